Source: an optimization exercise on an open RTL-to-GDS flow (aim: small area and a short achievable clock period). Production flows keep margins and buffers that such runs may drop.
RTL that was checked went through simulation tests only; none was proved equivalent to the original.
Runs are listed by start time; runs that overlapped did not see each other's results, and the first one shown may already differ from the original design.
The series may have gaps, and a smaller design here may also do less where the tests do not look.
Only the layout flow was run in run 2; the RTL was not checked for function there.

===== design/flow/config.mk =====
export PLATFORM = sky130hd
export DESIGN_NAME = Core
export DESIGN_NICKNAME = Core
export VERILOG_FILES = /design/flow/design.v
export SDC_FILE = /design/flow/constraint.sdc
export NUM_CORES = 4
export LEC_CHECK = 0
export CAP_MARGIN = 20
export CORE_MARGIN = 2
export CORE_UTILIZATION = 40
export SETUP_SLACK_MARGIN = 0.6
export SLEW_MARGIN = 20

===== design/flow/constraint.sdc =====
create_clock -name core_clock -period 14.5 [get_ports {clock}]
set_input_delay 2.9000 -clock core_clock [delete_from_list [all_inputs] [get_ports {clock}]]
set_output_delay 2.9000 -clock core_clock [all_outputs]
set_load 0.01 [all_outputs]

===== design/flow/design.v =====
module Control(
  input  [6:0] io_opcode,
  input  [2:0] io_funct3,
  input  [6:0] io_funct7,
  output       io_signals_regWrite,
  output       io_signals_memRead,
  output       io_signals_memWrite,
  output       io_signals_memToReg,
  output       io_signals_aluSrc,
  output       io_signals_branch,
  output       io_signals_jump,
  output [3:0] io_signals_aluOp
);
  wire  _io_signals_T = io_opcode == 7'h33;  
  wire  _io_signals_sig_aluOp_T = io_funct3 == 3'h0;  
  wire  _io_signals_sig_aluOp_T_2 = ~io_funct7[5];  
  wire  _io_signals_sig_aluOp_T_3 = io_funct3 == 3'h0 & ~io_funct7[5];  
  wire  _io_signals_sig_aluOp_T_7 = _io_signals_sig_aluOp_T & io_funct7[5];  
  wire  _io_signals_sig_aluOp_T_8 = io_funct3 == 3'h1;  
  wire  _io_signals_sig_aluOp_T_9 = io_funct3 == 3'h2;  
  wire  _io_signals_sig_aluOp_T_10 = io_funct3 == 3'h3;  
  wire  _io_signals_sig_aluOp_T_11 = io_funct3 == 3'h4;  
  wire  _io_signals_sig_aluOp_T_12 = io_funct3 == 3'h5;  
  wire  _io_signals_sig_aluOp_T_15 = io_funct3 == 3'h5 & _io_signals_sig_aluOp_T_2;  
  wire  _io_signals_sig_aluOp_T_19 = _io_signals_sig_aluOp_T_12 & io_funct7[5];  
  wire  _io_signals_sig_aluOp_T_20 = io_funct3 == 3'h6;  
  wire  _io_signals_sig_aluOp_T_21 = io_funct3 == 3'h7;  
  wire [3:0] _io_signals_sig_aluOp_T_22 = _io_signals_sig_aluOp_T_21 ? 4'h2 : 4'h0;  
  wire [3:0] _io_signals_sig_aluOp_T_23 = _io_signals_sig_aluOp_T_20 ? 4'h3 : _io_signals_sig_aluOp_T_22;  
  wire [3:0] _io_signals_sig_aluOp_T_24 = _io_signals_sig_aluOp_T_19 ? 4'h7 : _io_signals_sig_aluOp_T_23;  
  wire [3:0] _io_signals_sig_aluOp_T_25 = _io_signals_sig_aluOp_T_15 ? 4'h6 : _io_signals_sig_aluOp_T_24;  
  wire [3:0] _io_signals_sig_aluOp_T_26 = _io_signals_sig_aluOp_T_11 ? 4'h4 : _io_signals_sig_aluOp_T_25;  
  wire [3:0] _io_signals_sig_aluOp_T_27 = _io_signals_sig_aluOp_T_10 ? 4'h9 : _io_signals_sig_aluOp_T_26;  
  wire [3:0] _io_signals_sig_aluOp_T_28 = _io_signals_sig_aluOp_T_9 ? 4'h8 : _io_signals_sig_aluOp_T_27;  
  wire [3:0] _io_signals_sig_aluOp_T_29 = _io_signals_sig_aluOp_T_8 ? 4'h5 : _io_signals_sig_aluOp_T_28;  
  wire [3:0] _io_signals_sig_aluOp_T_30 = _io_signals_sig_aluOp_T_7 ? 4'h1 : _io_signals_sig_aluOp_T_29;  
  wire [3:0] io_signals_sig_aluOp = _io_signals_sig_aluOp_T_3 ? 4'h0 : _io_signals_sig_aluOp_T_30;  
  wire  _io_signals_T_1 = io_opcode == 7'h13;  
  wire [3:0] io_signals_sig_1_aluOp = _io_signals_sig_aluOp_T ? 4'h0 : _io_signals_sig_aluOp_T_29;  
  wire  _io_signals_T_2 = io_opcode == 7'h37;  
  wire  _io_signals_T_3 = io_opcode == 7'h17;  
  wire  _io_signals_T_4 = io_opcode == 7'h6f;  
  wire  _io_signals_T_5 = io_opcode == 7'h67;  
  wire  _io_signals_T_6 = io_opcode == 7'h63;  
  wire  _io_signals_T_7 = io_opcode == 7'h3;  
  wire  _io_signals_T_8 = io_opcode == 7'h23;  
  wire  _io_signals_T_10_memWrite = _io_signals_T_7 ? 1'h0 : _io_signals_T_8;  
  wire  _io_signals_T_11_regWrite = _io_signals_T_6 ? 1'h0 : _io_signals_T_7;  
  wire  _io_signals_T_11_memWrite = _io_signals_T_6 ? 1'h0 : _io_signals_T_10_memWrite;  
  wire  _io_signals_T_11_aluSrc = _io_signals_T_6 ? 1'h0 : _io_signals_T_7 | _io_signals_T_8;  
  wire  _io_signals_T_12_memRead = _io_signals_T_5 ? 1'h0 : _io_signals_T_11_regWrite;  
  wire  _io_signals_T_12_memWrite = _io_signals_T_5 ? 1'h0 : _io_signals_T_11_memWrite;  
  wire  _io_signals_T_12_branch = _io_signals_T_5 ? 1'h0 : _io_signals_T_6;  
  wire  _io_signals_T_13_memRead = _io_signals_T_4 ? 1'h0 : _io_signals_T_12_memRead;  
  wire  _io_signals_T_13_memWrite = _io_signals_T_4 ? 1'h0 : _io_signals_T_12_memWrite;  
  wire  _io_signals_T_13_aluSrc = _io_signals_T_4 ? 1'h0 : _io_signals_T_5 | _io_signals_T_11_aluSrc;  
  wire  _io_signals_T_13_branch = _io_signals_T_4 ? 1'h0 : _io_signals_T_12_branch;  
  wire  _io_signals_T_14_memRead = _io_signals_T_3 ? 1'h0 : _io_signals_T_13_memRead;  
  wire  _io_signals_T_14_memWrite = _io_signals_T_3 ? 1'h0 : _io_signals_T_13_memWrite;  
  wire  _io_signals_T_14_branch = _io_signals_T_3 ? 1'h0 : _io_signals_T_13_branch;  
  wire  _io_signals_T_14_jump = _io_signals_T_3 ? 1'h0 : _io_signals_T_4 | _io_signals_T_5;  
  wire  _io_signals_T_15_memRead = _io_signals_T_2 ? 1'h0 : _io_signals_T_14_memRead;  
  wire  _io_signals_T_15_memWrite = _io_signals_T_2 ? 1'h0 : _io_signals_T_14_memWrite;  
  wire  _io_signals_T_15_branch = _io_signals_T_2 ? 1'h0 : _io_signals_T_14_branch;  
  wire  _io_signals_T_15_jump = _io_signals_T_2 ? 1'h0 : _io_signals_T_14_jump;  
  wire  _io_signals_T_16_memRead = _io_signals_T_1 ? 1'h0 : _io_signals_T_15_memRead;  
  wire  _io_signals_T_16_memWrite = _io_signals_T_1 ? 1'h0 : _io_signals_T_15_memWrite;  
  wire  _io_signals_T_16_branch = _io_signals_T_1 ? 1'h0 : _io_signals_T_15_branch;  
  wire  _io_signals_T_16_jump = _io_signals_T_1 ? 1'h0 : _io_signals_T_15_jump;  
  wire [3:0] _io_signals_T_16_aluOp = _io_signals_T_1 ? io_signals_sig_1_aluOp : 4'h0;  
  assign io_signals_regWrite = _io_signals_T | (_io_signals_T_1 | (_io_signals_T_2 | (_io_signals_T_3 | (_io_signals_T_4
     | (_io_signals_T_5 | _io_signals_T_11_regWrite)))));  
  assign io_signals_memRead = _io_signals_T ? 1'h0 : _io_signals_T_16_memRead;  
  assign io_signals_memWrite = _io_signals_T ? 1'h0 : _io_signals_T_16_memWrite;  
  assign io_signals_memToReg = _io_signals_T ? 1'h0 : _io_signals_T_16_memRead;  
  assign io_signals_aluSrc = _io_signals_T ? 1'h0 : _io_signals_T_1 | (_io_signals_T_2 | (_io_signals_T_3 |
    _io_signals_T_13_aluSrc));  
  assign io_signals_branch = _io_signals_T ? 1'h0 : _io_signals_T_16_branch;  
  assign io_signals_jump = _io_signals_T ? 1'h0 : _io_signals_T_16_jump;  
  assign io_signals_aluOp = _io_signals_T ? io_signals_sig_aluOp : _io_signals_T_16_aluOp;  
endmodule
module RegFile(
  input         clock,
  input         reset,
  input  [4:0]  io_readAddr1,
  input  [4:0]  io_readAddr2,
  output [31:0] io_readData1,
  output [31:0] io_readData2,
  input  [4:0]  io_writeAddr,
  input  [31:0] io_writeData,
  input         io_writeEn
);
  reg [31:0] regs_0;  
  reg [31:0] regs_1;  
  reg [31:0] regs_2;  
  reg [31:0] regs_3;  
  reg [31:0] regs_4;  
  reg [31:0] regs_5;  
  reg [31:0] regs_6;  
  reg [31:0] regs_7;  
  reg [31:0] regs_8;  
  reg [31:0] regs_9;  
  reg [31:0] regs_10;  
  reg [31:0] regs_11;  
  reg [31:0] regs_12;  
  reg [31:0] regs_13;  
  reg [31:0] regs_14;  
  reg [31:0] regs_15;  
  reg [31:0] regs_16;  
  reg [31:0] regs_17;  
  reg [31:0] regs_18;  
  reg [31:0] regs_19;  
  reg [31:0] regs_20;  
  reg [31:0] regs_21;  
  reg [31:0] regs_22;  
  reg [31:0] regs_23;  
  reg [31:0] regs_24;  
  reg [31:0] regs_25;  
  reg [31:0] regs_26;  
  reg [31:0] regs_27;  
  reg [31:0] regs_28;  
  reg [31:0] regs_29;  
  reg [31:0] regs_30;  
  reg [31:0] regs_31;  
  wire [31:0] _GEN_1 = 5'h1 == io_readAddr1 ? regs_1 : regs_0;  
  wire [31:0] _GEN_2 = 5'h2 == io_readAddr1 ? regs_2 : _GEN_1;  
  wire [31:0] _GEN_3 = 5'h3 == io_readAddr1 ? regs_3 : _GEN_2;  
  wire [31:0] _GEN_4 = 5'h4 == io_readAddr1 ? regs_4 : _GEN_3;  
  wire [31:0] _GEN_5 = 5'h5 == io_readAddr1 ? regs_5 : _GEN_4;  
  wire [31:0] _GEN_6 = 5'h6 == io_readAddr1 ? regs_6 : _GEN_5;  
  wire [31:0] _GEN_7 = 5'h7 == io_readAddr1 ? regs_7 : _GEN_6;  
  wire [31:0] _GEN_8 = 5'h8 == io_readAddr1 ? regs_8 : _GEN_7;  
  wire [31:0] _GEN_9 = 5'h9 == io_readAddr1 ? regs_9 : _GEN_8;  
  wire [31:0] _GEN_10 = 5'ha == io_readAddr1 ? regs_10 : _GEN_9;  
  wire [31:0] _GEN_11 = 5'hb == io_readAddr1 ? regs_11 : _GEN_10;  
  wire [31:0] _GEN_12 = 5'hc == io_readAddr1 ? regs_12 : _GEN_11;  
  wire [31:0] _GEN_13 = 5'hd == io_readAddr1 ? regs_13 : _GEN_12;  
  wire [31:0] _GEN_14 = 5'he == io_readAddr1 ? regs_14 : _GEN_13;  
  wire [31:0] _GEN_15 = 5'hf == io_readAddr1 ? regs_15 : _GEN_14;  
  wire [31:0] _GEN_16 = 5'h10 == io_readAddr1 ? regs_16 : _GEN_15;  
  wire [31:0] _GEN_17 = 5'h11 == io_readAddr1 ? regs_17 : _GEN_16;  
  wire [31:0] _GEN_18 = 5'h12 == io_readAddr1 ? regs_18 : _GEN_17;  
  wire [31:0] _GEN_19 = 5'h13 == io_readAddr1 ? regs_19 : _GEN_18;  
  wire [31:0] _GEN_20 = 5'h14 == io_readAddr1 ? regs_20 : _GEN_19;  
  wire [31:0] _GEN_21 = 5'h15 == io_readAddr1 ? regs_21 : _GEN_20;  
  wire [31:0] _GEN_22 = 5'h16 == io_readAddr1 ? regs_22 : _GEN_21;  
  wire [31:0] _GEN_23 = 5'h17 == io_readAddr1 ? regs_23 : _GEN_22;  
  wire [31:0] _GEN_24 = 5'h18 == io_readAddr1 ? regs_24 : _GEN_23;  
  wire [31:0] _GEN_25 = 5'h19 == io_readAddr1 ? regs_25 : _GEN_24;  
  wire [31:0] _GEN_26 = 5'h1a == io_readAddr1 ? regs_26 : _GEN_25;  
  wire [31:0] _GEN_27 = 5'h1b == io_readAddr1 ? regs_27 : _GEN_26;  
  wire [31:0] _GEN_28 = 5'h1c == io_readAddr1 ? regs_28 : _GEN_27;  
  wire [31:0] _GEN_29 = 5'h1d == io_readAddr1 ? regs_29 : _GEN_28;  
  wire [31:0] _GEN_30 = 5'h1e == io_readAddr1 ? regs_30 : _GEN_29;  
  wire [31:0] _GEN_31 = 5'h1f == io_readAddr1 ? regs_31 : _GEN_30;  
  wire [31:0] _GEN_33 = 5'h1 == io_readAddr2 ? regs_1 : regs_0;  
  wire [31:0] _GEN_34 = 5'h2 == io_readAddr2 ? regs_2 : _GEN_33;  
  wire [31:0] _GEN_35 = 5'h3 == io_readAddr2 ? regs_3 : _GEN_34;  
  wire [31:0] _GEN_36 = 5'h4 == io_readAddr2 ? regs_4 : _GEN_35;  
  wire [31:0] _GEN_37 = 5'h5 == io_readAddr2 ? regs_5 : _GEN_36;  
  wire [31:0] _GEN_38 = 5'h6 == io_readAddr2 ? regs_6 : _GEN_37;  
  wire [31:0] _GEN_39 = 5'h7 == io_readAddr2 ? regs_7 : _GEN_38;  
  wire [31:0] _GEN_40 = 5'h8 == io_readAddr2 ? regs_8 : _GEN_39;  
  wire [31:0] _GEN_41 = 5'h9 == io_readAddr2 ? regs_9 : _GEN_40;  
  wire [31:0] _GEN_42 = 5'ha == io_readAddr2 ? regs_10 : _GEN_41;  
  wire [31:0] _GEN_43 = 5'hb == io_readAddr2 ? regs_11 : _GEN_42;  
  wire [31:0] _GEN_44 = 5'hc == io_readAddr2 ? regs_12 : _GEN_43;  
  wire [31:0] _GEN_45 = 5'hd == io_readAddr2 ? regs_13 : _GEN_44;  
  wire [31:0] _GEN_46 = 5'he == io_readAddr2 ? regs_14 : _GEN_45;  
  wire [31:0] _GEN_47 = 5'hf == io_readAddr2 ? regs_15 : _GEN_46;  
  wire [31:0] _GEN_48 = 5'h10 == io_readAddr2 ? regs_16 : _GEN_47;  
  wire [31:0] _GEN_49 = 5'h11 == io_readAddr2 ? regs_17 : _GEN_48;  
  wire [31:0] _GEN_50 = 5'h12 == io_readAddr2 ? regs_18 : _GEN_49;  
  wire [31:0] _GEN_51 = 5'h13 == io_readAddr2 ? regs_19 : _GEN_50;  
  wire [31:0] _GEN_52 = 5'h14 == io_readAddr2 ? regs_20 : _GEN_51;  
  wire [31:0] _GEN_53 = 5'h15 == io_readAddr2 ? regs_21 : _GEN_52;  
  wire [31:0] _GEN_54 = 5'h16 == io_readAddr2 ? regs_22 : _GEN_53;  
  wire [31:0] _GEN_55 = 5'h17 == io_readAddr2 ? regs_23 : _GEN_54;  
  wire [31:0] _GEN_56 = 5'h18 == io_readAddr2 ? regs_24 : _GEN_55;  
  wire [31:0] _GEN_57 = 5'h19 == io_readAddr2 ? regs_25 : _GEN_56;  
  wire [31:0] _GEN_58 = 5'h1a == io_readAddr2 ? regs_26 : _GEN_57;  
  wire [31:0] _GEN_59 = 5'h1b == io_readAddr2 ? regs_27 : _GEN_58;  
  wire [31:0] _GEN_60 = 5'h1c == io_readAddr2 ? regs_28 : _GEN_59;  
  wire [31:0] _GEN_61 = 5'h1d == io_readAddr2 ? regs_29 : _GEN_60;  
  wire [31:0] _GEN_62 = 5'h1e == io_readAddr2 ? regs_30 : _GEN_61;  
  wire [31:0] _GEN_63 = 5'h1f == io_readAddr2 ? regs_31 : _GEN_62;  
  assign io_readData1 = io_readAddr1 == 5'h0 ? 32'h0 : _GEN_31;  
  assign io_readData2 = io_readAddr2 == 5'h0 ? 32'h0 : _GEN_63;  
  always @(posedge clock) begin
    if (reset) begin  
      regs_0 <= 32'h0;  
    end else if (io_writeEn & io_writeAddr != 5'h0) begin  
      if (5'h0 == io_writeAddr) begin  
        regs_0 <= io_writeData;  
      end
    end
    if (reset) begin  
      regs_1 <= 32'h0;  
    end else if (io_writeEn & io_writeAddr != 5'h0) begin  
      if (5'h1 == io_writeAddr) begin  
        regs_1 <= io_writeData;  
      end
    end
    if (reset) begin  
      regs_2 <= 32'h0;  
    end else if (io_writeEn & io_writeAddr != 5'h0) begin  
      if (5'h2 == io_writeAddr) begin  
        regs_2 <= io_writeData;  
      end
    end
    if (reset) begin  
      regs_3 <= 32'h0;  
    end else if (io_writeEn & io_writeAddr != 5'h0) begin  
      if (5'h3 == io_writeAddr) begin  
        regs_3 <= io_writeData;  
      end
    end
    if (reset) begin  
      regs_4 <= 32'h0;  
    end else if (io_writeEn & io_writeAddr != 5'h0) begin  
      if (5'h4 == io_writeAddr) begin  
        regs_4 <= io_writeData;  
      end
    end
    if (reset) begin  
      regs_5 <= 32'h0;  
    end else if (io_writeEn & io_writeAddr != 5'h0) begin  
      if (5'h5 == io_writeAddr) begin  
        regs_5 <= io_writeData;  
      end
    end
    if (reset) begin  
      regs_6 <= 32'h0;  
    end else if (io_writeEn & io_writeAddr != 5'h0) begin  
      if (5'h6 == io_writeAddr) begin  
        regs_6 <= io_writeData;  
      end
    end
    if (reset) begin  
      regs_7 <= 32'h0;  
    end else if (io_writeEn & io_writeAddr != 5'h0) begin  
      if (5'h7 == io_writeAddr) begin  
        regs_7 <= io_writeData;  
      end
    end
    if (reset) begin  
      regs_8 <= 32'h0;  
    end else if (io_writeEn & io_writeAddr != 5'h0) begin  
      if (5'h8 == io_writeAddr) begin  
        regs_8 <= io_writeData;  
      end
    end
    if (reset) begin  
      regs_9 <= 32'h0;  
    end else if (io_writeEn & io_writeAddr != 5'h0) begin  
      if (5'h9 == io_writeAddr) begin  
        regs_9 <= io_writeData;  
      end
    end
    if (reset) begin  
      regs_10 <= 32'h0;  
    end else if (io_writeEn & io_writeAddr != 5'h0) begin  
      if (5'ha == io_writeAddr) begin  
        regs_10 <= io_writeData;  
      end
    end
    if (reset) begin  
      regs_11 <= 32'h0;  
    end else if (io_writeEn & io_writeAddr != 5'h0) begin  
      if (5'hb == io_writeAddr) begin  
        regs_11 <= io_writeData;  
      end
    end
    if (reset) begin  
      regs_12 <= 32'h0;  
    end else if (io_writeEn & io_writeAddr != 5'h0) begin  
      if (5'hc == io_writeAddr) begin  
        regs_12 <= io_writeData;  
      end
    end
    if (reset) begin  
      regs_13 <= 32'h0;  
    end else if (io_writeEn & io_writeAddr != 5'h0) begin  
      if (5'hd == io_writeAddr) begin  
        regs_13 <= io_writeData;  
      end
    end
    if (reset) begin  
      regs_14 <= 32'h0;  
    end else if (io_writeEn & io_writeAddr != 5'h0) begin  
      if (5'he == io_writeAddr) begin  
        regs_14 <= io_writeData;  
      end
    end
    if (reset) begin  
      regs_15 <= 32'h0;  
    end else if (io_writeEn & io_writeAddr != 5'h0) begin  
      if (5'hf == io_writeAddr) begin  
        regs_15 <= io_writeData;  
      end
    end
    if (reset) begin  
      regs_16 <= 32'h0;  
    end else if (io_writeEn & io_writeAddr != 5'h0) begin  
      if (5'h10 == io_writeAddr) begin  
        regs_16 <= io_writeData;  
      end
    end
    if (reset) begin  
      regs_17 <= 32'h0;  
    end else if (io_writeEn & io_writeAddr != 5'h0) begin  
      if (5'h11 == io_writeAddr) begin  
        regs_17 <= io_writeData;  
      end
    end
    if (reset) begin  
      regs_18 <= 32'h0;  
    end else if (io_writeEn & io_writeAddr != 5'h0) begin  
      if (5'h12 == io_writeAddr) begin  
        regs_18 <= io_writeData;  
      end
    end
    if (reset) begin  
      regs_19 <= 32'h0;  
    end else if (io_writeEn & io_writeAddr != 5'h0) begin  
      if (5'h13 == io_writeAddr) begin  
        regs_19 <= io_writeData;  
      end
    end
    if (reset) begin  
      regs_20 <= 32'h0;  
    end else if (io_writeEn & io_writeAddr != 5'h0) begin  
      if (5'h14 == io_writeAddr) begin  
        regs_20 <= io_writeData;  
      end
    end
    if (reset) begin  
      regs_21 <= 32'h0;  
    end else if (io_writeEn & io_writeAddr != 5'h0) begin  
      if (5'h15 == io_writeAddr) begin  
        regs_21 <= io_writeData;  
      end
    end
    if (reset) begin  
      regs_22 <= 32'h0;  
    end else if (io_writeEn & io_writeAddr != 5'h0) begin  
      if (5'h16 == io_writeAddr) begin  
        regs_22 <= io_writeData;  
      end
    end
    if (reset) begin  
      regs_23 <= 32'h0;  
    end else if (io_writeEn & io_writeAddr != 5'h0) begin  
      if (5'h17 == io_writeAddr) begin  
        regs_23 <= io_writeData;  
      end
    end
    if (reset) begin  
      regs_24 <= 32'h0;  
    end else if (io_writeEn & io_writeAddr != 5'h0) begin  
      if (5'h18 == io_writeAddr) begin  
        regs_24 <= io_writeData;  
      end
    end
    if (reset) begin  
      regs_25 <= 32'h0;  
    end else if (io_writeEn & io_writeAddr != 5'h0) begin  
      if (5'h19 == io_writeAddr) begin  
        regs_25 <= io_writeData;  
      end
    end
    if (reset) begin  
      regs_26 <= 32'h0;  
    end else if (io_writeEn & io_writeAddr != 5'h0) begin  
      if (5'h1a == io_writeAddr) begin  
        regs_26 <= io_writeData;  
      end
    end
    if (reset) begin  
      regs_27 <= 32'h0;  
    end else if (io_writeEn & io_writeAddr != 5'h0) begin  
      if (5'h1b == io_writeAddr) begin  
        regs_27 <= io_writeData;  
      end
    end
    if (reset) begin  
      regs_28 <= 32'h0;  
    end else if (io_writeEn & io_writeAddr != 5'h0) begin  
      if (5'h1c == io_writeAddr) begin  
        regs_28 <= io_writeData;  
      end
    end
    if (reset) begin  
      regs_29 <= 32'h0;  
    end else if (io_writeEn & io_writeAddr != 5'h0) begin  
      if (5'h1d == io_writeAddr) begin  
        regs_29 <= io_writeData;  
      end
    end
    if (reset) begin  
      regs_30 <= 32'h0;  
    end else if (io_writeEn & io_writeAddr != 5'h0) begin  
      if (5'h1e == io_writeAddr) begin  
        regs_30 <= io_writeData;  
      end
    end
    if (reset) begin  
      regs_31 <= 32'h0;  
    end else if (io_writeEn & io_writeAddr != 5'h0) begin  
      if (5'h1f == io_writeAddr) begin  
        regs_31 <= io_writeData;  
      end
    end
  end
endmodule
module Alu(
  input  [3:0]  io_op,
  input  [31:0] io_in1,
  input  [31:0] io_in2,
  output [31:0] io_out,
  output        io_zero
);
  wire [4:0] shamt = io_in2[4:0];  
  wire  _io_out_T = io_op == 4'h0;  
  wire [31:0] _io_out_T_2 = io_in1 + io_in2;  
  wire  _io_out_T_3 = io_op == 4'h1;  
  wire [31:0] _io_out_T_5 = io_in1 - io_in2;  
  wire  _io_out_T_6 = io_op == 4'h2;  
  wire [31:0] _io_out_T_7 = io_in1 & io_in2;  
  wire  _io_out_T_8 = io_op == 4'h3;  
  wire [31:0] _io_out_T_9 = io_in1 | io_in2;  
  wire  _io_out_T_10 = io_op == 4'h4;  
  wire [31:0] _io_out_T_11 = io_in1 ^ io_in2;  
  wire  _io_out_T_12 = io_op == 4'h5;  
  wire [62:0] _GEN_0 = {{31'd0}, io_in1};  
  wire [62:0] _io_out_T_13 = _GEN_0 << shamt;  
  wire  _io_out_T_14 = io_op == 4'h6;  
  wire [31:0] _io_out_T_15 = io_in1 >> shamt;  
  wire  _io_out_T_16 = io_op == 4'h7;  
  wire [31:0] _io_out_T_19 = $signed(io_in1) >>> shamt;  
  wire  _io_out_T_20 = io_op == 4'h8;  
  wire  _io_out_T_23 = $signed(io_in1) < $signed(io_in2);  
  wire  _io_out_T_24 = io_op == 4'h9;  
  wire  _io_out_T_25 = io_in1 < io_in2;  
  wire  _io_out_T_27 = _io_out_T_20 ? _io_out_T_23 : _io_out_T_24 & _io_out_T_25;  
  wire [31:0] _io_out_T_28 = _io_out_T_16 ? _io_out_T_19 : {{31'd0}, _io_out_T_27};  
  wire [31:0] _io_out_T_29 = _io_out_T_14 ? _io_out_T_15 : _io_out_T_28;  
  wire [62:0] _io_out_T_30 = _io_out_T_12 ? _io_out_T_13 : {{31'd0}, _io_out_T_29};  
  wire [62:0] _io_out_T_31 = _io_out_T_10 ? {{31'd0}, _io_out_T_11} : _io_out_T_30;  
  wire [62:0] _io_out_T_32 = _io_out_T_8 ? {{31'd0}, _io_out_T_9} : _io_out_T_31;  
  wire [62:0] _io_out_T_33 = _io_out_T_6 ? {{31'd0}, _io_out_T_7} : _io_out_T_32;  
  wire [62:0] _io_out_T_34 = _io_out_T_3 ? {{31'd0}, _io_out_T_5} : _io_out_T_33;  
  wire [62:0] _io_out_T_35 = _io_out_T ? {{31'd0}, _io_out_T_2} : _io_out_T_34;  
  assign io_out = _io_out_T_35[31:0];  
  assign io_zero = io_out == 32'h0;  
endmodule
module Core(
  input         clock,
  input         reset,
  output [31:0] io_instrAddr,
  input  [31:0] io_instrData,
  output [31:0] io_dataAddr,
  output [31:0] io_dataWrite,
  input  [31:0] io_dataRead,
  output        io_dataWen,
  output        io_dataRen,
  output [3:0]  io_dataMask,
  output [31:0] io_pcDebug
);
  wire [6:0] control_io_opcode;  
  wire [2:0] control_io_funct3;  
  wire [6:0] control_io_funct7;  
  wire  control_io_signals_regWrite;  
  wire  control_io_signals_memRead;  
  wire  control_io_signals_memWrite;  
  wire  control_io_signals_memToReg;  
  wire  control_io_signals_aluSrc;  
  wire  control_io_signals_branch;  
  wire  control_io_signals_jump;  
  wire [3:0] control_io_signals_aluOp;  
  wire  regFile_clock;  
  wire  regFile_reset;  
  wire [4:0] regFile_io_readAddr1;  
  wire [4:0] regFile_io_readAddr2;  
  wire [31:0] regFile_io_readData1;  
  wire [31:0] regFile_io_readData2;  
  wire [4:0] regFile_io_writeAddr;  
  wire [31:0] regFile_io_writeData;  
  wire  regFile_io_writeEn;  
  wire [3:0] alu_io_op;  
  wire [31:0] alu_io_in1;  
  wire [31:0] alu_io_in2;  
  wire [31:0] alu_io_out;  
  wire  alu_io_zero;  
  reg [31:0] pcReg;  
  wire  _aluIn1_T_1 = io_instrData[6:0] == 7'h17;  
  wire [31:0] datapath_regRead1 = regFile_io_readData1;  
  wire [19:0] _aluIn2_T_2 = io_instrData[31] ? 20'hfffff : 20'h0;  
  wire [31:0] _aluIn2_T_6 = {_aluIn2_T_2,io_instrData[31:20]};  
  wire [31:0] datapath_regRead2 = regFile_io_readData2;  
  wire [31:0] aluIn2 = control_io_signals_aluSrc ? _aluIn2_T_6 : datapath_regRead2;  
  wire [31:0] _finalAluIn2_T_6 = {io_instrData[31:12],12'h0};  
  wire [31:0] _datapath_regWriteData_T_1 = pcReg + 32'h4;  
  wire [31:0] datapath_aluResult = alu_io_out;  
  wire [31:0] _datapath_regWriteData_T_2 = control_io_signals_jump ? _datapath_regWriteData_T_1 : datapath_aluResult;  
  wire [18:0] _branchTarget_T_2 = io_instrData[31] ? 19'h7ffff : 19'h0;  
  wire [31:0] _branchTarget_T_9 = {_branchTarget_T_2,io_instrData[31],io_instrData[7],io_instrData[30:25],io_instrData[
    11:8],1'h0};  
  wire [31:0] branchTarget = pcReg + _branchTarget_T_9;  
  wire  _jumpTarget_T_1 = io_instrData[6:0] == 7'h67;  
  wire [31:0] _jumpTarget_T_10 = datapath_regRead1 + _aluIn2_T_6;  
  wire [31:0] _jumpTarget_T_12 = _jumpTarget_T_10 & 32'hfffffffe;  
  wire [10:0] _jumpTarget_T_15 = io_instrData[31] ? 11'h7ff : 11'h0;  
  wire [31:0] _jumpTarget_T_22 = {_jumpTarget_T_15,io_instrData[31],io_instrData[19:12],io_instrData[20],io_instrData[30
    :21],1'h0};  
  wire [31:0] _jumpTarget_T_24 = pcReg + _jumpTarget_T_22;  
  wire  _nextPc_T_2 = control_io_signals_branch & alu_io_zero;  
  Control control (  
    .io_opcode(control_io_opcode),
    .io_funct3(control_io_funct3),
    .io_funct7(control_io_funct7),
    .io_signals_regWrite(control_io_signals_regWrite),
    .io_signals_memRead(control_io_signals_memRead),
    .io_signals_memWrite(control_io_signals_memWrite),
    .io_signals_memToReg(control_io_signals_memToReg),
    .io_signals_aluSrc(control_io_signals_aluSrc),
    .io_signals_branch(control_io_signals_branch),
    .io_signals_jump(control_io_signals_jump),
    .io_signals_aluOp(control_io_signals_aluOp)
  );
  RegFile regFile (  
    .clock(regFile_clock),
    .reset(regFile_reset),
    .io_readAddr1(regFile_io_readAddr1),
    .io_readAddr2(regFile_io_readAddr2),
    .io_readData1(regFile_io_readData1),
    .io_readData2(regFile_io_readData2),
    .io_writeAddr(regFile_io_writeAddr),
    .io_writeData(regFile_io_writeData),
    .io_writeEn(regFile_io_writeEn)
  );
  Alu alu (  
    .io_op(alu_io_op),
    .io_in1(alu_io_in1),
    .io_in2(alu_io_in2),
    .io_out(alu_io_out),
    .io_zero(alu_io_zero)
  );
  assign io_instrAddr = pcReg;  
  assign io_dataAddr = alu_io_out;  
  assign io_dataWrite = regFile_io_readData2;  
  assign io_dataWen = control_io_signals_memWrite;  
  assign io_dataRen = control_io_signals_memRead;  
  assign io_dataMask = 4'hf;  
  assign io_pcDebug = pcReg;  
  assign control_io_opcode = io_instrData[6:0];  
  assign control_io_funct3 = io_instrData[14:12];  
  assign control_io_funct7 = io_instrData[31:25];  
  assign regFile_clock = clock;
  assign regFile_reset = reset;
  assign regFile_io_readAddr1 = io_instrData[19:15];  
  assign regFile_io_readAddr2 = io_instrData[24:20];  
  assign regFile_io_writeAddr = io_instrData[11:7];  
  assign regFile_io_writeData = control_io_signals_memToReg ? io_dataRead : _datapath_regWriteData_T_2;  
  assign regFile_io_writeEn = control_io_signals_regWrite;  
  assign alu_io_op = control_io_signals_aluOp;  
  assign alu_io_in1 = _aluIn1_T_1 ? pcReg : datapath_regRead1;  
  assign alu_io_in2 = io_instrData[6:0] == 7'h37 ? _finalAluIn2_T_6 : aluIn2;  
  always @(posedge clock) begin
    if (reset) begin  
      pcReg <= 32'h80000000;  
    end else if (control_io_signals_jump) begin  
      if (_jumpTarget_T_1) begin  
        pcReg <= _jumpTarget_T_12;
      end else begin
        pcReg <= _jumpTarget_T_24;
      end
    end else if (_nextPc_T_2) begin  
      pcReg <= branchTarget;
    end else begin
      pcReg <= _datapath_regWriteData_T_1;
    end
  end
endmodule

===== design/flow/run.sh =====
#!/bin/bash
# synth_recipe.tcl (not shown) runs the flow's synth.tcl, then flattens the netlist and writes it again
# the make line also repeats each setting of config.mk as NAME=value (left out here)
make -C /OpenROAD-flow-scripts/flow DESIGN_CONFIG=/design/flow/config.mk WORK_HOME=/design/flow/orfs CLKGATE_MAP_FILE= SYNTH_SCRIPT=/design/flow/synth_recipe.tcl finish

==> results of run 1 <==
## worst paths after layout
check | to | slack (ns) | cells past startpoint
max reg2reg | pcReg[23] | 5.29 | 39
min | regFile.regs_0[24] | 0.48 | 1
min reg2reg | regFile.regs_0[24] | 0.48 | 1
max | io_dataAddr[12] | 0.53 | 27
## kinds of logic (layout without fill, tap and decap cells)
kind of cell	Yosys count	count (layout)	synth area share [%]
flip-flops	1055	1055	29.2
adder cells (fa/ha/maj)	176	176	3.10
other	2	22	0.0104
AO/OA/AOI/OAI	3634	3634	34.9
XOR/XNOR	113	113	1.37
AND/OR/NAND/NOR	3299	3299	20.9
buffers and inverters	1173	1275	6.80
multiplexers	261	261	3.75
## final cells by class
type / count / area [um^2] / share of cell area, %
well taps: 2370 / 2970 / 3.53
diodes: 16 / 40.0 / 0.0477
repair buffers: 902 / 7730 / 9.21
clock buffers: 153 / 3250 / 3.87
flip-flops and latches: 1055 / 21100 / 25.2
inverters: 158 / 594 / 0.708
multi-input cells: 7489 / 47400 / 56.4
clock inverters: 62 / 891 / 1.06
## per-stage QoR
stage | setup TNS (ns) | hold slack [ns] | worst slack (ns)
CTS | 0 | 0.481 | 0.613
floorplan | 0 | 0.447 | 2.18
finish | 0 | 0.478 | 0.527
detailed placement | -0.0729 | 0.469 | -0.0372
global placement | -0.564 | 0.469 | -0.188
global route | 0 | 0.492 | 0.529
## repair_timing
item | 4_1_cts | 5_1_grt
pin swaps | 4 | 6
endpoints found under the setup margin | 18 | 18
resized for setup | 10 | 44
buffers inserted | 3 | 6
gates cloned | 0 | 0
## placed cells by master (no fill, tap or decap), types with 71 or more instances in the layout
cell and n:
nor2b_1 117, o21ai_0 453, xnor2_1 74, o22ai_1 191, a21oi_1 569, clkbuf_16 119, dfxtp_1 1055, a22oi_1 155
nand2_1 480, mux2i_1 217, clkdlybuf4s50_1 180, inv_1 143, o211ai_1 80, a211oi_1 1203, and3_1 74, a221oi_1 85
nor2_1 1626, nand3_1 254, nor3_1 224, ha_1 171, a21o_1 87, buf_4 674, a31oi_1 71
## per-layer routing
layer  GRT usage [%]  vias to the layer above  wire length [um]
li1                -                    36368                 -
met1            56.0                    40769            164000
met2            69.7                     6588            190000
met3            13.7                     1925             53300
met4            42.5                       32             50000
met5               0                        -               229
==> metrics.csv, run 1 <==
metric;value;unit
synthArstFlopShare;0;%
syn-cell-area;72400;um^2
cp_common_cell;buf_4;
worstHoldStart;regFile.regs_0[24];
die-area;184000;um^2
drtPass1Iterations;7;
hold_viol;0;
numCtsBuffers;118;
seq_area_frac_synth;29.2;%
io_buffers;193;
hold_path.class;reg -> reg;
cp.arrival;11.07;ns
crit_buf_inv;9;
ant_nets;0;
synth_edf_count;0;
antenna_found_initial;35;
dp.cells;11959;
die_w;429;um
crit_path_max_incr_delay;0.93;ns
yosys-top-cells-area;dfxtp_1 (29%), a211oi_1 (13%), nor2_1 (8.7%);
grt_usage;47.4;%
post_drt_via_cell_ratio;7.02;
slew_violations;0;
cts_tree;built;
synthDistinctLibCells;119;
setup_viol;0;
grt_pass1_wl;629000;um
nets;9966;
grt_pass1_vias;77552;
gp_congestion;1.16;
clockBufferDepth;3;
synthTopCellsByCount;nor2_1 (1672), a211oi_1 (1207), dfxtp_1 (1055);
hpwlAfterDp;341000;um
ys_ff_latch;1055;
cp-start-kind;input pin;
critical_path.top_delay_family;compound AO/OA/AOI/OAI gates;
required;11.60;ns
wl_per_cell;37.5;um
synth_most_common_cell;nor2_1;
yosys.area.top_type;dfxtp_1;
slowest_stage;clkdlybuf4s50_1;
fill_cells;18169;
core;180000;um^2
post-route-period-util;96.4;%
syn_inst;9713;
worst_pin_slew;1.40;ns
max_slew_margin;6.78;%
clock_skew;0.0638;ns
synth_warnings;2;
die_h;429;um
path_class;in -> out;
clock-root-buffer;clkbuf_16;
max_cap_violations;0;
vias;85682;
status;finished clean;
cts_max_level;3;
routed_wl;458000;um
rows;156;
drc_errors;0;
period_needed;13.97;ns
grt_setup_unrepaired;yes;
crit_start;io_instrData[5];
syn_to_final_growth;16.0;%
cts.sinks;1055;
dpl_cell_area;79300;um^2
grt_start_max_net_pins;195;
drt-initial-drc-count;13393;
clock_latency;0.82;ns
synth_ff_type;dfxtp_1;
hold_buffers;0;
worstSetupEndpointType;primary output;
clkTransAtPathRegs;0.06;ns
drive_above_1_share;12.5;%
start_util;40.2;%
timing.rr.start;regFile.regs_1[10];
instances_no_fill;12205;
final_area;84000;um^2
fmax;0.0716;GHz
overflow;0;
ios;200;
post-route-util;46.6;%
crit_path_max_fanout;10;
yosysTopAreaCellShare;29.2;%
syn-mean-instance-area;7.45;um^2
Power of run 1 is not shown: the default activity estimate is doubtful for this run.
==> inputs of run 2 (changes only) <==
==> design/flow/design.v (replaced) <==
module Core(
  input         clock,
  input         reset,
  output [31:0] io_instrAddr,
  input  [31:0] io_instrData,
  output [31:0] io_dataAddr,
  output [31:0] io_dataWrite,
  input  [31:0] io_dataRead,
  output        io_dataWen,
  output        io_dataRen,
  output [3:0]  io_dataMask,
  output [31:0] io_pcDebug
);
  wire [31:0] ins = io_instrData;
  wire [6:0]  op  = ins[6:0];
  wire [4:0]  rd  = ins[11:7];
  wire [2:0]  f3  = ins[14:12];
  wire [4:0]  rs1 = ins[19:15];
  wire [4:0]  rs2 = ins[24:20];
  wire isOP    = op == 7'h33;
  wire isOPI   = op == 7'h13;
  wire isLUI   = op == 7'h37;
  wire isAUIPC = op == 7'h17;
  wire isJAL   = op == 7'h6f;
  wire isJALR  = op == 7'h67;
  wire isBR    = op == 7'h63;
  wire isLD    = op == 7'h03;
  wire isST    = op == 7'h23;
  wire regWrite = isOP | isOPI | isLUI | isAUIPC | isJAL | isJALR | isLD;
  wire [31:0] iimm = {{20{ins[31]}}, ins[31:20]};
  wire [31:0] uimm = {ins[31:12], 12'h0};
  wire [31:0] bimm = {{20{ins[31]}}, ins[7], ins[30:25], ins[11:8], 1'b0};
  wire [31:0] jimm = {{12{ins[31]}}, ins[19:12], ins[20], ins[30:21], 1'b0};
  reg  [31:0] pc;
  reg  [32*32-1:32] rf;
  reg  [31:1] valid;
  wire [31:1] sel1, sel2, wen;
  genvar gi;
  generate
    for (gi = 1; gi < 32; gi = gi + 1) begin : g_dec
      assign sel1[gi] = valid[gi] & (rs1 == gi);
      assign sel2[gi] = valid[gi] & (rs2 == gi);
      assign wen[gi]  = regWrite & (rd == gi);
    end
  endgenerate
  reg [31:0] r1, r2;
  integer i;
  always @* begin
    r1 = 32'h0;
    r2 = 32'h0;
    for (i = 1; i < 32; i = i + 1) begin
      r1 = r1 | ({32{sel1[i]}} & rf[i*32 +: 32]);
      r2 = r2 | ({32{sel2[i]}} & rf[i*32 +: 32]);
    end
  end
  wire [12:0] alo  = {1'b0, r1[11:0]} + {1'b0, ins[31:20]};
  wire [19:0] ahi  = r1[31:12];
  wire [19:0] ainc = ahi + 20'h1;
  wire [19:0] adec = ahi - 20'h1;
  wire        c12  = alo[12];
  wire        sgn  = ins[31];
  wire [19:0] ahiSum = (c12 == sgn) ? ahi : (c12 ? ainc : adec);
  wire [31:0] addr = {ahiSum, alo[11:0]};
  wire [31:0] bsrc = isLUI ? uimm : (isOPI ? iimm : r2);
  wire opAlu = isOP | isOPI;
  wire isCmp = opAlu & (f3[2:1] == 2'b01);
  wire sub   = (isOP & (f3 == 3'h0) & ins[30]) | isCmp;
  wire [32:0] sum33 = {1'b0, r1} + {1'b0, bsrc ^ {32{sub}}} + {32'h0, sub};
  wire [31:0] sum = sum33[31:0];
  wire sltu = ~sum33[32];
  wire slt  = (r1[31] ^ bsrc[31]) ? r1[31] : sum[31];
  wire [4:0]  shamt = bsrc[4:0];
  wire        left  = ~f3[2];
  wire [31:0] r1rev;
  wire [31:0] shrev;
  generate
    for (gi = 0; gi < 32; gi = gi + 1) begin : g_rev
      assign r1rev[gi] = r1[31 - gi];
    end
  endgenerate
  wire [31:0] shin = left ? r1rev : r1;
  wire        fill = ~left & ins[30] & r1[31];
  wire [63:0] shx  = {{32{fill}}, shin} >> shamt;
  wire [31:0] shr  = shx[31:0];
  generate
    for (gi = 0; gi < 32; gi = gi + 1) begin : g_rev2
      assign shrev[gi] = shr[31 - gi];
    end
  endgenerate
  wire [31:0] shres = left ? shrev : shr;
  reg [31:0] aluOut;
  always @* begin
    if (opAlu) begin
      case (f3)
        3'h0: aluOut = sum;
        3'h1: aluOut = shres;
        3'h2: aluOut = {31'h0, slt};
        3'h3: aluOut = {31'h0, sltu};
        3'h4: aluOut = r1 ^ bsrc;
        3'h5: aluOut = shres;
        3'h6: aluOut = r1 | bsrc;
        default: aluOut = r1 & bsrc;
      endcase
    end else begin
      aluOut = sum;
    end
  end
  wire [31:0] pc4   = pc + 32'h4;
  wire [31:0] pcImm = isAUIPC ? iimm : (ins[3] ? jimm : bimm);
  wire [31:0] pcAdd = pc + pcImm;
  wire        taken = isBR & (sum == 32'h0);
  wire [31:0] wdata = isLD ? io_dataRead :
                      (isJAL | isJALR) ? pc4 :
                      isAUIPC ? pcAdd : aluOut;
  always @(posedge clock) begin
    if (reset)
      pc <= 32'h80000000;
    else if (isJALR)
      pc <= {addr[31:1], 1'b0};
    else if (isJAL | taken)
      pc <= pcAdd;
    else
      pc <= pc4;
  end
  always @(posedge clock) begin
    if (reset)
      valid <= 31'h0;
    else
      valid <= valid | wen;
  end
  integer k;
  always @(posedge clock) begin
    for (k = 1; k < 32; k = k + 1)
      if (wen[k]) rf[k*32 +: 32] <= wdata;
  end
  assign io_instrAddr = pc;
  assign io_pcDebug   = pc;
  assign io_dataAddr  = addr;
  assign io_dataWrite = r2;
  assign io_dataWen   = isST;
  assign io_dataRen   = isLD;
  assign io_dataMask  = 4'hf;
endmodule
==> run 2 against run 1 <==
  * Clock skew rose by 0.023 ns
  * Synthesized cell count fell by 47%
  * Via count is 34% lower
  * Still clean on timing, DRC and antenna
  * Worst setup slack gained 0.46 ns
  * Utilization up 0.27 points
==> metrics.csv, run 2 <==
metric;value;unit;change
grt_start_max_net_pins;54;;-72%
synth_xor_xnor_area_share;2.04;%;+0.67 points
cp.arrival;10.61;ns;-0.46 ns
cp-start-kind;input pin;;
synth_most_common_cell;edfxtp_1;;
synthTopCellsByCount;edfxtp_1 (992), a22oi_1 (620), nand2_1 (402);;
routed_wl;349000;um;-24%
post_drt_via_cell_ratio;7.67;;+9.2%
drt-initial-drc-count;12788;;-4.5%
period_needed;13.51;ns;-0.460 ns
synth_warnings;1;;-1
crit_path_max_fanout;37;;+27
yosys-top-cells-area;edfxtp_1 (52%), a22oi_1 (8.1%), ha_1 (3.4%);;
die-area;147000;um^2;-20%
hold_buffers;0;;unchanged
synth_compound_area_share;19.0;%;-16 points
antenna_found_initial;34;;-2.9%
status;finished clean;;
syn_to_final_growth;16.5;%;
grt_usage;45.9;%;-1.5 points
cts_resized;0;;-10
max_cap_violations;0;;unchanged
post-route-period-util;93.2;%;-3.2 points
core;143000;um^2;-20%
grt_pass1_vias;51626;;-33%
synthDistinctLibCells;93;;-22%
rows;139;;-11%
io_buffers;195;;+1.0%
worst_pin_slew;1.29;ns;-0.105 ns
slowest_stage;clkdlybuf4s50_1;;
largestRegisters;rf x992, pc x31, valid x31;;
final_area;67200;um^2;-20%
hpwlAfterDp;230000;um;-33%
crit_path_max_incr_delay;0.62;ns;-0.31 ns
synth_edf_count;992;;+992
final_common_cell;edfxtp_1;;
synthAdderAreaFrac;3.55;%;+0.45 points
synth-simple-area-share;15.1;%;-5.8 points
nets;5583;;-44%
overflow;0;;unchanged
synthMuxAreaShare;2.71;%;-1.0 points
ios;200;;unchanged
grt_setup_unrepaired;no;;
syn_inst;5134;;-47%
syn-cell-area;57600;um^2;-20%
drc_errors;0;;unchanged
grt_pass1_wl;457000;um;-27%
finalSetupTns;0;ns;unchanged
postCtsSetupBuffers;0;;-3
max_slew_margin;11.5;%;+4.8 points
synth_top_family_by_area;compound AO/OA/AOI/OAI gates;;
drtPass1Iterations;14;;+7
setup_viol;0;;unchanged
clkTransAtPathRegs;0.06;ns;about the same
die_h;384;um;-11%
clock_skew;0.0868;ns;+0.0231 ns
cts.sinks;1055;;unchanged
ys_ff_latch;1055;;unchanged
fill_cells;13160;;-28%
dpl_cell_area;63200;um^2;-20%
ant_nets;0;;unchanged
clock_latency;0.81;ns;about the same
regMostFlops;rf;;
yosysTopAreaCellShare;51.7;%;+22 points
drive_above_1_share;12.7;%;+0.26 points
slew_violations;0;;unchanged
start_util;40.2;%;+0.059 points
fmax;0.0740;GHz;+3.4%
numCtsBuffers;111;;-5.9%
yosys.area.top_type;edfxtp_1;;
cts_max_level;3;;unchanged
worstSetupEndpointType;primary output;;
hold_path.class;reg -> reg;;
hold_viol;0;;unchanged
wl_per_cell;47.3;um;+26%
die_w;384;um;-11%
cts_tree;built;;
hold_ws;0.554;ns;+0.0759 ns
synthArstFlopShare;0;%;unchanged
clockBufferDepth;3;;unchanged
seq_area_frac_synth;53.9;%;+25 points
path_class;in -> out;;
vias;56578;;-34%
final_cell_mix;edfxtp_1 (992), a22oi_1 (620), nand2_1 (402);;
clock-root-buffer;clkbuf_16;;
synth_ff_type;edfxtp_1;;
syn-mean-instance-area;11.2;um^2;+51%
required;11.60;ns;about the same
gp_congestion;1.05;;-9.8%
largest_register_ffs;992;;
==> run 2: changes by cell type in the layout (fill, tap and decap cells not counted), moves of 359 or more <==
cell      change
edfxtp_1    +992
nor2_1     -1423
a211oi_1   -1163
dfxtp_1     -992
a22oi_1     +465
a21oi_1     -408
buf_4       -359
==> run 2: metrics by stage <==
step / std cells / utilization [%] / setup WS, ns
finish: 7379 / 46.9 / 0.986
global route: 7354 / 46.8 / 0.607
CTS: 7348 / 46.8 / 0.882
detailed placement: 7141 / 44.1 / 0.892
global placement: 7139 / 44.1 / 0.817
floorplan: 5137 / - / 2.69
==> run 2: final cells by class <==
type / count / area, um^2 / share of cell area (%)
antenna: 26 / 65.1 / 0.0969
clock buffer: 129 / 2880 / 4.28
clock inverter: 78 / 961 / 1.43
inverter: 114 / 429 / 0.639
multi-input combinational: 3557 / 25000 / 37.2
sequential: 1055 / 31000 / 46.2
tap: 1903 / 2380 / 3.54
timing repair buffer: 517 / 4430 / 6.59
==> run 2: cell families (layout without fill, tap and decap cells) <==
kind of cell    after synthesis  after routing
compound gates             1475           1475
xor+xnor                    134            134
fa+ha+maj                   161            161
buf+inv                     525            838
flops                      1055           1055
mux                         123            123
other cells                   1             30
simple gates               1660           1660
==> run 2: metal layers <==
metal | up-vias | GRT usage (%) | wire length (um)
met4 | 34 | 36.6 | 36300
met2 | 6295 | 65.0 | 141000
met1 | 27326 | 54.7 | 117000
li1 | 20996 | - | -
met5 | - | 0.390 | 363
met3 | 1927 | 18.8 | 54400
==> run 2: worst max-delay path, delay by kind of cell <==
| family | cells | cell delay, ns |
|---|---|---|
| AO/OA/AOI/OAI | 13 | 3.08 |
| buffers and inverters | 7 | 2.13 |
| AND/OR/NAND/NOR | 9 | 1.42 |
| adder cells (fa/ha/maj) | 2 | 0.55 |
| XOR/XNOR | 1 | 0.34 |
| multiplexers | 1 | 0.14 |
==> run 2: final timing paths <==
| kind | startpoint | end | slack, ns | cells past startpoint |
|---|---|---|---|---|
| worst max-delay path | io_instrData[17] | io_dataAddr[31] | 0.99 | 33 |
| worst max register to register | valid[12] | pc[31] | 5.19 | 23 |
| worst min-delay path | valid[3] | valid[3] | 0.55 | 2 |
| worst min register to register | valid[3] | valid[3] | 0.55 | 2 |
Power of run 2 is not shown: the default activity estimate is doubtful for this run.
==> inputs of run 3 (changes only) <==
==> design/flow/design.v (replaced) <==
module Core(
  input         clock,
  input         reset,
  output [31:0] io_instrAddr,
  input  [31:0] io_instrData,
  output [31:0] io_dataAddr,
  output [31:0] io_dataWrite,
  input  [31:0] io_dataRead,
  output        io_dataWen,
  output        io_dataRen,
  output [3:0]  io_dataMask,
  output [31:0] io_pcDebug
);
  wire [31:0] ins = io_instrData;
  wire [6:0]  op  = ins[6:0];
  wire [4:0]  rd  = ins[11:7];
  wire [2:0]  f3  = ins[14:12];
  wire [4:0]  rs1 = ins[19:15];
  wire [4:0]  rs2 = ins[24:20];
  wire isOP    = op == 7'h33;
  wire isOPI   = op == 7'h13;
  wire isLUI   = op == 7'h37;
  wire isAUIPC = op == 7'h17;
  wire isJAL   = op == 7'h6f;
  wire isJALR  = op == 7'h67;
  wire isBR    = op == 7'h63;
  wire isLD    = op == 7'h03;
  wire isST    = op == 7'h23;
  wire regWrite = isOP | isOPI | isLUI | isAUIPC | isJAL | isJALR | isLD;
  wire [31:0] iimm = {{20{ins[31]}}, ins[31:20]};
  wire [31:0] uimm = {ins[31:12], 12'h0};
  wire [31:0] bimm = {{20{ins[31]}}, ins[7], ins[30:25], ins[11:8], 1'b0};
  wire [31:0] jimm = {{12{ins[31]}}, ins[19:12], ins[20], ins[30:21], 1'b0};
  reg  [31:1] pcr;
  wire [31:0] pc = {pcr, 1'b0};    
  reg  [32*32-1:32] rf;
  reg  [31:1] valid;
  wire [31:1] wen;
  genvar gi;
  generate
    for (gi = 1; gi < 32; gi = gi + 1) begin : g_dec
      assign wen[gi] = regWrite & (rd == gi);
    end
  endgenerate
  wire [31:0] r1, r2;
  RegRead read1 (.rs(rs1), .valid(valid), .rf(rf), .r(r1));
  RegRead read2 (.rs(rs2), .valid(valid), .rf(rf), .r(r2));
  wire [31:0] addr;
  AddrGen agen (.r1(r1), .imm(ins[31:20]), .addr(addr));
  wire [31:0] bsrc = isLUI ? uimm : (isOPI ? iimm : r2);
  wire opAlu = isOP | isOPI;
  wire isCmp = opAlu & (f3[2:1] == 2'b01);
  wire sub   = (isOP & (f3 == 3'h0) & ins[30]) | isCmp;
  wire [31:0] pc4   = pc + 32'h4;
  wire [31:0] pcImm = isAUIPC ? iimm : (ins[3] ? jimm : bimm);
  wire [31:0] pcAdd = pc + pcImm;
  wire [9:0] wsel;
  assign wsel[0] = isLUI | (opAlu & (f3 == 3'h0));           
  assign wsel[1] = opAlu & (f3 == 3'h1);                     
  assign wsel[2] = opAlu & (f3 == 3'h5);                     
  assign wsel[3] = opAlu & (f3 == 3'h4 | f3 == 3'h6);        
  assign wsel[4] = opAlu & (f3 == 3'h6 | f3 == 3'h7);        
  assign wsel[5] = opAlu & (f3 == 3'h2);                     
  assign wsel[6] = opAlu & (f3 == 3'h3);                     
  assign wsel[7] = isLD;
  assign wsel[8] = isJAL | isJALR;
  assign wsel[9] = isAUIPC;
  wire [31:0] wdata;
  wire        sumZero;
  Exec exec (.r1(r1), .b(bsrc), .sub(sub), .left(~f3[2]), .arith(ins[30]),
             .wsel(wsel), .ld(io_dataRead), .pc4(pc4), .pcAdd(pcAdd),
             .wdata(wdata), .zero(sumZero));
  wire        taken = isBR & sumZero;
  always @(posedge clock) begin
    if (reset)
      pcr <= 31'h40000000;
    else if (isJALR)
      pcr <= addr[31:1];
    else if (isJAL | taken)
      pcr <= pcAdd[31:1];
    else
      pcr <= pc4[31:1];
  end
  always @(posedge clock) begin
    if (reset)
      valid <= 31'h0;
    else
      valid <= valid | wen;
  end
  integer k;
  always @(posedge clock) begin
    for (k = 1; k < 32; k = k + 1)
      if (wen[k]) rf[k*32 +: 32] <= wdata;
  end
  assign io_instrAddr = pc;
  assign io_pcDebug   = pc;
  assign io_dataAddr  = addr;
  assign io_dataWrite = r2;
  assign io_dataWen   = isST;
  assign io_dataRen   = isLD;
  assign io_dataMask  = 4'hf;
endmodule
module RegRead(
  input  [4:0]       rs,
  input  [31:1]      valid,
  input  [1023:32]   rf,
  output reg [31:0]  r
);
  wire [3:0] lo;
  wire [7:0] hi;
  genvar gi;
  generate
    for (gi = 0; gi < 4; gi = gi + 1) begin : g_lo
      assign lo[gi] = rs[1:0] == gi;
    end
    for (gi = 0; gi < 8; gi = gi + 1) begin : g_hi
      assign hi[gi] = rs[4:2] == gi;
    end
  endgenerate
  wire [31:1] sel;
  generate
    for (gi = 1; gi < 32; gi = gi + 1) begin : g_sel
      assign sel[gi] = valid[gi] & lo[gi % 4] & hi[gi / 4];
    end
  endgenerate
  wire [32:0] sx = {1'b0, sel, 1'b0};    
  generate
    for (gi = 0; gi < 32; gi = gi + 1) begin : g_bit
      wire [32:0] d;
      wire [10:0] y;
      genvar k;
      for (k = 0; k < 33; k = k + 1) begin : g_d
        if (k >= 1 && k <= 31) begin : v
          assign d[k] = rf[k*32 + gi];
        end else begin : z
          assign d[k] = 1'b0;
        end
      end
      for (k = 0; k < 11; k = k + 1) begin : g_aoi
        Aoi222 u (.a1(sx[3*k]), .a2(d[3*k]), .b1(sx[3*k+1]), .b2(d[3*k+1]),
                  .c1(sx[3*k+2]), .c2(d[3*k+2]), .y(y[k]));
      end
      wire o0, o1, o2;
      Nand4 n0 (.a(y[0]), .b(y[1]), .c(y[2]), .d(y[3]), .y(o0));
      Nand4 n1 (.a(y[4]), .b(y[5]), .c(y[6]), .d(y[7]), .y(o1));
      Nand3 n2 (.a(y[8]), .b(y[9]), .c(y[10]), .y(o2));
      always @* r[gi] = o0 | o1 | o2;
    end
  endgenerate
endmodule
module AddrGen(
  input  [31:0] r1,
  input  [11:0] imm,
  output [31:0] addr
);
  genvar gi;
  wire [11:0] la = r1[11:0];
  wire [11:0] lb = imm;
  wire [11:0] kg0 = la & lb;
  wire [11:0] kt0 = la | lb;
  wire [11:0] kg1, kt1, kg2, kt2, kg3, kt3, kg4;
  generate
    for (gi = 0; gi < 12; gi = gi + 1) begin : g_ks
      if (gi >= 1) begin : l1
        assign kg1[gi] = kg0[gi] | (kt0[gi] & kg0[gi-1]);
        assign kt1[gi] = kt0[gi] & kt0[gi-1];
      end else begin : l1n
        assign kg1[gi] = kg0[gi];
        assign kt1[gi] = kt0[gi];
      end
      if (gi >= 2) begin : l2
        assign kg2[gi] = kg1[gi] | (kt1[gi] & kg1[gi-2]);
        assign kt2[gi] = kt1[gi] & kt1[gi-2];
      end else begin : l2n
        assign kg2[gi] = kg1[gi];
        assign kt2[gi] = kt1[gi];
      end
      if (gi >= 4) begin : l3
        assign kg3[gi] = kg2[gi] | (kt2[gi] & kg2[gi-4]);
        assign kt3[gi] = kt2[gi] & kt2[gi-4];
      end else begin : l3n
        assign kg3[gi] = kg2[gi];
        assign kt3[gi] = kt2[gi];
      end
      if (gi >= 8) begin : l4
        assign kg4[gi] = kg3[gi] | (kt3[gi] & kg3[gi-8]);
      end else begin : l4n
        assign kg4[gi] = kg3[gi];
      end
    end
  endgenerate
  wire [11:0] lc  = {kg4[10:0], 1'b0};
  wire [11:0] alo = (la ^ lc) ^ lb;
  wire        c12 = kg4[11];
  wire [19:0] ahi = r1[31:12];
  wire [19:0] incm, decm;
  generate
    for (gi = 0; gi < 20; gi = gi + 1) begin : g_incdec
      if (gi == 0) begin : b0
        assign incm[gi] = 1'b1;
        assign decm[gi] = 1'b1;
      end else begin : bn
        assign incm[gi] = &ahi[gi-1:0];
        assign decm[gi] = ~|ahi[gi-1:0];
      end
    end
  endgenerate
  wire        sgn  = imm[11];
  wire [19:0] flip = (c12 == sgn) ? 20'h0 : (c12 ? incm : decm);
  assign addr = {ahi ^ flip, alo};
endmodule
module Aoi222(input a1, a2, b1, b2, c1, c2, output y);
  assign y = ~((a1 & a2) | (b1 & b2) | (c1 & c2));
endmodule
module Nand4(input a, b, c, d, output y);
  assign y = ~(a & b & c & d);
endmodule
module Nand3(input a, b, c, output y);
  assign y = ~(a & b & c);
endmodule
module Exec(
  input  [31:0] r1,
  input  [31:0] b,
  input         sub,
  input         left,
  input         arith,
  input  [9:0]  wsel,
  input  [31:0] ld,
  input  [31:0] pc4,
  input  [31:0] pcAdd,
  output [31:0] wdata,
  output        zero
);
  genvar gi, l;
  wire [31:0] bx = b ^ {32{sub}};
  wire [31:0] p  = r1 ^ bx;
  wire [31:0] g  = r1 & bx;
  wire [31:0] G [0:5];
  wire [31:0] P [0:5];
  assign G[0] = {g[31:1], g[0] | (p[0] & sub)};
  assign P[0] = p;
  generate
    for (l = 0; l < 5; l = l + 1) begin : g_lvl
      for (gi = 0; gi < 32; gi = gi + 1) begin : g_b
        if ((gi >> l) & 1) begin : m
          localparam integer J = ((gi >> l) << l) - 1;
          assign G[l+1][gi] = G[l][gi] | (P[l][gi] & G[l][J]);
          assign P[l+1][gi] = P[l][gi] & P[l][J];
        end else begin : k
          assign G[l+1][gi] = G[l][gi];
          assign P[l+1][gi] = P[l][gi];
        end
      end
    end
  endgenerate
  wire [31:0] c   = {G[5][30:0], sub};
  wire [31:0] sum = p ^ c;
  wire        cout = G[5][31];
  wire sltu = ~cout;
  wire slt  = (r1[31] ^ b[31]) ? r1[31] : sum[31];
  assign zero = ~|sum;
  wire [31:0] shin;
  generate
    for (gi = 0; gi < 32; gi = gi + 1) begin : g_rev
      assign shin[gi] = left ? r1[31 - gi] : r1[gi];
    end
  endgenerate
  wire fill = ~left & arith & r1[31];
  wire [4:0] sh = b[4:0];
  wire [31:0] S [0:5];
  assign S[0] = shin;
  generate
    for (l = 0; l < 5; l = l + 1) begin : g_sh
      for (gi = 0; gi < 32; gi = gi + 1) begin : g_b
        if (gi + (1 << l) < 32) begin : m
          assign S[l+1][gi] = sh[l] ? S[l][gi + (1 << l)] : S[l][gi];
        end else begin : f
          assign S[l+1][gi] = sh[l] ? fill : S[l][gi];
        end
      end
    end
  endgenerate
  wire [31:0] shr = S[5];
  generate
    for (gi = 0; gi < 32; gi = gi + 1) begin : g_out
      wire t = (wsel[0] & sum[gi]) | (wsel[1] & shr[31 - gi]) | (wsel[2] & shr[gi]) |
               (wsel[3] & p[gi]) | (wsel[4] & g[gi]) |
               (wsel[7] & ld[gi]) | (wsel[8] & pc4[gi]) | (wsel[9] & pcAdd[gi]);
      if (gi == 0) begin : b0
        assign wdata[gi] = t | (wsel[5] & slt) | (wsel[6] & sltu);
      end else begin : bn
        assign wdata[gi] = t;
      end
    end
  endgenerate
endmodule
--- a/design/flow/config.mk
+++ b/design/flow/config.mk
@@ -9,4 +9,5 @@
 export CORE_MARGIN = 2
-export CORE_UTILIZATION = 40
-export SETUP_SLACK_MARGIN = 0.6
+export CORE_UTILIZATION = 50
+export SETUP_SLACK_MARGIN = 5
 export SLEW_MARGIN = 20
+export SYNTH_HIERARCHICAL = 1
==> run 3 against run 2 <==
  * Still clean
  * Register-to-register slack gained 1.7 ns
  * Non-clock buffer count rose by 131
  * Hold slack got worse by 0.068 ns
  * Worst setup slack gained 3.2 ns
  * Global-route usage up 0.78 points
  * Flip-flop and latch count decreased by 1
  * Wire length fell by 26%
  * Clock skew fell by 0.051 ns
  * Critical path type unchanged
==> metrics.csv, run 3 <==
metric;value;unit;change
clockBufferDepth;3;;unchanged
cts_max_level;3;;unchanged
synth_ff_type;edfxtp_1;;
synth_warnings;9;;+8
grt_pass1_wl;343000;um;-25%
crit_chain;buf_12 > and3b_2 > and3_4 > buf_12 > buf_6 > buf_6 > bufbuf_16 > a222oi_1 > nand4_1 > or3_4 > nor3_4 > buf_4 > nand2b_1 > or3_1 > mux2i_1 > xor2_1 > buf_4 > clkdlybuf4s15_2;;
syn_inst;3766;;-27%
final_common_cell;edfxtp_1;;
vias;47673;;-16%
synthDistinctLibCells;101;;+8.6%
drive_above_1_share;22.3;%;+9.6 points
cts.sinks;1054;;-0.095%
max_slew_margin;23.3;%;+12 points
max_cap_violations;0;;unchanged
ys_ff_latch;1054;;-0.095%
crit_path_max_fanout;9;;-76%
hpwlAfterDp;156000;um;-32%
rows;117;;-16%
slowest_stage;or3_4;;
grt_pass1_vias;43351;;-16%
io_buffers;193;;-1.0%
clock_latency;0.74;ns;-0.07 ns
start_util;50.5;%;+10 points
clock_skew;0.0362;ns;-0.0506 ns
die-area;106000;um^2;-28%
core;102000;um^2;-29%
required;11.60;ns;about the same
hold_buffers;0;;unchanged
yosysTopAreaCellShare;57.9;%;+6.2 points
dpl_cell_area;56700;um^2;-10%
die_w;325;um;-15%
fill_cells;7654;;-42%
nets;4763;;-15%
timing.rr.start;valid[18];;
synth_edf_count;992;;unchanged
routed_wl;258000;um;-26%
period_needed;10.30;ns;-3.21 ns
clkTransAtPathRegs;0.06;ns;about the same
gp_congestion;1.05;;+0.39%
syn-mean-instance-area;13.7;um^2;+22%
hold_ws;0.486;ns;-0.0685 ns
largest_register_ffs;992;;unchanged
instances_no_fill;6098;;-17%
regMostFlops;rf;;
drc_errors;0;;unchanged
hold_viol;0;;unchanged
crit_path_max_incr_delay;0.73;ns;+0.11 ns
finalSetupTns;0;ns;unchanged
largestRegisters;rf x992, pcr x31, valid x31;;
hold_depth;1;;-1
drtPass1Iterations;13;;-1
clock-root-buffer;clkbuf_16;;
ios;200;;unchanged
fmax;0.0971;GHz;+31%
seq_area_frac_synth;60.3;%;+6.4 points
hold_path.class;reg -> reg;;
worst_pin_slew;1.15;ns;-0.145 ns
grt_setup_unrepaired;yes;;
ant_nets;0;;unchanged
slew_violations;0;;unchanged
overflow;0;;unchanged
final_cell_mix;edfxtp_1 (992), a222oi_1 (725), buf_4 (318);;
die_h;325;um;-15%
path_class;in -> out;;
cp.arrival;7.40;ns;-3.21 ns
wl_per_cell;42.3;um;-11%
synthArstFlopShare;0;%;unchanged
worstSetupEndpointType;primary output;;
r2r_cells;27;;+17%
grt_usage;46.7;%;+0.78 points
multiInputGateArea;22300;um^2;-11%
worstHoldStart;valid[26];;
antenna_found_initial;30;;-12%
synth_most_common_cell;edfxtp_1;;
syn-cell-area;51500;um^2;-11%
numCtsBuffers;108;;-2.7%
seq_area;31000;um^2;about the same
setup_viol;0;;unchanged
dp.cells;5570;;-22%
yosys.area.top_type;edfxtp_1;;
final_area;65700;um^2;-2.2%
grt_start_max_net_pins;49;;-9.3%
synthTopCellsByCount;edfxtp_1 (992), a222oi_1 (725), nand2_1 (202);;
post_drt_via_cell_ratio;7.82;;+2.0%
syn_to_final_growth;27.5;%;
post-route-period-util;71.0;%;-22 points
status;finished clean;;
cts_tree;built;;
yosys-top-cells-area;edfxtp_1 (58%), a222oi_1 (14%), dfxtp_1 (2.4%);;
drt-initial-drc-count;12338;;-3.5%
crit_start;io_instrData[17];;
cp-start-kind;input pin;;
-- run 3: per-layer routing --
layer  track usage, %  wire length (um)  share of wire [%]
met1             59.9             87300                 34
met2             66.0            105000                 41
met3             18.0             43300                 17
met4             30.1             21900                8.5
met5                0               361               0.14
-- run 3: layout make-up --
type | instances | share of cell area, %
Clock inverter | 70 | 1.17
Clock buffer | 129 | 4.27
Inverter | 48 | 0.274
Sequential cell | 1054 | 47.3
Tap cell | 1368 | 2.61
Timing Repair Buffer | 648 | 10.5
Antenna cell | 18 | 0.0686
Multi-Input combinational cell | 2763 | 33.9
-- run 3: logic make-up (layout without fill, tap and decap cells) --
kind of cell	after synthesis	in the layout	synth area share, %
other	4	281	0.0292
flip-flops	1054	1054	60.3
adder cells (fa/ha/maj)	81	81	2.05
XOR/XNOR	153	153	2.62
AO/OA/AOI/OAI	1193	1194	20.5
buffers and inverters	223	895	2.25
multiplexers	110	110	2.73
AND/OR/NAND/NOR	948	962	9.62
-- run 3: timing repair --
action                     in CTS  in global routing
gates resized for setup       534                129
cloned                         40                  7
pin swaps                     207                140
buffers inserted              194                 70
setup endpoints to repair     215                 65
-- run 3: per-module statistics from Yosys, one instance, submodules excluded --
module   copies in the design  cell area (um^2)  flip-flops and latches
Exec                        1              5480                       0
RegRead                     2               523                       0
Nand3                      64              5.00                       0
Nand4                     128              6.26                       0
Aoi222                    704              10.0                       0
Core                        1             35500                    1054
AddrGen                     1              1300                       0
-- run 3: critical path, delay by kind of cell --
family          cells  cell delay (ns)
compound gates      1             0.39
xor+xnor            1             0.17
buf+inv             8             1.31
mux                 1             0.17
simple gates        7             2.44
-- run 3: per-stage QoR --
stage / worst slack (ns) / util, %
6_report: 4.20 / 64.5
3_3_place_gp: 2.30 / 55.7
3_5_place_dp: 2.11 / 55.7
4_1_cts: 4.44 / 63.1
5_1_grt: 4.20 / 64.4
2_1_floorplan: 4.96 / -
-- run 3: final timing paths --
kind                          end  slack, ns
setup / recovery  io_dataAddr[22]       4.20
hold / removal          valid[26]       0.49
setup reg to reg          pcr[27]       6.92
hold reg to reg         valid[26]       0.49
Power of run 3 is not shown: the default activity estimate is doubtful for this run.
==> inputs of run 4 (changes only) <==
==> design/flow/flow/run.sh (new file) <==
#!/bin/bash
# Layout flow: the standard flow (standard.sh) with the standard synthesis
# unchanged, and two changes to how the layout is made:
#  - the port buffers are buf_2 cells instead of the delay buffers buffer_ports
#    picks by default (every port still gets its buffer);
#  - the clock tree is built without dummy loads;
# Each step's full output goes to a log file of its own in this folder.
set -euo pipefail
bash standard.sh synth > log_1_synth.txt 2>&1
bash standard.sh \
  "BUFFER_PORTS_ARGS=-buffer_cell sky130_fd_sc_hd__buf_2" \
  "CTS_ARGS=-sink_clustering_enable -repair_clock_nets -dont_use_dummy_load" \
  finish > log_2_layout.txt 2>&1
==> design/flow/standard.sh (new file) <==
#!/bin/bash
# synth_recipe.tcl (not shown) runs the flow's synth.tcl, then flattens the netlist and writes it again
# the make line also repeats each setting of config.mk as NAME=value (left out here)
make -C /OpenROAD-flow-scripts/flow DESIGN_CONFIG=/design/flow/config.mk WORK_HOME=/design/flow/orfs CLKGATE_MAP_FILE= SYNTH_SCRIPT=/design/flow/synth_recipe.tcl "${@:-finish}"
removed: design/flow/run.sh
==> run 4 against run 3 <==
  * Register-to-register slack worse by 0.03 ns
  * Critical endpoint is now io_dataAddr[31]
  * Still clean
  * Die area unchanged
  * Synthesized cell count unchanged
  * Final cell count shrank 2.9%
  * Worst setup slack better by 0.046 ns
  * Global-route usage fell by 3.4 points
  * Synthesized area unchanged
==> metrics.csv, run 4 <==
metric;value;unit;change
status;finished clean;;
hold_buffers;0;;unchanged
grt_usage;43.3;%;-3.4 points
die_h;325;um;unchanged
core;102000;um^2;unchanged
required;11.60;ns;about the same
cp.arrival;7.36;ns;-0.04 ns
synth_compound_area_share;20.5;%;unchanged
drtPass1Iterations;13;;unchanged
synth_ff_type;edfxtp_1;;
synthDistinctLibCells;101;;unchanged
synthMuxAreaShare;2.73;%;unchanged
clockBufferDepth;3;;unchanged
finalSetupTns;0;ns;unchanged
gp_congestion;1.08;;+2.6%
clkTransAtPathRegs;0.06;ns;about the same
period_needed;10.26;ns;-0.0464 ns
clock-root-buffer;clkbuf_16;;
cts_tree;built;;
ys_ff_latch;1054;;unchanged
io_buffers;193;;unchanged
hold_viol;0;;unchanged
worstSetupEndpointType;primary output;;
numCtsBuffers;106;;-1.9%
largest_register_ffs;992;;unchanged
drive_above_1_share;23.4;%;+1.1 points
worst_pin_slew;1.22;ns;+0.0678 ns
routed_wl;246000;um;-4.5%
antenna_found_initial;33;;+10%
grt_pass1_wl;321000;um;-6.3%
yosys.area.top_type;edfxtp_1;;
clock_skew;0.103;ns;+0.0670 ns
synthArstFlopShare;0;%;unchanged
die-area;106000;um^2;unchanged
synth_xor_xnor_area_share;2.62;%;unchanged
yosysTopAreaCellShare;57.9;%;unchanged
hpwlAfterDp;149000;um;-4.9%
slew_violations;0;;unchanged
grt_setup_unrepaired;yes;;
max_slew_margin;18.9;%;-4.3 points
synth_warnings;9;;unchanged
regMostFlops;rf;;
final_cell_mix;edfxtp_1 (992), a222oi_1 (725), conb_1 (263);;
syn_to_final_growth;22.4;%;
drc_errors;0;;unchanged
path_class;in -> out;;
syn-mean-instance-area;13.7;um^2;unchanged
yosys-top-cells-area;edfxtp_1 (58%), a222oi_1 (14%), dfxtp_1 (2.4%);;
grt_pass1_vias;40993;;-5.4%
cts_max_level;3;;unchanged
synth-simple-area-share;9.62;%;unchanged
final_common_cell;edfxtp_1;;
cp-start-kind;input pin;;
die_w;325;um;unchanged
overflow;0;;unchanged
hold_path.class;reg -> reg;;
crit_path_max_fanout;11;;+2
synthAdderAreaFrac;2.05;%;unchanged
rows;117;;unchanged
syn_inst;3766;;unchanged
drt-initial-drc-count;12198;;-1.1%
setup_viol;0;;unchanged
vias;46218;;-3.1%
nets;4673;;-1.9%
synthTopCellsByCount;edfxtp_1 (992), a222oi_1 (725), nand2_1 (202);;
ios;200;;unchanged
post-route-period-util;70.7;%;-0.32 points
synth_top_family_by_area;compound AO/OA/AOI/OAI gates;;
grt_start_max_net_pins;50;;+2.0%
largestRegisters;rf x992, pcr x31, valid x31;;
wl_per_cell;41.6;um;-1.7%
synth_edf_count;992;;unchanged
ant_nets;0;;unchanged
seq_area_frac_synth;60.3;%;unchanged
synth_most_common_cell;edfxtp_1;;
post_drt_via_cell_ratio;7.80;;-0.17%
max_cap_violations;0;;unchanged
multiInputGateArea;22300;um^2;about the same
cts.sinks;1054;;unchanged
clock_latency;0.72;ns;-0.02 ns
seq_area;31000;um^2;unchanged
fill_cells;7944;;+3.8%
fmax;0.0975;GHz;+0.45%
syn-cell-area;51500;um^2;unchanged
start_util;50.5;%;unchanged
-- run 4: changes by cell type in the layout (fill, tap and decap cells not counted), moves of 10 or more --
cell,before,now
clkinv_2,19,0
clkdlybuf4s50_1,153,0
bufinv_16,13,0
and3_4,56,44
bufbuf_16,22,8
buf_12,53,43
buf_4,318,252
clkinv_1,27,1
buf_6,56,43
buf_2,22,180
clkbuf_1,20,0
-- run 4: kinds of logic after synthesis --
group,Yosys count
AO/OA/AOI/OAI,1193
flip-flops,1054
AND/OR/NAND/NOR,948
buffers and inverters,223
XOR/XNOR,153
multiplexers,110
adder cells (fa/ha/maj),81
other,4
-- run 4: path summary, 6_finish.rpt --
check                           slack, ns  cells after the start               to              from
worst max-delay path                 4.24                     13  io_dataAddr[31]  io_instrData[16]
worst min-delay path                 0.48                      2        valid[29]         valid[29]
worst max register to register       6.89                     24          pcr[31]         valid[21]
worst min register to register       0.48                      2        valid[29]         valid[29]
-- run 4: area by class of cell --
cell class / count / area share, %
multi-input combinational: 2765 / 35.3
tap: 1368 / 2.72
antenna: 23 / 0.0914
clock buffer: 106 / 4.21
inverter: 48 / 0.286
timing repair buffer: 558 / 8.11
sequential: 1054 / 49.3
-- run 4: metal layers --
layer	wire length, um	part of all wire [%]	track usage [%]	vias up
met5	174	0.071	0	-
met3	42000	17	17.0	854
met1	84100	34	56.2	22732
li1	-	-	-	18066
met4	17100	6.9	22.3	28
met2	103000	42	62.9	4538
-- run 4: stage by stage --
stage	instances	setup slack [ns]	hold slack, ns	area (um^2)	util, %
2_1_floorplan	4025	4.96	0.446	52500	-
3_3_place_gp	5558	2.90	0.463	55700	54.7
3_5_place_dp	5559	2.74	0.469	55700	54.7
4_1_cts	5784	4.49	0.483	60900	59.8
5_1_grt	5901	4.27	0.522	62900	61.8
6_report	5922	4.24	0.483	63000	61.8
-- run 4: what timing repair did --
| item | 4_1_cts | 5_1_grt |
|---|---|---|
| setup endpoints to repair | 61 | 58 |
| cloned | 23 | 24 |
| pin swaps | 125 | 133 |
| buffers inserted | 96 | 91 |
| gates resized for setup | 292 | 182 |
-- run 4: worst max-delay path: stages --
cell,delay (ns)
buf_12,0.13
and3b_2,0.24
and3_4,0.20
bufbuf_16,0.30
a222oi_1,0.43
nand4_1,0.69
or3_4,0.74
nor3_4,0.26
nand4_1,0.17
or4b_1,0.52
mux2i_1,0.19
xor2_1,0.31
buf_2,0.21
-- run 4: per-module statistics from Yosys, one instance, submodules excluded --
module / times used / cell area, um^2 / flip-flops and latches / cells
AddrGen: 1 / 1300 / 0 / 185
Aoi222: 704 / 10.0 / 0 / 1
Exec: 1 / 5480 / 0 / 773
Nand3: 64 / 5.00 / 0 / 1
Nand4: 128 / 6.26 / 0 / 1
RegRead: 2 / 523 / 0 / 80
Core: 1 / 35500 / 1054 / 1752
Power of run 4 is not shown: the default activity estimate is doubtful for this run.
==> inputs of run 5 (changes only) <==
--- a/design/flow/design.v
+++ b/design/flow/design.v
@@ -45,6 +45,9 @@
   wire [31:0] r1, r2;
-  RegRead read1 (.rs(rs1), .valid(valid), .rf(rf), .r(r1));
-  RegRead read2 (.rs(rs2), .valid(valid), .rf(rf), .r(r2));
+  wire [31:0] r1n, r2n;
+  RegRead read1 (.rs(rs1), .valid(valid), .rf(rf), .rn(r1n));
+  RegRead read2 (.rs(rs2), .valid(valid), .rf(rf), .rn(r2n));
+  assign r1 = ~r1n;
+  assign r2 = ~r2n;
   wire [31:0] addr;
-  AddrGen agen (.r1(r1), .imm(ins[31:20]), .addr(addr));
+  AddrGen agen (.r1n(r1n), .imm(ins[31:20]), .addr(addr));
   wire [31:0] bsrc = isLUI ? uimm : (isOPI ? iimm : r2);
@@ -70,3 +73,3 @@
   Exec exec (.r1(r1), .b(bsrc), .sub(sub), .left(~f3[2]), .arith(ins[30]),
-             .wsel(wsel), .ld(io_dataRead), .pc4(pc4), .pcAdd(pcAdd),
+             .wsel(wsel), .ld(io_dataRead), .pc4(pc4[31:1]), .pcAdd(pcAdd),
              .wdata(wdata), .zero(sumZero));
@@ -106,3 +109,3 @@
   input  [1023:32]   rf,
-  output reg [31:0]  r
+  output [31:0]      rn
 );
@@ -125,19 +128,15 @@
   endgenerate
-  wire [32:0] sx = {1'b0, sel, 1'b0};    
   generate
     for (gi = 0; gi < 32; gi = gi + 1) begin : g_bit
-      wire [32:0] d;
+      wire [31:1] d;
       wire [10:0] y;
       genvar k;
-      for (k = 0; k < 33; k = k + 1) begin : g_d
-        if (k >= 1 && k <= 31) begin : v
-          assign d[k] = rf[k*32 + gi];
-        end else begin : z
-          assign d[k] = 1'b0;
-        end
+      for (k = 1; k < 32; k = k + 1) begin : g_d
+        assign d[k] = rf[k*32 + gi];
       end
-      for (k = 0; k < 11; k = k + 1) begin : g_aoi
-        Aoi222 u (.a1(sx[3*k]), .a2(d[3*k]), .b1(sx[3*k+1]), .b2(d[3*k+1]),
-                  .c1(sx[3*k+2]), .c2(d[3*k+2]), .y(y[k]));
+      for (k = 0; k < 10; k = k + 1) begin : g_aoi
+        Aoi222 u (.a1(sel[3*k+1]), .a2(d[3*k+1]), .b1(sel[3*k+2]), .b2(d[3*k+2]),
+                  .c1(sel[3*k+3]), .c2(d[3*k+3]), .y(y[k]));
       end
+      Nand2 u31 (.a(sel[31]), .b(d[31]), .y(y[10]));
       wire o0, o1, o2;
@@ -146,3 +145,3 @@
       Nand3 n2 (.a(y[8]), .b(y[9]), .c(y[10]), .y(o2));
-      always @* r[gi] = o0 | o1 | o2;
+      Nor3 nr (.a(o0), .b(o1), .c(o2), .y(rn[gi]));
     end
@@ -151,3 +150,3 @@
 module AddrGen(
-  input  [31:0] r1,
+  input  [31:0] r1n,
   input  [11:0] imm,
@@ -156,7 +155,10 @@
   genvar gi;
-  wire [11:0] la = r1[11:0];
-  wire [11:0] lb = imm;
-  wire [11:0] kg0 = la & lb;
-  wire [11:0] kt0 = la | lb;
-  wire [11:0] kg1, kt1, kg2, kt2, kg3, kt3, kg4;
+  wire [11:0] an = r1n[11:0];
+  wire [11:0] g0, t0;
+  generate
+    for (gi = 0; gi < 12; gi = gi + 1) begin : g_gt
+      GtN u (.an(an[gi]), .b(imm[gi]), .g(g0[gi]), .t(t0[gi]));
+    end
+  endgenerate
+  wire [11:0] g1, t1, g2, t2, g3, t3, g4;
   generate
@@ -164,26 +166,26 @@
       if (gi >= 1) begin : l1
-        assign kg1[gi] = kg0[gi] | (kt0[gi] & kg0[gi-1]);
-        assign kt1[gi] = kt0[gi] & kt0[gi-1];
+        Ao21 ug (.g1(g0[gi]), .t1(t0[gi]), .g0(g0[gi-1]), .g(g1[gi]));
+        And2 ut (.a(t0[gi]), .b(t0[gi-1]), .y(t1[gi]));
       end else begin : l1n
-        assign kg1[gi] = kg0[gi];
-        assign kt1[gi] = kt0[gi];
+        assign g1[gi] = g0[gi];
+        assign t1[gi] = t0[gi];
       end
       if (gi >= 2) begin : l2
-        assign kg2[gi] = kg1[gi] | (kt1[gi] & kg1[gi-2]);
-        assign kt2[gi] = kt1[gi] & kt1[gi-2];
+        Ao21 ug (.g1(g1[gi]), .t1(t1[gi]), .g0(g1[gi-2]), .g(g2[gi]));
+        And2 ut (.a(t1[gi]), .b(t1[gi-2]), .y(t2[gi]));
       end else begin : l2n
-        assign kg2[gi] = kg1[gi];
-        assign kt2[gi] = kt1[gi];
+        assign g2[gi] = g1[gi];
+        assign t2[gi] = t1[gi];
       end
       if (gi >= 4) begin : l3
-        assign kg3[gi] = kg2[gi] | (kt2[gi] & kg2[gi-4]);
-        assign kt3[gi] = kt2[gi] & kt2[gi-4];
+        Ao21 ug (.g1(g2[gi]), .t1(t2[gi]), .g0(g2[gi-4]), .g(g3[gi]));
+        And2 ut (.a(t2[gi]), .b(t2[gi-4]), .y(t3[gi]));
       end else begin : l3n
-        assign kg3[gi] = kg2[gi];
-        assign kt3[gi] = kt2[gi];
+        assign g3[gi] = g2[gi];
+        assign t3[gi] = t2[gi];
       end
       if (gi >= 8) begin : l4
-        assign kg4[gi] = kg3[gi] | (kt3[gi] & kg3[gi-8]);
+        Ao21 ug (.g1(g3[gi]), .t1(t3[gi]), .g0(g3[gi-8]), .g(g4[gi]));
       end else begin : l4n
-        assign kg4[gi] = kg3[gi];
+        assign g4[gi] = g3[gi];
       end
@@ -191,15 +193,24 @@
   endgenerate
-  wire [11:0] lc  = {kg4[10:0], 1'b0};
-  wire [11:0] alo = (la ^ lc) ^ lb;
-  wire        c12 = kg4[11];
-  wire [19:0] ahi = r1[31:12];
-  wire [19:0] incm, decm;
+  wire [11:0] c   = {g4[10:0], 1'b0};
+  wire [11:0] x   = an ^ ~imm;
+  wire [11:0] lo  = x ^ c;
+  wire        c12 = g4[11];
+  wire [19:0] hn = r1n[31:12];
+  wire [19:0] hi = ~hn;
+  wire [19:0] A [0:5];
+  wire [19:0] D [0:5];
+  assign A[0] = hi;
+  assign D[0] = hn;
+  genvar l;
   generate
-    for (gi = 0; gi < 20; gi = gi + 1) begin : g_incdec
-      if (gi == 0) begin : b0
-        assign incm[gi] = 1'b1;
-        assign decm[gi] = 1'b1;
-      end else begin : bn
-        assign incm[gi] = &ahi[gi-1:0];
-        assign decm[gi] = ~|ahi[gi-1:0];
+    for (l = 0; l < 5; l = l + 1) begin : g_pl
+      for (gi = 0; gi < 20; gi = gi + 1) begin : g_b
+        if ((gi >> l) & 1) begin : m
+          localparam integer J = ((gi >> l) << l) - 1;
+          And2 ua (.a(A[l][gi]), .b(A[l][J]), .y(A[l+1][gi]));
+          And2 ud (.a(D[l][gi]), .b(D[l][J]), .y(D[l+1][gi]));
+        end else begin : k
+          assign A[l+1][gi] = A[l][gi];
+          assign D[l+1][gi] = D[l][gi];
+        end
       end
@@ -207,5 +218,24 @@
   endgenerate
-  wire        sgn  = imm[11];
-  wire [19:0] flip = (c12 == sgn) ? 20'h0 : (c12 ? incm : decm);
-  assign addr = {ahi ^ flip, alo};
+  wire [19:0] incm = {A[5][18:0], 1'b1};
+  wire [19:0] decm = {D[5][18:0], 1'b1};
+  wire        sgn = imm[11];
+  wire [19:0] withC = sgn ? hi : hi ^ incm;
+  wire [19:0] noC   = sgn ? hi ^ decm : hi;
+  assign addr = {c12 ? withC : noC, lo};
+endmodule
+module GtN(input an, b, output g, t);
+  assign g = ~an & b;
+  assign t = ~an | b;
+endmodule
+module Nand2(input a, b, output y);
+  assign y = ~(a & b);
+endmodule
+module Nor3(input a, b, c, output y);
+  assign y = ~(a | b | c);
+endmodule
+module Ao21(input g1, t1, g0, output g);
+  assign g = g1 | (t1 & g0);
+endmodule
+module And2(input a, b, output y);
+  assign y = a & b;
 endmodule
@@ -228,3 +258,3 @@
   input  [31:0] ld,
-  input  [31:0] pc4,
+  input  [31:1] pc4,
   input  [31:0] pcAdd,
@@ -287,3 +317,3 @@
                (wsel[3] & p[gi]) | (wsel[4] & g[gi]) |
-               (wsel[7] & ld[gi]) | (wsel[8] & pc4[gi]) | (wsel[9] & pcAdd[gi]);
+               (wsel[7] & ld[gi]) | (wsel[9] & pcAdd[gi]);
       if (gi == 0) begin : b0
@@ -291,3 +321,3 @@
       end else begin : bn
-        assign wdata[gi] = t;
+        assign wdata[gi] = t | (wsel[8] & pc4[gi]);
       end
==> run 5 against run 4 <==
  * Worst setup slack improved by 0.34 ns
  * Clock-buffer cell count is the same
  * Final cell count is 2.6% lower
  * Die area up 1.3%
  * Non-clock buffer count down 43
  * Final area down 2.0%
  * Clock skew down 0.060 ns
  * Utilization shrank 2.2 points
  * Register-to-register slack gained 0.32 ns
  * Wire length decreased by 3.8%
  * First-iteration DRC count fell by 12%
  * Critical endpoint is now io_dataAddr[26]
==> metrics.csv, run 5 <==
metric;value;unit;change
io_buffers;193;;unchanged
final_common_cell;edfxtp_1;;
core;103000;um^2;+1.6%
status;finished clean;;
syn-cell-area;52200;um^2;+1.3%
fmax;0.101;GHz;+3.4%
post_drt_via_cell_ratio;7.77;;-0.45%
crit_cells;17;;+4
largestRegisters;rf x992, pcr x31, valid x31;;
drt-initial-drc-count;10684;;-12%
path_class;in -> out;;
hpwlAfterDp;148000;um;-0.23%
syn-mean-instance-area;13.4;um^2;-1.8%
worstSetupEndpointType;primary output;;
finalSetupTns;0;ns;unchanged
hold_path.class;reg -> reg;;
setup_viol;0;;unchanged
gp_congestion;1.11;;+2.6%
crit_path_max_fanout;10;;-1
clockBufferDepth;3;;unchanged
max_cap_violations;0;;unchanged
syn_to_final_growth;18.4;%;
worst_pin_slew;1.20;ns;-0.0179 ns
critical_path.top_delay_family;simple AND/OR/NAND/NOR gates;;
regMostFlops;rf;;
die_h;327;um;+0.64%
start_util;50.4;%;-0.14 points
crit_path_max_incr_delay;0.48;ns;-0.26 ns
post-route-util;59.7;%;-2.2 points
slew_violations;0;;unchanged
period_needed;9.92;ns;-0.340 ns
max_slew_margin;20.1;%;+1.2 points
ant_nets;0;;unchanged
die-area;107000;um^2;+1.3%
clock_skew;0.0430;ns;-0.0602 ns
clock_latency;0.71;ns;about the same
rows;118;;+0.85%
routed_wl;237000;um;-3.8%
grt_pass1_vias;40832;;-0.39%
r2r_cells;29;;+21%
clock-root-buffer;clkbuf_16;;
synth_warnings;9;;unchanged
grt_usage;42.2;%;-1.1 points
slowest_stage;nor3_4;;
overflow;0;;unchanged
cts_tree;built;;
clkTransAtPathRegs;0.06;ns;about the same
required;11.60;ns;about the same
hold_ws;0.502;ns;+0.0191 ns
final_cell_mix;edfxtp_1 (992), a222oi_1 (660), nand2_1 (234);;
grt_setup_unrepaired;yes;;
grt_pass1_wl;316000;um;-1.6%
ios;200;;unchanged
grt_start_max_net_pins;51;;+2.0%
hold_depth;1;;-1
numCtsBuffers;106;;unchanged
drive_above_1_share;23.2;%;-0.17 points
wl_per_cell;41.0;um;-1.2%
hold_viol;0;;unchanged
largest_register_ffs;992;;unchanged
crit_chain;buf_6 > and2_1 > and3_4 > buf_4 > a222oi_1 > nand4_1 > nor3_4 > nand2b_1 > a21o_1 > a21o_1 > a21o_1 > a21o_4 > and2b_4 > buf_12 > a22oi_2 > xnor2_2 > buf_2;;
cp-start-kind;input pin;;
vias;44806;;-3.1%
syn_inst;3886;;+3.2%
drtPass1Iterations;13;;unchanged
antenna_found_initial;21;;-36%
cts.sinks;1054;;unchanged
cp.arrival;7.02;ns;-0.34 ns
cts_max_level;3;;unchanged
post-route-period-util;68.4;%;-2.3 points
drc_errors;0;;unchanged
nets;4511;;-3.5%
crit_buf_inv;4;;+1
die_w;327;um;+0.64%
cp_common_cell;a21o_1;;
==> run 5: through the flow <==
stage               std cells  worst slack [ns]  cell area (um^2)
floorplan                3890              5.14             52200
global placement         5457              2.63             55600
detailed placement       5457              2.67             55600
CTS                      5673              4.89             60400
global route             5753              4.68             61700
finish                   5767              4.58             61700
==> run 5: path summary, 6_finish.rpt <==
path / start / endpoint / slack (ns)
hold reg to reg: valid[29] / valid[29] / 0.50
hold / removal: valid[29] / valid[29] / 0.50
setup reg to reg: valid[16] / pcr[27] / 7.21
setup / recovery: io_instrData[15] / io_dataAddr[26] / 4.58
==> run 5: layer usage <==
metal / routed length (um) / GRT usage, %
met2: 102000 / 63.5
met1: 78600 / 51.7
met3: 37000 / 15.5
met4: 18600 / 26.1
met5: 116 / 0
==> run 5: what timing repair did <==
item / in CTS / in global routing
hold buffers: 0 / 0
pin swaps: 127 / 114
setup buffers: 93 / 65
endpoints found under the setup margin: 61 / 58
gates cloned: 17 / 13
gates resized for setup: 228 / 113
==> run 5: area by class of cell <==
type                       count  area, um^2
timing repair buffer         515        4560
clock buffer                 106        2650
inverter                     126         473
sequential                  1054       31000
antenna                       16        40.0
multi-input combinational   2570       21300
tap                         1380        1730
fill                        8225       41800
==> run 5: worst reg2reg max path, delay by kind of cell (launching register included) <==
kind	cells	cell delay [ns]
flops	1	0.39
fa+ha+maj	2	0.76
xor+xnor	2	0.41
buf+inv	6	1.09
compound gates	10	1.92
simple gates	9	2.58
Power of run 5 is not shown: the default activity estimate is doubtful for this run.
==> inputs of run 6 (changes only) <==
--- a/design/flow/design.v
+++ b/design/flow/design.v
@@ -122,6 +122,7 @@
   endgenerate
-  wire [31:1] sel;
+  wire [31:1] selA, selB;
   generate
     for (gi = 1; gi < 32; gi = gi + 1) begin : g_sel
-      assign sel[gi] = valid[gi] & lo[gi % 4] & hi[gi / 4];
+      And3 ua (.a(valid[gi]), .b(lo[gi % 4]), .c(hi[gi / 4]), .y(selA[gi]));
+      And3 ub (.a(valid[gi]), .b(lo[gi % 4]), .c(hi[gi / 4]), .y(selB[gi]));
     end
@@ -130,2 +131,3 @@
     for (gi = 0; gi < 32; gi = gi + 1) begin : g_bit
+      wire [31:1] sel = (gi < 16) ? selA : selB;
       wire [31:1] d;
@@ -229,2 +231,5 @@
 endmodule
+module And3(input a, b, c, output y);
+  assign y = a & b & c;
+endmodule
 module Nand2(input a, b, output y);
--- a/design/flow/flow/run.sh
+++ b/design/flow/flow/run.sh
@@ -5,3 +5,3 @@
 #    picks by default (every port still gets its buffer);
-#  - the clock tree is built without dummy loads;
+#  - the clock tree is built without dummy loads, from larger sink clusters.
 # Each step's full output goes to a log file of its own in this folder.
@@ -11,3 +11,3 @@
   "BUFFER_PORTS_ARGS=-buffer_cell sky130_fd_sc_hd__buf_2" \
-  "CTS_ARGS=-sink_clustering_enable -repair_clock_nets -dont_use_dummy_load" \
+  "CTS_ARGS=-sink_clustering_enable -repair_clock_nets -dont_use_dummy_load -sink_clustering_size 30 -sink_clustering_max_diameter 100" \
   finish > log_2_layout.txt 2>&1
==> run 6 against run 5 <==
  * Hold slack better by 0.055 ns
  * Critical path type unchanged
  * Clock skew rose by 0.092 ns
  * Flip-flop and latch count did not move
  * Synthesized cell count grew 3.1%
  * Final cell count is 0.52% lower
==> metrics.csv, run 6 <==
metric;value;unit;change
status;finished clean;;
hold_depth;2;;+1
synth_warnings;9;;unchanged
clock_latency;0.72;ns;about the same
clkTransAtPathRegs;0.10;ns;+0.04 ns
fmax;0.103;GHz;+1.8%
r2r_cells;29;;unchanged
post-route-period-util;67.2;%;-1.2 points
dpl_cell_area;55800;um^2;+0.38%
nets;4493;;-0.40%
cts.sinks;1054;;unchanged
syn-mean-instance-area;13.1;um^2;-2.4%
clock-root-buffer;clkbuf_16;;
ant_nets;0;;unchanged
final_cell_mix;edfxtp_1 (992), a222oi_1 (661), nand2_1 (254);;
drc_errors;0;;unchanged
post_drt_via_cell_ratio;7.57;;-2.5%
regMostFlops;rf;;
die_w;328;um;+0.32%
overflow;0;;unchanged
max_slew_margin;27.1;%;+7.0 points
hold_path.class;reg -> reg;;
largestRegisters;rf x992, pcr x31, valid x31;;
gp_congestion;1.07;;-3.7%
numCtsBuffers;46;;-57%
core;104000;um^2;+0.29%
routed_wl;209000;um;-12%
worstSetupEndpointType;primary output;;
required;11.60;ns;about the same
cts_max_level;2;;-1
grt_start_max_net_pins;65;;+27%
hold_viol;0;;unchanged
drive_above_1_share;20.7;%;-2.5 points
path_class;in -> out;;
syn_to_final_growth;13.5;%;
final_common_cell;edfxtp_1;;
vias;43440;;-3.0%
cp.arrival;6.84;ns;-0.18 ns
wl_per_cell;36.5;um;-11%
wl_met2;92800;um;-9.4%
clock_skew;0.135;ns;+0.0920 ns
fill_cells;8538;;+3.8%
grt_pass1_vias;39651;;-2.9%
die-area;108000;um^2;+0.63%
m1WireLength;75100;um;-4.5%
start_util;50.6;%;+0.18 points
drt-initial-drc-count;9599;;-10%
io_buffers;193;;unchanged
syn_inst;4007;;+3.1%
top_layer_used;met5;;
die_h;328;um;+0.32%
grt_usage;37.1;%;-5.1 points
largest_register_ffs;992;;unchanged
wl_met3;29700;um;-19%
cp-start-kind;input pin;;
clockBufferDepth;3;;unchanged
hold_buffers;0;;unchanged
antenna_found_initial;3;;-86%
ios;200;;unchanged
max_cap_violations;0;;unchanged
slew_violations;0;;unchanged
final_area;59600;um^2;-3.5%
grt_pass1_wl;289000;um;-8.7%
drtPass1Iterations;11;;-2
worst_pin_slew;1.09;ns;-0.109 ns
setup_viol;0;;unchanged
grt_setup_unrepaired;yes;;
cts_tree;built;;
syn-cell-area;52500;um^2;+0.64%
period_needed;9.74;ns;-0.175 ns
hpwlAfterDp;140000;um;-5.7%
finalSetupTns;0;ns;unchanged
rows;118;;unchanged
crit_path_max_fanout;16;;+6
-- run 6: cell count changes in the layout (fill, tap and decap cells not counted), sizes merged, moves of 12 or more --
cell    previous run  this run
a21oi             93       106
and3              85       143
buf              497       441
clkbuf           118        53
diode             16         4
nand2            236       256
nor2             171       208
o21a              40        11
-- run 6: cell type report --
cell class | count | area, um^2 | area share [%]
Inverter | 130 | 488 | 0.819
Tap cell | 1380 | 1730 | 2.90
Antenna cell | 4 | 10.0 | 0.0168
Timing Repair Buffer | 448 | 3530 | 5.93
Multi-Input combinational cell | 2675 | 21600 | 36.3
Clock buffer | 46 | 1150 | 1.93
Sequential cell | 1054 | 31000 | 52.1
-- run 6: metrics by stage --
| stage | utilization, % | cells | worst slack, ns | hold slack (ns) |
|---|---|---|---|---|
| final | 57.4 | 5737 | 4.76 | 0.557 |
| after floorplan | - | 4011 | 5.20 | 0.471 |
| after global routing | 57.4 | 5733 | 4.80 | 0.581 |
| after detailed placement | 53.8 | 5556 | 2.66 | 0.518 |
| after global placement | 53.7 | 5552 | 2.84 | 0.516 |
| after CTS | 56.3 | 5673 | 4.94 | 0.533 |
-- run 6: final timing paths --
kind / startpoint / to / slack, ns
hold reg to reg: valid[3] / valid[3] / 0.56
hold / removal: valid[3] / valid[3] / 0.56
setup reg to reg: valid[22] / pcr[29] / 7.40
setup / recovery: io_instrData[16] / io_dataAddr[24] / 4.76
-- run 6: worst max-delay path: stages --
cell and delay [ns]:
buf_4 0.16, nor2b_4 0.16, buf_6 0.16, and3_2 0.35
a222oi_1 0.46, nand3_1 0.36, nor3_4 0.26, buf_6 0.18
nor2b_2 0.06, a21o_1 0.17, a21o_1 0.16, a21o_1 0.16
a21o_4 0.24, and2b_4 0.35, buf_12 0.14, buf_12 0.11
a22oi_2 0.06, xnor2_2 0.20, buf_2 0.16
-- run 6: what timing repair did --
item                                    CTS  global route
endpoints found under the setup margin  187            50
resized for setup                       222           115
pin swaps                                80           118
hold endpoints to repair                  0             0
setup buffers                            59            53
gates cloned                             12             7
-- run 6: layer usage --
| metal | vias up | global-route usage [%] |
|---|---|---|
| li1 | 17873 | - |
| met1 | 21405 | 49.1 |
| met2 | 3557 | 57.2 |
| met3 | 601 | 9.52 |
| met4 | 4 | 17.6 |
| met5 | - | 0 |
Power of run 6 is not shown: the default activity estimate is doubtful for this run.
==> inputs of run 7 (changes only) <==
--- a/design/flow/design.v
+++ b/design/flow/design.v
@@ -234,2 +234,5 @@
 endmodule
+module Xor2(input a, b, output y);
+  assign y = a ^ b;
+endmodule
 module Nand2(input a, b, output y);
@@ -295,3 +298,14 @@
   wire slt  = (r1[31] ^ b[31]) ? r1[31] : sum[31];
-  assign zero = ~|sum;
+  wire [31:0] t = r1 | bx;
+  wire [31:0] z;
+  generate
+    for (gi = 0; gi < 32; gi = gi + 1) begin : g_z
+      if (gi == 0) begin : b0
+        Xor2 u (.a(p[0]), .b(sub), .y(z[0]));
+      end else begin : bn
+        Xor2 u (.a(p[gi]), .b(t[gi-1]), .y(z[gi]));
+      end
+    end
+  endgenerate
+  assign zero = ~|z;
   wire [31:0] shin;
==> run 7 against run 6 <==
  * Non-clock buffer count down 95
  * Via count down 1.0%
  * Critical path type unchanged
  * First-iteration DRC count rose by 7.6%
  * Still clean on timing, DRC and antenna
  * Fmax about the same
  * Final cell count decreased by 1.0%
  * Critical path depth decreased by 2
  * Clock skew fell by 0.0097 ns
  * Register-to-register slack better by 0.25 ns
  * Synthesized cell count barely moved
  * Flip-flop and latch count unchanged
==> metrics.csv, run 7 <==
metric;value;unit;change
finalSetupTns;0;ns;unchanged
largest_register_ffs;992;;unchanged
multiInputGateArea;21500;um^2;-0.56%
cts.sinks;1054;;unchanged
setup_viol;0;;unchanged
gp_congestion;1.00;;-6.4%
final_common_cell;edfxtp_1;;
clock_skew;0.125;ns;-0.00972 ns
clkTransAtPathRegs;0.11;ns;about the same
cp.arrival;6.84;ns;about the same
clock-root-buffer;clkbuf_16;;
crit_path_max_fanout;12;;-4
critical_path.top_delay_family;simple AND/OR/NAND/NOR gates;;
hpwlAfterDp;141000;um;+1.0%
crit_chain;buf_12 > and3b_2 > and3_4 > a222oi_1 > nand4_1 > nor3_4 > nand2b_1 > and2_4 > a21o_1 > a21o_1 > a21o_4 > and2b_4 > buf_12 > buf_12 > a22oi_4 > xnor2_1 > buf_2;;
fill_cells;8704;;+1.9%
status;finished clean;;
drive_above_1_share;17.4;%;-3.3 points
clock_latency;0.71;ns;about the same
hold_buffers;0;;unchanged
syn_inst;4010;;+0.075%
period_needed;9.74;ns;-0.00198 ns
die_h;330;um;+0.49%
numCtsBuffers;45;;-2.2%
dp_slack;3.65;ns;+0.985 ns
syn_to_final_growth;10.6;%;
hold_viol;0;;unchanged
dp.cells;5560;;+0.072%
seq_area;31000;um^2;unchanged
max_slew_margin;19.4;%;-7.7 points
post_drt_via_cell_ratio;7.57;;about the same
nets;4451;;-0.93%
timing.rr.start;valid[22];;
overflow;0;;unchanged
crit_start;io_instrData[19];;
rows;119;;+0.85%
cp_common_cell;buf_12;;
crit_buf_inv;4;;-2
ant_nets;0;;unchanged
fmax;0.103;GHz;about the same
post-route-period-util;67.2;%;about the same
final_cell_mix;edfxtp_1 (992), a222oi_1 (663), inv_1 (210);;
drt-initial-drc-count;10327;;+7.6%
grt_start_max_net_pins;41;;-37%
worst_slack;4.76;ns;+0.00198 ns
cp-start-kind;input pin;;
clockBufferDepth;3;;unchanged
start_util;50.4;%;-0.21 points
hold_path.class;reg -> reg;;
path_class;in -> out;;
drtPass1Iterations;14;;+3
instances_no_fill;5677;;-1.0%
worst_pin_slew;1.20;ns;+0.108 ns
syn-mean-instance-area;13.2;um^2;+0.92%
cts_max_level;2;;unchanged
required;11.60;ns;about the same
wl_per_cell;36.8;um;+0.67%
grt_pass1_wl;291000;um;+0.78%
vias;42995;;-1.0%
drc_errors;0;;unchanged
syn-cell-area;53000;um^2;+0.99%
die_w;330;um;+0.49%
routed_wl;209000;um;-0.38%
regMostFlops;rf;;
core;105000;um^2;+1.4%
largestRegisters;rf x992, pcr x31, valid x31;;
synth_warnings;9;;unchanged
max_cap_violations;0;;unchanged
slowest_stage;nand4_1;;
grt_usage;37.3;%;+0.22 points
io_buffers;193;;unchanged
grt_pass1_vias;39867;;+0.54%
worstSetupEndpointType;primary output;;
slew_violations;0;;unchanged
crit_path_max_incr_delay;0.47;ns;about the same
ios;200;;unchanged
cts_tree;built;;
worstHoldStart;valid[3];;
antenna_found_initial;6;;+3
die-area;109000;um^2;+0.98%
grt_setup_unrepaired;yes;;
[run 7: cell count changes in the layout (fill, tap and decap cells not counted), sizes merged, moves of 18 or more]
cell / delta
xor2: +19
mux2i: -18
a211oi: -27
nand2: -53
buf: -88
ha: +30
inv: +80
o21a: +21
nor2: -34
[run 7: final timing paths]
check / cells past startpoint / to / slack, ns
worst max-delay path: 17 / io_dataAddr[20] / 4.76
worst min-delay path: 2 / valid[3] / 0.54
worst max register to register: 16 / rf[188] / 7.65
worst min register to register: 2 / valid[3] / 0.54
[run 7: area by class of cell]
cell class,instances,area share [%]
Clock buffer,45,1.92
Timing Repair Buffer,353,4.17
Sequential cell,1054,52.9
Inverter,213,1.36
Antenna cell,5,0.0213
Multi-Input combinational cell,2616,36.7
Tap cell,1391,2.97
[run 7: per-stage QoR]
stage	util (%)	cell area, um^2	hold slack, ns
6_report	55.7	58700	0.540
5_1_grt	55.7	58600	0.568
4_1_cts	55.5	58400	0.531
3_5_place_dp	53.4	56200	0.513
3_3_place_gp	53.3	56100	0.506
2_1_floorplan	-	53000	0.476
[run 7: worst register-to-register path, stage by stage (launching register included)]
cell and delay (ns):
dfxtp_1 0.44, and3_1 0.56, a222oi_1 0.50, nand4_1 0.41, nor3_2 0.65, o21ai_0 0.22
xor2_1 0.24, inv_1 0.07, ha_1 0.46, nand4_1 0.29, a2111oi_4 0.60, a32oi_1 0.23
o21a_1 0.22, o21ai_2 0.40, nand2_1 0.16, mux2i_1 0.14, or3_2 0.81
[run 7: what timing repair did]
item | 4_1_cts | 5_1_grt
setup endpoints to repair | 61 | 243
gates cloned | 11 | 0
buffers inserted | 44 | 12
gates resized for setup | 148 | 38
pin swaps | 57 | 39
[run 7: metal layers]
| metal | track usage [%] | vias up | routed length (um) |
|---|---|---|---|
| li1 | - | 17665 | - |
| met3 | 9.68 | 502 | 28300 |
| met1 | 49.8 | 21394 | 76600 |
| met4 | 16.0 | 6 | 11100 |
| met5 | 0 | - | 45 |
| met2 | 57.9 | 3428 | 92600 |
Power of run 7 is not shown: the default activity estimate is doubtful for this run.
==> inputs of run 8 (changes only) <==
--- a/design/flow/design.v
+++ b/design/flow/design.v
@@ -234,5 +234,2 @@
 endmodule
-module Xor2(input a, b, output y);
-  assign y = a ^ b;
-endmodule
 module Nand2(input a, b, output y);
@@ -298,14 +295,3 @@
   wire slt  = (r1[31] ^ b[31]) ? r1[31] : sum[31];
-  wire [31:0] t = r1 | bx;
-  wire [31:0] z;
-  generate
-    for (gi = 0; gi < 32; gi = gi + 1) begin : g_z
-      if (gi == 0) begin : b0
-        Xor2 u (.a(p[0]), .b(sub), .y(z[0]));
-      end else begin : bn
-        Xor2 u (.a(p[gi]), .b(t[gi-1]), .y(z[gi]));
-      end
-    end
-  endgenerate
-  assign zero = ~|z;
+  assign zero = ~|sum;
   wire [31:0] shin;
--- a/design/flow/config.mk
+++ b/design/flow/config.mk
@@ -9,3 +9,3 @@
 export CORE_MARGIN = 2
-export CORE_UTILIZATION = 50
+export CORE_UTILIZATION = 58
 export SETUP_SLACK_MARGIN = 5
==> run 8 against run 7 <==
  * Hold slack is essentially flat
  * Wire length shrank 0.96%
  * Synthesized cell count is essentially flat
  * Die area shrank 14%
  * Final cell count shrank 3.0%
  * Worst setup slack lost 0.019 ns
  * Clock skew shrank 0.024 ns
  * Via count grew 2.6%
  * Final area grew 0.40%
  * First-iteration DRC count grew 0.66%
  * Fmax shrank 0.19%
==> metrics.csv, run 8 <==
metric;value;unit;change
crit_chain;buf_12 > nor2b_4 > buf_6 > buf_4 > and3_1 > buf_4 > a222oi_1 > nand4_1 > nor3_4 > inv_1 > and2_1 > and2_4 > and2_1 > and2_1 > and2_1 > a22oi_2 > xor2_2 > buf_2;;
hold_viol;0;;unchanged
hold_buffers;0;;unchanged
worstSetupEndpointType;primary output;;
worstHoldStart;valid[3];;
post_drt_via_cell_ratio;8.01;;+5.7%
syn_to_final_growth;12.2;%;
max_cap_violations;0;;unchanged
vias;44107;;+2.6%
required;11.60;ns;about the same
drive_above_1_share;19.8;%;+2.4 points
grt_pass1_wl;285000;um;-2.0%
grt_usage;42.2;%;+4.9 points
syn-mean-instance-area;13.1;um^2;-0.91%
hold_path.class;reg -> reg;;
r2r_cells;26;;+10
finalSetupTns;0;ns;unchanged
final_cell_mix;edfxtp_1 (992), a222oi_1 (661), nand2_1 (253);;
final_common_cell;edfxtp_1;;
met2_usage;64.7;%;+6.8 points
period_needed;9.76;ns;+0.0189 ns
die_w;305;um;-7.5%
rows;110;;-7.6%
regMostFlops;rf;;
cts_tree;built;;
path_class;in -> out;;
cp_common_cell;and2_1;;
numCtsBuffers;43;;-4.4%
clock_skew;0.101;ns;-0.0239 ns
slowest_stage;nand4_1;;
antenna_found_initial;4;;-2
reg2reg_to;pcr[31];;
nets;4471;;+0.45%
fill_cells;6669;;-23%
syn-cell-area;52500;um^2;-0.98%
core;89900;um^2;-15%
post-route-period-util;67.3;%;+0.13 points
max_slew_margin;19.0;%;-0.37 points
status;finished clean;;
grt_start_max_net_pins;65;;+59%
start_util;58.4;%;+8.0 points
wl_per_cell;37.5;um;+2.1%
drc_errors;0;;unchanged
gp_congestion;1.02;;+2.3%
use_met3;12.3;%;+2.6 points
multiInputGateArea;21600;um^2;+0.54%
clockBufferDepth;3;;unchanged
cts_max_level;2;;unchanged
hpwlAfterDp;140000;um;-0.68%
io_buffers;193;;unchanged
hold-path-endpoint;valid[3];;
ios;200;;unchanged
routed_wl;207000;um;-0.96%
synth_warnings;9;;unchanged
setup_viol;0;;unchanged
largest_register_ffs;992;;unchanged
seq_area;31000;um^2;unchanged
grt-busiest-layer;met2;;
timing.rr.start;valid[22];;
worst_slack;4.74;ns;-0.0189 ns
syn_inst;4007;;-0.075%
grt_use_met1;56.5;%;+6.7 points
clock_latency;0.67;ns;-0.04 ns
die-area;92900;um^2;-14%
instances_no_fill;5509;;-3.0%
largestRegisters;rf x992, pcr x31, valid x31;;
drt-initial-drc-count;10395;;+0.66%
grt_pass1_vias;40407;;+1.4%
cp-start-kind;input pin;;
grt_setup_unrepaired;yes;;
reg2reg_slack;7.21;ns;-0.44 ns
hold_depth;2;;unchanged
cts.sinks;1054;;unchanged
drtPass1Iterations;15;;+1
cp.arrival;6.86;ns;+0.02 ns
slew_violations;0;;unchanged
fmax;0.102;GHz;-0.19%
crit_path_max_fanout;16;;+4
clkTransAtPathRegs;0.11;ns;about the same
hold_ws;0.540;ns;-0.000149 ns
ant_nets;0;;unchanged
worst_pin_slew;1.21;ns;+0.0138 ns
dp_slack;2.85;ns;-0.793 ns
overflow;0;;unchanged
crit_path_max_incr_delay;0.48;ns;about the same
clock-root-buffer;clkbuf_16;;
dp.cells;5347;;-3.8%
die_h;305;um;-7.5%
[run 8: what timing repair did]
item / CTS / global route
resized for setup: 196 / 131
buffers inserted: 40 / 61
setup endpoints to repair: 190 / 54
pin swaps: 67 / 131
gates cloned: 2 / 14
[run 8: metal layers]
metal	vias up	part of all wire, %	wire [um]
met4	2	5.7	11900
met5	-	0.0068	14
li1	17822	-	-
met2	4002	44	91200
met3	649	16	33300
met1	21632	34	70300
[run 8: cell type report]
class                      instances  area share, %
sequential                      1054           52.7
multi-input combinational       2676           36.7
timing repair buffer             428           5.44
tap                             1176           2.50
clock buffer                      43           1.83
inverter                         130          0.829
antenna                            2        0.00850
[run 8: worst max-delay path by stage]
stage / slack, ns / startpoint / end / depth (start not counted)
after CTS: 4.98 / io_instrData[18] / io_dataAddr[15] / 19
after floorplan: 5.20 / io_instrData[3] / pcr[30] / 30
final: 4.74 / io_instrData[16] / io_dataAddr[31] / 18
after global routing: 4.76 / io_instrData[18] / io_dataAddr[30] / 18
after detailed placement: 2.85 / io_instrData[24] / pcr[24] / 30
after global placement: 3.00 / io_instrData[24] / pcr[30] / 30
[run 8: through the flow]
step	util, %	instance area, um^2
2_1_floorplan	-	52500
3_3_place_gp	61.7	55500
3_5_place_dp	61.7	55500
4_1_cts	64.1	57700
5_1_grt	65.5	58900
6_report	65.5	58900
[run 8: critical path: cells and delay by family]
family	cells	cell delay (ns)
compound gates	2	0.66
xor+xnor	1	0.22
simple gates	9	2.07
buf+inv	6	0.95
Power of run 8 is not shown: the default activity estimate is doubtful for this run.
==> inputs of run 9 (changes only) <==
--- a/design/flow/design.v
+++ b/design/flow/design.v
@@ -198,3 +198,2 @@
   wire [11:0] lo  = x ^ c;
-  wire        c12 = g4[11];
   wire [19:0] hn = r1n[31:12];
@@ -225,3 +224,13 @@
   wire [19:0] noC   = sgn ? hi ^ decm : hi;
-  assign addr = {c12 ? withC : noC, lo};
+  wire [3:0] c12x;
+  wire [19:0] up;
+  generate
+    for (gi = 0; gi < 4; gi = gi + 1) begin : g_c12
+      Ao21 uc (.g1(g3[11]), .t1(t3[11]), .g0(g3[3]), .g(c12x[gi]));
+    end
+    for (gi = 0; gi < 20; gi = gi + 1) begin : g_up
+      Mux2 um (.s(c12x[gi / 5]), .a1(withC[gi]), .a0(noC[gi]), .y(up[gi]));
+    end
+  endgenerate
+  assign addr = {up, lo};
 endmodule
@@ -234,2 +243,8 @@
 endmodule
+module Mux2(input s, a1, a0, output y);
+  assign y = s ? a1 : a0;
+endmodule
+module Xor2(input a, b, output y);
+  assign y = a ^ b;
+endmodule
 module Nand2(input a, b, output y);
@@ -295,3 +310,14 @@
   wire slt  = (r1[31] ^ b[31]) ? r1[31] : sum[31];
-  assign zero = ~|sum;
+  wire [31:0] t = r1 | bx;
+  wire [31:0] z;
+  generate
+    for (gi = 0; gi < 32; gi = gi + 1) begin : g_z
+      if (gi == 0) begin : b0
+        Xor2 u (.a(p[0]), .b(sub), .y(z[0]));
+      end else begin : bn
+        Xor2 u (.a(p[gi]), .b(t[gi-1]), .y(z[gi]));
+      end
+    end
+  endgenerate
+  assign zero = ~|z;
   wire [31:0] shin;
--- a/design/flow/config.mk
+++ b/design/flow/config.mk
@@ -9,3 +9,3 @@
 export CORE_MARGIN = 2
-export CORE_UTILIZATION = 58
+export CORE_UTILIZATION = 50
 export SETUP_SLACK_MARGIN = 5
==> run 9 against run 8 <==
  * Now fails the layout checks on max-slew violations
  * Final cell count up 4.8%
  * Flip-flop and latch count is the same
  * Clock-buffer cell count is 2 higher
  * Synthesized cell count rose by 1.9%
  * Synthesized area rose by 2.1%
  * Wire length grew 0.57%
  * Critical path type unchanged
  * Critical endpoint is now io_dataAddr[8]
==> metrics.csv, run 9 <==
metric;value;unit;change
cts.sinks;1054;;unchanged
regMostFlops;rf;;
largestRegisters;rf x992, pcr x31, valid x31;;
clockBufferDepth;3;;unchanged
start_util;50.2;%;-8.2 points
post-route-period-util;66.1;%;-1.2 points
required;11.60;ns;about the same
cts_tree;built;;
reg2reg_slack;7.69;ns;+0.48 ns
fmax;0.104;GHz;+1.8%
max_slew_margin;-4.82;%;-24 points
grt_pass1_wl;289000;um;+1.2%
path_class;in -> out;;
vias;43512;;-1.3%
clock_skew;0.135;ns;+0.0339 ns
slowest_stage;nand4_1;;
cp_common_cell;buf_6;;
hold_buffers;0;;unchanged
ant_nets;0;;unchanged
period_needed;9.58;ns;-0.175 ns
finalSetupTns;0;ns;unchanged
dp.cells;5646;;+5.6%
cp.arrival;6.68;ns;-0.18 ns
grt_setup_unrepaired;yes;;
syn_inst;4085;;+1.9%
cp-start-kind;input pin;;
die-area;110000;um^2;+18%
hpwlAfterDp;140000;um;-0.47%
clock-root-buffer;clkbuf_16;;
so.violations;max-slew violations;;
nets;4538;;+1.5%
multiInputGateArea;22100;um^2;+2.4%
crit_path_max_fanout;13;;-3
final_cell_mix;edfxtp_1 (992), a222oi_1 (663), nand2_1 (233);;
io_buffers;193;;unchanged
hold_viol;0;;unchanged
overflow;0;;unchanged
antenna_found_initial;1;;-3
seq_area;31000;um^2;unchanged
instances_no_fill;5772;;+4.8%
crit_path_max_incr_delay;0.55;ns;+0.07 ns
synth_warnings;9;;unchanged
post_drt_via_cell_ratio;7.54;;-5.8%
routed_wl;208000;um;+0.57%
clock_latency;0.71;ns;+0.04 ns
die_w;331;um;+8.7%
drc_errors;0;;unchanged
rows;120;;+9.1%
numCtsBuffers;45;;+4.7%
clkTransAtPathRegs;0.07;ns;-0.04 ns
core;107000;um^2;+19%
final_common_cell;edfxtp_1;;
worst_pin_slew;1.57;ns;+0.362 ns
largest_register_ffs;992;;unchanged
cts_max_level;2;;unchanged
drtPass1Iterations;13;;-2
fill_cells;8866;;+33%
slew_violations;2;;+2
syn-mean-instance-area;13.1;um^2;+0.17%
ios;200;;unchanged
setup_viol;0;;unchanged
drt-initial-drc-count;10018;;-3.6%
post-route-util;55.6;%;-9.9 points
grt_pass1_vias;40119;;-0.71%
syn_to_final_growth;10.7;%;
syn-cell-area;53600;um^2;+2.1%
wl_per_cell;36.0;um;-4.0%
drive_above_1_share;18.5;%;-1.3 points
max_cap_violations;0;;unchanged
crit_chain;buf_6 > nor2b_1 > buf_6 > buf_12 > and3_4 > a222oi_1 > nand4_1 > nor3_4 > nand2b_1 > and2_1 > a21o_2 > a21o_1 > xor2_1 > xnor2_2 > buf_2;;
worstSetupEndpointType;primary output;;
gp_congestion;1.06;;+3.6%
die_h;331;um;+8.7%
hold_path.class;reg -> reg;;
grt_start_max_net_pins;58;;-11%
status;complete, but fails checks;;
grt_usage;36.0;%;-6.3 points
-- run 9: changes by cell type in the layout (fill, tap and decap cells not counted), sizes merged, moves of 23 or more --
| cell | change |
|---|---|
| ha | +30 |
| nor2 | -55 |
| inv | +78 |
| buf | -60 |
| mux2i | -23 |
| xor2 | +24 |
| mux2 | +26 |
-- run 9: area by class of cell --
| type | count | share of cell area [%] |
|---|---|---|
| antenna | 1 | 0.00422 |
| clock buffer | 45 | 1.90 |
| inverter | 209 | 1.32 |
| multi-input combinational | 2694 | 37.3 |
| sequential | 1054 | 52.3 |
| tap | 1403 | 2.96 |
| timing repair buffer | 366 | 4.21 |
-- run 9: critical path, delay by kind of cell --
| kind | cells | cell delay, ns |
|---|---|---|
| AND/OR/NAND/NOR | 6 | 1.73 |
| AO/OA/AOI/OAI | 3 | 1.01 |
| buffers and inverters | 4 | 0.62 |
| XOR/XNOR | 2 | 0.41 |
-- run 9: final timing paths --
check,start,endpoint,depth (start not counted)
worst max-delay path,io_instrData[16],io_dataAddr[8],15
worst min-delay path,valid[29],valid[29],2
worst max register to register,valid[22],rf[47],18
worst min register to register,valid[29],valid[29],2
-- run 9: metal layers --
metal	track usage, %	share of wire (%)
met1	47.5	36
met2	56.5	45
met3	8.75	14
met4	16.1	5.4
met5	0	0
-- run 9: what timing repair did --
action,CTS,global route
gates resized for setup,140,92
setup endpoints to repair,43,307
pin swaps,56,64
gates cloned,0,8
setup buffers,34,38
-- run 9: through the flow --
stage                     hold slack (ns)  instance area, um^2  setup WS [ns]
after detailed placement            0.507                56800           4.20
after global placement              0.500                56700           4.23
final                               0.533                59300           4.92
after CTS                           0.524                58600           5.00
after floorplan                     0.476                53600           5.86
after global routing                0.557                59300           4.91
Power of run 9 is not shown: the default activity estimate is doubtful for this run.
==> inputs of run 10 (changes only) <==
--- a/design/flow/design.v
+++ b/design/flow/design.v
@@ -198,2 +198,3 @@
   wire [11:0] lo  = x ^ c;
+  wire        c12 = g4[11];
   wire [19:0] hn = r1n[31:12];
@@ -224,13 +225,3 @@
   wire [19:0] noC   = sgn ? hi ^ decm : hi;
-  wire [3:0] c12x;
-  wire [19:0] up;
-  generate
-    for (gi = 0; gi < 4; gi = gi + 1) begin : g_c12
-      Ao21 uc (.g1(g3[11]), .t1(t3[11]), .g0(g3[3]), .g(c12x[gi]));
-    end
-    for (gi = 0; gi < 20; gi = gi + 1) begin : g_up
-      Mux2 um (.s(c12x[gi / 5]), .a1(withC[gi]), .a0(noC[gi]), .y(up[gi]));
-    end
-  endgenerate
-  assign addr = {up, lo};
+  assign addr = {c12 ? withC : noC, lo};
 endmodule
@@ -243,5 +234,2 @@
 endmodule
-module Mux2(input s, a1, a0, output y);
-  assign y = s ? a1 : a0;
-endmodule
 module Xor2(input a, b, output y);
--- a/design/flow/flow/run.sh
+++ b/design/flow/flow/run.sh
@@ -11,3 +11,3 @@
   "BUFFER_PORTS_ARGS=-buffer_cell sky130_fd_sc_hd__buf_2" \
-  "CTS_ARGS=-sink_clustering_enable -repair_clock_nets -dont_use_dummy_load -sink_clustering_size 30 -sink_clustering_max_diameter 100" \
+  "CTS_ARGS=-sink_clustering_enable -repair_clock_nets -dont_use_dummy_load -sink_clustering_size 25 -sink_clustering_max_diameter 80" \
   finish > log_2_layout.txt 2>&1
==> run 10 against run 9 <==
  * Now clean on timing, DRC and antenna
  * Critical path type unchanged
  * First-iteration DRC count is 0.72% higher
  * Utilization rose by 0.60 points
  * Synthesized cell count fell by 1.8%
  * Critical endpoint is now io_dataAddr[25]
  * Critical path depth is 1 higher
  * Sequential share of layout area is 0.18 points higher
  * Highest routed layer is now met5
  * Clock skew down 0.0015 ns
  * Largest cell class unchanged
  * Die area down 1.1%
==> metrics.csv, run 10 <==
metric;value;unit;change
multiInputGateArea;21600;um^2;-2.5%
routed_wl;211000;um;+1.3%
hold_depth;2;;unchanged
gp_congestion;1.00;;-5.6%
fmax;0.103;GHz;-1.5%
core;105000;um^2;-1.4%
drc_errors;0;;unchanged
required;11.60;ns;about the same
syn_inst;4010;;-1.8%
grt_usage;37.3;%;+1.4 points
drtPass1Iterations;17;;+4
timing.rr.start;valid[22];;
worstSetupEndpointType;primary output;;
numCtsBuffers;56;;+24%
die-area;109000;um^2;-1.1%
regMostFlops;rf;;
max_cap_violations;0;;unchanged
hold_path.class;reg -> reg;;
reg2reg_slack;7.57;ns;-0.12 ns
seq_area;31000;um^2;unchanged
reg2reg_to;rf[188];;
max_slew_margin;18.4;%;+23 points
ios;200;;unchanged
syn-mean-instance-area;13.2;um^2;+0.74%
hold-path-endpoint;valid[3];;
setup_viol;0;;unchanged
rows;119;;-0.83%
final_cell_mix;edfxtp_1 (992), a222oi_1 (663), inv_1 (210);;
ant_nets;0;;unchanged
largestRegisters;rf x992, pcr x31, valid x31;;
clockBufferDepth;3;;unchanged
largest_register_ffs;992;;unchanged
antenna_found_initial;6;;+5
worstHoldStart;valid[3];;
drt-initial-drc-count;10090;;+0.72%
nets;4486;;-1.1%
grt_start_max_net_pins;41;;-29%
hold_viol;0;;unchanged
final_common_cell;edfxtp_1;;
grt_pass1_wl;291000;um;+0.94%
post-route-period-util;67.1;%;+1.0 points
clock-root-buffer;clkbuf_16;;
post_drt_via_cell_ratio;7.58;;+0.61%
cts_max_level;2;;unchanged
start_util;50.4;%;+0.15 points
drive_above_1_share;18.2;%;-0.29 points
syn-cell-area;53000;um^2;-1.1%
syn_to_final_growth;11.5;%;
slew_violations;0;;-2
die_h;330;um;-0.55%
finalSetupTns;0;ns;unchanged
status;finished clean;;
r2r_cells;17;;-1
synth_warnings;9;;unchanged
hold_buffers;0;;unchanged
clock_latency;0.74;ns;+0.03 ns
vias;43321;;-0.44%
cp.arrival;6.83;ns;+0.15 ns
clock_skew;0.134;ns;-0.00149 ns
crit_path_max_fanout;13;;unchanged
die_w;330;um;-0.55%
wl_per_cell;36.9;um;+2.4%
worst_pin_slew;1.21;ns;-0.361 ns
period_needed;9.73;ns;+0.149 ns
cp-start-kind;input pin;;
grt_pass1_vias;40145;;+0.065%
overflow;0;;unchanged
clkTransAtPathRegs;0.09;ns;+0.02 ns
path_class;in -> out;;
grt_setup_unrepaired;yes;;
io_buffers;193;;unchanged
cts_tree;built;;
fill_cells;8683;;-2.1%
cts.sinks;1054;;unchanged
hpwlAfterDp;141000;um;+1.2%
-- run 10: area by class of cell --
class	instances	share of cell area [%]
Sequential cell	1054	52.5
Tap cell	1391	2.94
Multi-Input combinational cell	2620	36.5
Clock buffer	56	2.37
Timing Repair Buffer	373	4.34
Inverter	213	1.35
Antenna cell	5	0.0212
-- run 10: metrics by stage --
stage / cell area (um^2) / worst slack [ns] / cells / hold WS (ns) / util [%]
after floorplan: 53000 / 5.79 / 4014 / 0.476 / -
after global placement: 56100 / 3.61 / 5557 / 0.506 / 53.3
after detailed placement: 56200 / 3.65 / 5560 / 0.513 / 53.4
after CTS: 58400 / 4.94 / 5662 / 0.527 / 55.5
after global routing: 59100 / 4.77 / 5708 / 0.564 / 56.2
final: 59100 / 4.77 / 5712 / 0.541 / 56.2
-- run 10: timing repair --
action | CTS | global route
cloned | 12 | 5
setup buffers | 34 | 40
setup endpoints to repair | 58 | 243
pin swaps | 44 | 72
gates resized for setup | 127 | 82
hold endpoints to repair | 0 | 0
-- run 10: how the worst max path moves through the flow --
stage	start	endpoint
CTS	io_instrData[18]	io_dataAddr[31]
global route	io_instrData[18]	io_dataAddr[31]
floorplan	io_instrData[18]	io_dataAddr[24]
finish	io_instrData[18]	io_dataAddr[25]
global placement	io_instrData[19]	io_dataAddr[31]
detailed placement	io_instrData[17]	io_dataAddr[31]
-- run 10: routing by layer --
layer,global-route usage [%],share of wire (%),vias up
met1,49.2,36,21405
li1,-,-,17740
met5,0,0.025,-
met3,10.7,14,618
met4,17.8,6.1,8
met2,57.0,44,3550
-- run 10: critical path, stage by stage --
cell and delay [ns]:
buf_6 0.18, and3b_4 0.30, and3_4 0.27, a222oi_1 0.37, nand4_1 0.42, nor3_4 0.41
nand2b_1 0.15, a21o_1 0.22, a21o_1 0.17, a21o_1 0.16, a21o_4 0.23, and2b_4 0.37
buf_12 0.16, a22oi_2 0.06, xnor2_1 0.24, buf_2 0.19
Power of run 10 is not shown: the default activity estimate is doubtful for this run.
==> inputs of run 11 (changes only) <==
--- a/design/flow/config.mk
+++ b/design/flow/config.mk
@@ -9,3 +9,3 @@
 export CORE_MARGIN = 2
-export CORE_UTILIZATION = 50
+export CORE_UTILIZATION = 58
 export SETUP_SLACK_MARGIN = 5
==> run 11 against run 10 <==
  * Flip-flop and latch count is the same
  * Highest routed layer is now met4
  * Sequential share of layout area grew 0.21 points
  * Fmax grew 0.82%
  * Global-route usage grew 4.0 points
  * First-iteration DRC count grew 6.2%
  * Hold slack lost 0.013 ns
  * Final cell count shrank 3.7%
  * Clock skew shrank 0.0026 ns
  * Still clean on timing, DRC and antenna
  * Die area shrank 14%
  * Worst setup slack gained 0.079 ns
  * Utilization grew 9.1 points
  * Non-clock buffer count grew 14
==> metrics.csv, run 11 <==
metric;value;unit;change
crit_path_max_incr_delay;0.44;ns;+0.02 ns
max_slew_margin;15.9;%;-2.5 points
worst_slack;4.85;ns;+0.0791 ns
grt_use_met1;54.5;%;+5.3 points
cts_max_level;2;;unchanged
syn-mean-instance-area;13.2;um^2;unchanged
reg2reg_slack;7.63;ns;+0.06 ns
crit_chain;clkbuf_16 > and3b_2 > and3_4 > buf_6 > a222oi_1 > nand4_1 > nor3_4 > nor2b_2 > a21o_1 > a21o_1 > a21o_1 > a21o_4 > nor2b_4 > buf_12 > buf_12 > a22oi_2 > xnor2_1 > buf_2;;
crit_cells;18;;+2
fmax;0.104;GHz;+0.82%
cp_common_cell;a21o_1;;
post-route-util;65.2;%;+9.1 points
drt-initial-drc-count;10715;;+6.2%
hold_depth;2;;unchanged
grt_setup_unrepaired;yes;;
grt_pass1_wl;281000;um;-3.5%
clkTransAtPathRegs;0.08;ns;about the same
slew_violations;0;;unchanged
crit_path_max_fanout;7;;-6
clock_latency;0.74;ns;about the same
hold_path.class;reg -> reg;;
synth_warnings;9;;unchanged
regMostFlops;rf;;
final_common_cell;edfxtp_1;;
numCtsBuffers;54;;-3.6%
fill_cells;6781;;-22%
start_util;58.7;%;+8.4 points
hold-path-endpoint;valid[31];;
syn_to_final_growth;11.1;%;
cp.arrival;6.75;ns;-0.08 ns
wl_per_cell;36.5;um;-1.0%
overflow;0;;unchanged
ios;200;;unchanged
met2_usage;63.5;%;+6.5 points
largestRegisters;rf x992, pcr x31, valid x31;;
path_class;in -> out;;
clockBufferDepth;3;;unchanged
hold_buffers;0;;unchanged
grt_pass1_vias;40030;;-0.29%
dp_slack;3.56;ns;-0.0819 ns
hpwlAfterDp;134000;um;-5.4%
syn_inst;4010;;unchanged
ant_nets;0;;unchanged
rows;110;;-7.6%
reg2reg_to;rf[155];;
gp_congestion;1.11;;+11%
crit_buf_inv;5;;+2
hold_viol;0;;unchanged
die_h;306;um;-7.1%
largest_register_ffs;992;;unchanged
grt-busiest-layer;met2;;
r2r_cells;16;;-1
cts.sinks;1054;;unchanged
worstSetupEndpointType;primary output;;
worst_pin_slew;1.25;ns;+0.0371 ns
worstHoldStart;valid[31];;
core;90300;um^2;-14%
finalSetupTns;0;ns;unchanged
max_cap_violations;0;;unchanged
drive_above_1_share;18.4;%;+0.23 points
period_needed;9.65;ns;-0.0791 ns
cp-start-kind;input pin;;
required;11.60;ns;about the same
dpl_cell_area;55900;um^2;-0.48%
post_drt_via_cell_ratio;7.87;;+3.8%
antenna_found_initial;1;;-5
syn-cell-area;53000;um^2;unchanged
io_buffers;193;;unchanged
clock_skew;0.131;ns;-0.00263 ns
drc_errors;0;;unchanged
vias;43285;;-0.083%
setup_viol;0;;unchanged
slowest_stage;nand4_1;;
status;finished clean;;
die-area;93800;um^2;-14%
routed_wl;201000;um;-4.7%
final_area;58900;um^2;-0.39%
num_antenna_cells;0;;-5
grt_usage;41.4;%;+4.0 points
die_w;306;um;-7.1%
critical_path.top_delay_family;simple AND/OR/NAND/NOR gates;;
use_met3;11.4;%;+0.74 points
drtPass1Iterations;13;;-4
clock-root-buffer;clkbuf_16;;
grt_start_max_net_pins;45;;+9.8%
post-route-period-util;66.6;%;-0.55 points
cts_tree;built;;
timing.rr.start;valid[13];;
final_cell_mix;edfxtp_1 (992), a222oi_1 (663), inv_1 (208);;
nets;4493;;+0.16%
run 11: cell types whose count changed in the layout (fill, tap and decap cells not counted), sizes merged:
cell    before  now
buf        372  383
and3b       11   10
and3       152  148
diode        5    0
clkbuf      57   58
run 11: how the worst max path moves through the flow:
stage	startpoint	end	slack (ns)
after floorplan	io_instrData[18]	io_dataAddr[24]	5.79
after global placement	io_instrData[19]	io_dataAddr[30]	3.73
after detailed placement	io_instrData[19]	io_dataAddr[30]	3.56
after CTS	io_instrData[16]	io_dataAddr[31]	5.00
after global routing	io_instrData[19]	io_dataAddr[29]	4.84
final	io_instrData[18]	io_dataAddr[29]	4.85
run 11: cell type report:
cell class                      count  area (um^2)  area share [%]
Clock buffer                       54         1350            2.29
Inverter                          213          800            1.36
Multi-Input combinational cell   2615        21500            36.6
Sequential cell                  1054        31000            52.7
Tap cell                         1176         1470            2.50
Timing Repair Buffer              387         2720            4.61
run 11: layer usage:
layer | up-vias | part of all wire (%) | wire length, um
met5 | - | 0 | 0
met4 | 0 | 6.1 | 12200
met3 | 644 | 16 | 31300
met2 | 3820 | 44 | 88500
met1 | 21093 | 34 | 68700
li1 | 17728 | - | -
run 11: timing repair:
| item | CTS | global route |
|---|---|---|
| endpoints found under the setup margin | 30 | 23 |
| gates cloned | 9 | 4 |
| pin swaps | 56 | 73 |
| resized for setup | 147 | 59 |
| setup buffers | 42 | 38 |
run 11: tightest hold or removal path, delay by kind of cell, from the launching register on:
kind	cells	cell delay, ns
DFF	1	0.34
and+or+nand+nor	2	0.15
run 11: through the flow:
stage               hold WS (ns)  instances
floorplan                  0.476       4014
global route               0.541       5499
global placement           0.511       5349
CTS                        0.525       5454
detailed placement         0.508       5349
finish                     0.528       5499
Power of run 11 is not shown: the default activity estimate is doubtful for this run.
==> inputs of run 12 (changes only) <==
--- a/design/flow/design.v
+++ b/design/flow/design.v
@@ -198,3 +198,2 @@
   wire [11:0] lo  = x ^ c;
-  wire        c12 = g4[11];
   wire [19:0] hn = r1n[31:12];
@@ -225,3 +224,13 @@
   wire [19:0] noC   = sgn ? hi ^ decm : hi;
-  assign addr = {c12 ? withC : noC, lo};
+  wire [3:0] c12x;
+  wire [19:0] up;
+  generate
+    for (gi = 0; gi < 4; gi = gi + 1) begin : g_c12
+      Ao21 uc (.g1(g3[11]), .t1(t3[11]), .g0(g3[3]), .g(c12x[gi]));
+    end
+    for (gi = 0; gi < 20; gi = gi + 1) begin : g_up
+      Mux2 um (.s(c12x[gi / 5]), .a1(withC[gi]), .a0(noC[gi]), .y(up[gi]));
+    end
+  endgenerate
+  assign addr = {up, lo};
 endmodule
@@ -234,2 +243,5 @@
 endmodule
+module Mux2(input s, a1, a0, output y);
+  assign y = s ? a1 : a0;
+endmodule
 module Xor2(input a, b, output y);
==> run 12 against run 11 <==
  * The layout now fails its checks (max-slew violations)
  * Wire length grew 0.54%
  * Sequential share of layout area shrank 0.30 points
  * Clock skew shrank 0.0054 ns
  * Fmax grew 1.4%
  * Die area grew 1.1%
  * Clock-buffer cell count shrank 1
  * Worst setup slack gained 0.13 ns
  * Final cell count grew 1.3%
  * Utilization shrank 0.61 points
  * First-iteration DRC count shrank 3.7%
  * Register-to-register slack gained 0.11 ns
  * Via count grew 0.85%
  * Largest cell class unchanged
==> metrics.csv, run 12 <==
metric;value;unit;change
clock_latency;0.74;ns;about the same
grt_pass1_vias;39639;;-0.98%
routed_wl;202000;um;+0.54%
io_buffers;193;;unchanged
worstSetupEndpointType;primary output;;
clock_skew;0.126;ns;-0.00545 ns
crit_chain;buf_6 > and3b_4 > and3_4 > clkbuf_8 > a222oi_1 > nand4_1 > nor3_4 > inv_1 > and2_1 > and2_1 > and2_4 > and2_4 > and2_1 > nor2b_2 > xnor2_1 > mux2_4 > buf_6;;
num_antenna_cells;0;;unchanged
required;11.60;ns;about the same
synth_warnings;9;;unchanged
fill_cells;6934;;+2.3%
overflow;0;;unchanged
worst_slack;4.98;ns;+0.132 ns
clkTransAtPathRegs;0.10;ns;+0.02 ns
fmax;0.105;GHz;+1.4%
cts_tree;built;;
drc_errors;0;;unchanged
period_needed;9.52;ns;-0.132 ns
numCtsBuffers;53;;-1.9%
rows;111;;+0.91%
post-route-util;64.6;%;-0.61 points
syn_inst;4085;;+1.9%
slew_violations;2;;+2
cp.arrival;6.62;ns;-0.13 ns
setup_viol;0;;unchanged
grt_pass1_wl;278000;um;-0.99%
hold_path.class;reg -> reg;;
cts.sinks;1054;;unchanged
so.violations;max-slew violations;;
largest_register_ffs;992;;unchanged
cp-start-kind;input pin;;
vias;43654;;+0.85%
grt_usage;40.5;%;-0.82 points
drive_above_1_share;18.3;%;-0.092 points
wl_per_cell;36.2;um;-0.72%
finalSetupTns;0;ns;unchanged
drt-initial-drc-count;10319;;-3.7%
final_cell_mix;edfxtp_1 (992), a222oi_1 (663), nand2_1 (234);;
post-route-period-util;65.7;%;-0.91 points
path_class;in -> out;;
crit_path_max_incr_delay;0.43;ns;about the same
max_slew_margin;-2.54;%;-18 points
gp_congestion;0.983;;-12%
ios;200;;unchanged
die-area;94900;um^2;+1.1%
worst_pin_slew;1.54;ns;+0.290 ns
clockBufferDepth;3;;unchanged
cts_max_level;2;;unchanged
core;91700;um^2;+1.5%
nets;4553;;+1.3%
post_drt_via_cell_ratio;7.84;;-0.42%
hold_buffers;0;;unchanged
slowest_stage;nand4_1;;
regMostFlops;rf;;
final_common_cell;edfxtp_1;;
hpwlAfterDp;134000;um;+0.55%
grt_start_max_net_pins;58;;+29%
largestRegisters;rf x992, pcr x31, valid x31;;
syn-cell-area;53600;um^2;+1.1%
syn_to_final_growth;10.5;%;
crit_path_max_fanout;11;;+4
max_cap_violations;0;;unchanged
cp_common_cell;and2_1;;
dp_slack;4.08;ns;+0.518 ns
seq_area;31000;um^2;unchanged
grt_setup_unrepaired;yes;;
antenna_found_initial;0;;-1
die_w;308;um;+0.55%
clock-root-buffer;clkbuf_16;;
ant_nets;0;;unchanged
die_h;308;um;+0.55%
drtPass1Iterations;13;;unchanged
status;complete, but fails checks;;
start_util;58.5;%;-0.23 points
hold_viol;0;;unchanged
multiInputGateArea;22100;um^2;+2.8%
syn-mean-instance-area;13.1;um^2;-0.74%
## run 12: per-stage QoR
stage | hold WS [ns] | instance area [um^2] | cells
after floorplan | 0.476 | 53600 | 4089
after global placement | 0.498 | 56500 | 5431
after detailed placement | 0.510 | 56500 | 5431
after CTS | 0.533 | 58400 | 5506
after global routing | 0.551 | 59200 | 5569
final | 0.540 | 59200 | 5569
## run 12: final timing paths
check / from / end / slack [ns] / cells past startpoint
setup / recovery: io_instrData[18] / io_dataAddr[29] / 4.98 / 17
hold / removal: valid[5] / valid[5] / 0.54 / 1
setup reg to reg: valid[15] / pcr[30] / 7.74 / 18
hold reg to reg: valid[5] / valid[5] / 0.54 / 1
## run 12: final cells by class
class,count,share of cell area (%)
clock buffer,53,2.24
inverter,209,1.33
multi-input combinational,2695,37.4
sequential,1054,52.4
tap,1186,2.51
timing repair buffer,372,4.17
## run 12: worst max-delay path, delay by kind of cell
kind            cells  cell delay [ns]
buf+inv             4             0.59
mux                 1             0.28
simple gates       10             2.27
compound gates      1             0.39
xor+xnor            1             0.16
## run 12: per-layer routing
layer,share of wire (%),GRT usage (%)
met2,45,63.0
met3,14,9.55
met1,35,54.6
met4,5.5,17.8
met5,0,0
## run 12: what timing repair did
action                     CTS  global route
setup endpoints to repair   72           256
buffers inserted            22            53
resized for setup          121           107
gates cloned                 0             9
pin swaps                   56            89
Power of run 12 is not shown: the default activity estimate is doubtful for this run.

-- static timing again, ports no longer ideal --
How much do the figures lean on ideal ports? The routed layouts below were timed once more, with nothing changed but the port constraints. Step 1 (the two cells are an assumption about what drives the block):
set clk [get_ports {clock}]
set_driving_cell -lib_cell sky130_fd_sc_hd__clkbuf_16 $clk
set_driving_cell -lib_cell sky130_fd_sc_hd__buf_2 [delete_from_list [all_inputs] $clk]
Step 2 adds t to the input delays and takes it off the output delays; t is the mean of the earliest and latest rising clock arrival at the registers after step 1. Input paths then give back, and output paths get back, about the clock's delay inside the block. Three values: ideal ports, drivers, drivers and shift; two values: the first two.
run	shift t [ns]	setup slack, ns	worst setup path after step 2	worst slew at a driven data input, ns	pins driven straight from the clock port
run 1	0.880	0.527 / 0.421 / 0.421	input to output	0.36	1
run 2	0.853	0.986 / 0.963 / 0.963	input to output	0.10	1
run 3	0.802	4.198 / 4.032 / 3.918	input to register	0.18	1
run 4	0.749	4.245 / 4.026 / 3.791	input to register	0.26	1
run 5	0.764	4.585 / 4.393 / 4.227	input to register	0.30	1
run 6	0.733	4.760 / 4.560 / 4.401	input to register	0.32	1
run 7	0.730	4.762 / 4.695 / 4.428	input to register	0.13	1
run 8	0.699	4.743 / 4.692 / 4.242	input to register	0.09	1
run 9	0.723	4.918 / 4.880 / 4.467	input to register	0.06	1
run 10	0.754	4.769 / 4.728 / 4.441	input to register	0.12	1
run 11	0.745	4.849 / 4.591 / 4.460	input to register	0.29	1
run 12	0.750	4.980 / 4.929 / 4.444	input to register	0.07	1
For run 12, which loses most, drivers alone change the setup slack by -0.051 ns; drivers and shift together by -0.536 ns.
